This is an optimization exercise on Yosys and OpenROAD, whose aim is small area, not a production implementation.
RTL that was checked went through simulation tests only; none was proved equivalent to the original.
The runs stand in the order in which they began. Some may have run side by side, so a run need not build on the results above it, and the first need not be the original design.
Some runs may be left out. An edit can pass the tests and still lose a function that they never use.
No functional check of the RTL was part of runs 1 and 8.
Power is estimated from default activity; no workload was simulated.

==> flow/design.v <==
module full_adder 
#(
    parameter DATA_WIDTH = 2
) 
(
    input  logic [DATA_WIDTH - 1:0] i_input1,
    input  logic [DATA_WIDTH - 1:0] i_input2,
    input  logic                    i_cin,
    output logic [DATA_WIDTH - 1:0] o_sum,
    output logic                    o_cout
);
    assign {o_cout, o_sum} = i_input1 + i_input2 + {1'b0, i_cin};
endmodule
module counter 
(
    input logic i_clk,
    input logic i_arstn,
    input logic i_valid,
    output logic [3:0] o_count
);
    always_ff @(posedge i_clk, negedge i_arstn) begin
        if (~ i_arstn) 
            o_count <= '0;
        else if (o_count == 4'd12)
            o_count <= '0;
        else if (i_valid)
            o_count <= o_count + 4'b1;
    end
endmodule
module i2b
(
    input  logic       i_clk,
    input  logic       i_arstn,
    input  logic       i_valid,
    input  logic       i_a,
    input  logic       i_b,
    output logic [1:0] o_sum,
    output logic       o_a,
    output logic       o_b
);
    logic s_a_ff1;
    logic s_a_ff2;
    logic s_b_ff1;
    logic s_b_ff2;
    logic s_A0;
    logic s_A1;
    logic s_B0;
    logic s_B1;
    logic s_carry_out;
    logic s_carry_in;
    assign s_A0 = s_a_ff1 & s_b_ff2;
    assign s_A1 = i_a     & s_b_ff2;
    assign s_B0 = s_a_ff2 & s_b_ff1;
    assign s_B1 = s_a_ff1 & s_b_ff1;
    always_ff @(posedge i_clk, negedge i_arstn) begin
        if (~ i_arstn) begin
            s_a_ff1    <= 1'b0;
            s_a_ff2    <= 1'b0;
            s_b_ff1    <= 1'b0;
            s_b_ff2    <= 1'b0;
            s_carry_in <= 1'b0;
        end
        else if (i_valid) begin
            s_a_ff1    <= i_a;
            s_a_ff2    <= s_a_ff1;
            s_b_ff1    <= i_b;
            s_b_ff2    <= s_b_ff1;
            s_carry_in <= s_carry_out;
        end
    end
    full_adder FA1 (
        .i_input1 ( {s_A1, s_A0} ),
        .i_input2 ( {s_B1, s_B0} ),
        .i_cin    ( s_carry_in   ),
        .o_sum    ( o_sum        ),
        .o_cout   ( s_carry_out  )
    );
    assign o_a = s_a_ff2;
    assign o_b = s_b_ff2;
endmodule
module t2b
(
    input  logic        i_clk,
    input  logic        i_arstn,
    input  logic        i_valid,
    input  logic        i_a,
    input  logic        i_b,
    output logic [1:0] o_sum,
    output logic       o_b
);
    logic s_a_ff1;
    logic s_b_ff1;
    logic s_A0;
    logic s_A1;
    logic s_B0;
    logic s_B1;
    logic s_carry_out;
    logic s_carry_in;
    assign s_A0 = s_a_ff1 & s_b_ff1;
    assign s_A1 = i_a     & s_b_ff1;
    assign s_B0 = 1'b0;
    assign s_B1 = s_a_ff1 & i_b;
    always_ff @(posedge i_clk, negedge i_arstn) begin
        if (~ i_arstn) begin
            s_a_ff1    <= 1'b0;
            s_b_ff1    <= 1'b0;
            s_carry_in <= 1'b0;
        end
        else if (i_valid) begin
            s_a_ff1    <= i_a;
            s_b_ff1    <= i_b;
            s_carry_in <= s_carry_out;
        end
    end
    full_adder FA0 (
        .i_input1 ( {s_A1, s_A0} ),
        .i_input2 ( {s_B1, s_B0} ),
        .i_cin    ( s_carry_in   ),
        .o_sum    ( o_sum        ),
        .o_cout   ( s_carry_out  )
    );
    assign o_b = s_b_ff1;
endmodule
module serial_mul
#(
    parameter DATA_WIDTH = 8    
)
(
    input  logic       i_clk,
    input  logic       i_arstn,
    input  logic       i_valid,
    input  logic       i_a,
    input  logic       i_b,
    output logic [1:0] o_product
);
    localparam N_OF_I2B = 1 + (DATA_WIDTH - 4)/2;  
    localparam N_OF_2FA = N_OF_I2B;                
    logic [1:0] s_i2b_sum [N_OF_I2B - 1:0];
    logic [1:0] s_t2b_sum;
    logic s_a [N_OF_I2B - 1:0];
    logic s_b [N_OF_I2B - 1:0];
    logic unused_s_b_i2b_out;
    logic [N_OF_2FA - 1:0] s_carry_in;
    logic [N_OF_2FA - 1:0] s_carry_out;
    logic [1:0] s_adder_sum_0;
    logic [1:0] s_adder_sum_1;
    logic [1:0] s_adder_sum_2;
    i2b I2B0 (
        .i_clk   ( i_clk              ),
        .i_arstn ( i_arstn            ),
        .i_valid ( i_valid            ),
        .i_a     ( i_a                ),
        .i_b     ( s_b[0]             ),
        .o_sum   ( s_i2b_sum[0]       ),
        .o_a     ( s_a[0]             ),
        .o_b     ( unused_s_b_i2b_out )
    );
    genvar i;
    generate
        for (i = 0; i < N_OF_I2B - 1; i++) begin : i2b_multipier
            i2b I2B_MODULE (
                .i_clk   ( i_clk            ),
                .i_arstn ( i_arstn          ),
                .i_valid ( i_valid          ),
                .i_a     ( s_a[i]           ),
                .i_b     ( s_b[i + 1]       ),
                .o_sum   ( s_i2b_sum[i + 1] ),
                .o_a     ( s_a[i + 1]       ),
                .o_b     ( s_b[i]           )
            );
        end
    endgenerate
    t2b T2B0 (
        .i_clk   ( i_clk             ),
        .i_arstn ( i_arstn           ),
        .i_valid ( i_valid           ),
        .i_a     ( s_a[N_OF_I2B - 1] ),
        .i_b     ( i_b               ),
        .o_sum   ( s_t2b_sum         ),
        .o_b     ( s_b[N_OF_I2B - 1] )
    );
    full_adder FA0_0 (
        .i_input1 ( s_i2b_sum[0]   ),
        .i_input2 ( s_i2b_sum[1]   ),
        .i_cin    ( s_carry_in[0]  ),
        .o_sum    ( s_adder_sum_0  ),
        .o_cout   ( s_carry_out[0] )
    );
    full_adder FA0_3 (
        .i_input1 ( s_i2b_sum[2]   ),
        .i_input2 ( s_t2b_sum      ),
        .i_cin    ( s_carry_in[1]  ),
        .o_sum    ( s_adder_sum_1  ),
        .o_cout   ( s_carry_out[1] )
    );
    full_adder FA1_0 (
        .i_input1 ( s_adder_sum_0  ),
        .i_input2 ( s_adder_sum_1  ),
        .i_cin    ( s_carry_in[2]  ),
        .o_sum    ( s_adder_sum_2  ),
        .o_cout   ( s_carry_out[2] )
    );
    always_ff @( posedge i_clk, negedge i_arstn ) begin
        if ( ~ i_arstn ) 
            s_carry_in <= '0;
        else if (i_valid) 
            s_carry_in <= s_carry_out;
    end
    assign o_product = s_adder_sum_2;
endmodule
module conv_top
#(
    parameter DATA_WIDTH  = 8,
    parameter KERNEL_SIZE = 25
)
(
    input  logic                     i_clk,
    input  logic                     i_arstn,
	input  logic                     i_arstn_perf,
	input  logic                     i_enable_count2,
    input  logic                     i_ready,
    input  logic                     i_valid,
    input  logic [KERNEL_SIZE - 1:0] i_bit_X,
    input  logic [KERNEL_SIZE - 1:0] i_bit_K,
    output logic [              1:0] o_conv,
    output logic                     o_ready,
    output logic                     o_valid,
	output logic [             31:0] o_perf_cycle_count,
	output logic [             31:0] o_perf_cycle_count2
);
    logic [3:0] s_count;
    logic s_valid_data_in;
    logic s_valid_data_out;
	logic [KERNEL_SIZE - 1:0] s_bit_X_delayed;
	logic [KERNEL_SIZE - 1:0] s_bit_K_delayed;
    logic [1:0] s_product [KERNEL_SIZE - 1:0];
    localparam N_OF_2FA = KERNEL_SIZE - 1;
    logic [N_OF_2FA - 1:0] s_carry_in;
    logic [N_OF_2FA - 1:0] s_carry_out;
    always_ff @(posedge i_clk, negedge i_arstn) begin
        if (~ i_arstn) begin
            s_bit_X_delayed <= '0;
            s_bit_K_delayed <= '0;
        end
        else if (s_valid_data_in) begin
            s_bit_X_delayed <= i_bit_X;
            s_bit_K_delayed <= i_bit_K;
        end
    end
    genvar i;
    generate
        for (i = 0; i < KERNEL_SIZE; i++) begin : serial_multipier
            serial_mul #(
                .DATA_WIDTH ( DATA_WIDTH )
            ) S_MUL0 (
                .i_clk     ( i_clk              ),
                .i_arstn   ( i_arstn            ),
                .i_valid   ( s_valid_data_in    ),
                .i_a       ( s_bit_X_delayed[i] ),
                .i_b       ( s_bit_K_delayed[i] ),
                .o_product ( s_product[i]       )
            );
        end
    endgenerate
    counter COUNT0 (
        .i_clk   ( i_clk           ),
        .i_arstn ( i_arstn         ),
        .i_valid ( s_valid_data_in ),
        .o_count ( s_count         )
    );
	assign s_valid_data_out = (s_count >= 4'd5) & (s_count <= 4'd12);
	always_ff @(posedge i_clk, negedge i_arstn_perf) begin
	    if (~ i_arstn_perf)
		    o_perf_cycle_count <= 32'b0;
		else if (s_valid_data_in)
		    o_perf_cycle_count <= o_perf_cycle_count + 32'b1;
	end
	always_ff @(posedge i_clk, negedge i_arstn_perf) begin
	     if (~ i_arstn_perf)
		    o_perf_cycle_count2 <= 32'b0;
		else if (i_enable_count2)
		    o_perf_cycle_count2 <= o_perf_cycle_count2 + 32'b1;
	end
    logic [1:0] s_sum_0;
    logic [1:0] s_sum_1;
    logic [1:0] s_sum_2;
    logic [1:0] s_sum_3;
    logic [1:0] s_sum_4;
    logic [1:0] s_sum_5;
    logic [1:0] s_sum_6;
    logic [1:0] s_sum_7;
    logic [1:0] s_sum_8;
    logic [1:0] s_sum_9;
    logic [1:0] s_sum_10;
    logic [1:0] s_sum_11;
    logic [1:0] s_sum_12;
    logic [1:0] s_sum_13;
    logic [1:0] s_sum_14;
    logic [1:0] s_sum_15;
    logic [1:0] s_sum_16;
    logic [1:0] s_sum_17;
    logic [1:0] s_sum_18;
    logic [1:0] s_sum_19;
    logic [1:0] s_sum_20;
    logic [1:0] s_sum_21;
    logic [1:0] s_sum_22;
    logic [1:0] s_sum_23;
    full_adder FA0_0 (
        .i_input1 ( s_product[0]    ),
        .i_input2 ( s_product[1]    ),
        .i_cin    ( s_carry_in[0]   ),
        .o_sum    ( s_sum_0         ),
        .o_cout   ( s_carry_out[0]  )
    );
    full_adder FA0_1 (
        .i_input1 ( s_product[2]    ),
        .i_input2 ( s_product[3]    ),
        .i_cin    ( s_carry_in[1]   ),
        .o_sum    ( s_sum_1         ),
        .o_cout   ( s_carry_out[1]  )
    );
    full_adder FA0_2 (
        .i_input1 ( s_product[4]    ),
        .i_input2 ( s_product[5]    ),
        .i_cin    ( s_carry_in[2]   ),
        .o_sum    ( s_sum_2         ),
        .o_cout   ( s_carry_out[2]  )
    );
    full_adder FA0_3 (
        .i_input1 ( s_product[6]    ),
        .i_input2 ( s_product[7]    ),
        .i_cin    ( s_carry_in[3]   ),
        .o_sum    ( s_sum_3         ),
        .o_cout   ( s_carry_out[3]  )
    );
    full_adder FA0_4 (
        .i_input1 ( s_product[8]    ),
        .i_input2 ( s_product[9]    ),
        .i_cin    ( s_carry_in[4]   ),
        .o_sum    ( s_sum_4         ),
        .o_cout   ( s_carry_out[4]  )
    );
    full_adder FA0_5 (
        .i_input1 ( s_product[10]   ),
        .i_input2 ( s_product[11]   ),
        .i_cin    ( s_carry_in[5]   ),
        .o_sum    ( s_sum_5         ),
        .o_cout   ( s_carry_out[5]  )
    );
    full_adder FA0_6 (
        .i_input1 ( s_product[12]   ),
        .i_input2 ( s_product[13]   ),
        .i_cin    ( s_carry_in[6]   ),
        .o_sum    ( s_sum_6         ),
        .o_cout   ( s_carry_out[6]  )
    );
    full_adder FA0_7 (
        .i_input1 ( s_product[14]   ),
        .i_input2 ( s_product[15]   ),
        .i_cin    ( s_carry_in[7]   ),
        .o_sum    ( s_sum_7         ),
        .o_cout   ( s_carry_out[7]  )
    );
    full_adder FA0_8 (
        .i_input1 ( s_product[16]   ),
        .i_input2 ( s_product[17]   ),
        .i_cin    ( s_carry_in[8]   ),
        .o_sum    ( s_sum_8         ),
        .o_cout   ( s_carry_out[8]  )
    );
    full_adder FA0_9 (
        .i_input1 ( s_product[18]   ),
        .i_input2 ( s_product[19]   ),
        .i_cin    ( s_carry_in[9]   ),
        .o_sum    ( s_sum_9         ),
        .o_cout   ( s_carry_out[9]  )
    );
    full_adder FA0_10 (
        .i_input1 ( s_product[20]   ),
        .i_input2 ( s_product[21]   ),
        .i_cin    ( s_carry_in[10]  ),
        .o_sum    ( s_sum_10        ),
        .o_cout   ( s_carry_out[10] )
    );
    full_adder FA0_11 (
        .i_input1 ( s_product[22]   ),
        .i_input2 ( s_product[23]   ),
        .i_cin    ( s_carry_in[11]  ),
        .o_sum    ( s_sum_11        ),
        .o_cout   ( s_carry_out[11] )
    );
    logic [1:0] s_last;
    assign s_last = s_product[24];  
    full_adder FA1_0 (
        .i_input1 ( s_sum_0         ),
        .i_input2 ( s_sum_1         ),
        .i_cin    ( s_carry_in[12]  ),
        .o_sum    ( s_sum_12        ),
        .o_cout   ( s_carry_out[12] )
    );
    full_adder FA1_1 (
        .i_input1 ( s_sum_2         ),
        .i_input2 ( s_sum_3         ),
        .i_cin    ( s_carry_in[13]  ),
        .o_sum    ( s_sum_13        ),
        .o_cout   ( s_carry_out[13] )
    );
    full_adder FA1_2 (
        .i_input1 ( s_sum_4         ),
        .i_input2 ( s_sum_5         ),
        .i_cin    ( s_carry_in[14]  ),
        .o_sum    ( s_sum_14        ),
        .o_cout   ( s_carry_out[14] )
    );
    full_adder FA1_3 (
        .i_input1 ( s_sum_6         ),
        .i_input2 ( s_sum_7         ),
        .i_cin    ( s_carry_in[15]  ),
        .o_sum    ( s_sum_15        ),
        .o_cout   ( s_carry_out[15] )
    );
    full_adder FA1_4 (
        .i_input1 ( s_sum_8         ),
        .i_input2 ( s_sum_9         ),
        .i_cin    ( s_carry_in[16]  ),
        .o_sum    ( s_sum_16        ),
        .o_cout   ( s_carry_out[16] )
    );
    full_adder FA1_5 (
        .i_input1 ( s_sum_10        ),
        .i_input2 ( s_sum_11        ),
        .i_cin    ( s_carry_in[17]  ),
        .o_sum    ( s_sum_17        ),
        .o_cout   ( s_carry_out[17] )
    );
    full_adder FA2_0 (
        .i_input1 ( s_sum_12        ),
        .i_input2 ( s_sum_13        ),
        .i_cin    ( s_carry_in[18]  ),
        .o_sum    ( s_sum_18        ),
        .o_cout   ( s_carry_out[18] )
    );
    full_adder FA2_1 (
        .i_input1 ( s_sum_14        ),
        .i_input2 ( s_sum_15        ),
        .i_cin    ( s_carry_in[19]  ),
        .o_sum    ( s_sum_19        ),
        .o_cout   ( s_carry_out[19] )
    );
    full_adder FA2_2 (
        .i_input1 ( s_sum_16        ),
        .i_input2 ( s_sum_17        ),
        .i_cin    ( s_carry_in[20]  ),
        .o_sum    ( s_sum_20        ),
        .o_cout   ( s_carry_out[20] )
    );
    full_adder FA3_0 (
        .i_input1 ( s_sum_18        ),
        .i_input2 ( s_sum_19        ),
        .i_cin    ( s_carry_in[21]  ),
        .o_sum    ( s_sum_21        ),
        .o_cout   ( s_carry_out[21] )
    );
    full_adder FA3_1 (
        .i_input1 ( s_sum_20        ),
        .i_input2 ( s_last          ),  
        .i_cin    ( s_carry_in[22]  ),
        .o_sum    ( s_sum_22        ),
        .o_cout   ( s_carry_out[22] )
    );
    full_adder FA4_0 (
        .i_input1 ( s_sum_21        ),
        .i_input2 ( s_sum_22        ),
        .i_cin    ( s_carry_in[23]  ),
        .o_sum    ( s_sum_23        ),  
        .o_cout   ( s_carry_out[23] )
    );
    assign o_conv = s_sum_23;
    always_ff @( posedge i_clk, negedge i_arstn ) begin
        if ( ~ i_arstn ) 
            s_carry_in <= '0;
        else if (s_valid_data_in) 
            s_carry_in <= s_carry_out;
    end
    typedef enum logic [2:0] {
        IDLE      = 3'd0,
        READ      = 3'd1,
        WAIT_RES  = 3'd2,
        READ_DONE = 3'd3,
        WRITE     = 3'd4,
        WRITE_DONE = 3'd5
    } state_t;
    state_t PS;
    state_t NS;
    always_ff @(posedge i_clk, negedge i_arstn) begin
        if (~ i_arstn)
            PS <= IDLE;
        else
            PS <= NS;
    end
    always_comb begin
        NS = PS;
        case (PS)
            IDLE: 
				if (i_valid) 
				    NS = READ;
            READ:   NS = WAIT_RES;
            WAIT_RES: 
				if (s_valid_data_out)
				    NS = WRITE;
                else
					NS = READ_DONE;
            READ_DONE: 
				if (~ i_valid)
				     NS = IDLE;
            WRITE:
				if (~ i_ready)
				    NS = WRITE_DONE;
            WRITE_DONE: 
				if (i_ready)
				    NS = IDLE;
            default: 
				    NS = PS;
        endcase
    end
    always_comb begin
        s_valid_data_in = 1'b0;
        o_ready         = 1'b0;
        o_valid         = 1'b0;
        case (PS)
            IDLE : o_ready         = 1'b1;
            READ : s_valid_data_in = 1'b1; 
            WRITE: o_valid         = 1'b1;
            default: begin
                s_valid_data_in = 1'b0;
                o_ready         = 1'b0;
                o_valid         = 1'b0;
            end
        endcase
    end
endmodule
==> flow/run.sh <==
#!/bin/bash
# synth_recipe.tcl (not shown) runs the flow's synth.tcl, then flattens the netlist and writes it again
# the make line also repeats each setting of config.mk as NAME=value (left out here)
make -C /OpenROAD-flow-scripts/flow DESIGN_CONFIG=/design/flow/config.mk WORK_HOME=/design/flow/orfs CLKGATE_MAP_FILE= SYNTH_SCRIPT=/design/flow/synth_recipe.tcl finish
==> flow/config.mk <==
export PLATFORM = sky130hd
export DESIGN_NAME = conv_top
export DESIGN_NICKNAME = conv_top
export VERILOG_FILES = /design/flow/design.v
export SDC_FILE = /design/flow/constraint.sdc
export NUM_CORES = 4
export LEC_CHECK = 0
export CAP_MARGIN = 20
export CORE_MARGIN = 2
export CORE_UTILIZATION = 40
export SLEW_MARGIN = 20
==> flow/constraint.sdc <==
create_clock -name core_clock -period 12.0 [get_ports {i_clk}]
set_input_delay 2.4000 -clock core_clock [delete_from_list [all_inputs] [get_ports {i_clk}]]
set_output_delay 2.4000 -clock core_clock [all_outputs]
set_load 0.01 [all_outputs]
==> flow_metrics.py, run 1 <==
metrics = {
    "setup_path": {
        "crit_chain": "and2_1 -> fa_1 -> fa_1 -> inv_1 -> fa_1 -> inv_1 -> fa_1 -> inv_1 -> fa_1 -> inv_1 -> fa_1 -> fa_1 -> fa_1 -> fa_1 -> clkdlybuf4s50_1",
        "criticalPathCategory": "reg2out",
        "path_buf_inv": 5,
        "r2r.worst_path.cells": 16,
        "cp.arrival_ns": 6.63,
        "required_ns": 9.60,
        "cp_slowest_cell": "fa_1",
        "reg2reg_slack_ns": 6.46,
        "slowest_delay_ns": 0.61,
        "worstSetupStartpointType": "flip-flop",
        "crit_family": "adder cells",
        "endpoint_kind": "primary output",
        "cp.depth": 15,
        "critPathMaxFanout": 4,
        "r2r-end": "s_carry_in[23]",
        "cpMostUsedCell": "fa_1",
    },
    "clock_network": {
        "cts.hold.buffers_added": 0,
        "cts-root-buf": "clkbuf_16",
        "cts_tree": "yes",
        "clk_pin_slew_ns": 0.06,
        "cts_htree_levels": 3,
        "clock_latency_ns": 0.62,
        "numCtsBuffers": 79,
        "clockBufferDepth": 3,
        "ctsResizeCount": 0,
        "clock_sinks": 670,
        "postCtsSetupRepairBufs": 0,
    },
    "logic_synthesis": {
        "synth_nets": 4215,
        "ys_warn_count": 9,
        "synth_cell_types": 36,
        "syn-cell-area_sq_um": 36300,
        "avgSynthCellArea_sq_um": 9.65,
        "ys_seq_area_frac": 0.462,
        "async_flop_share": 1.00,
        "synth_edf_count": 0,
        "synth_top_area_frac": 0.462,
        "syn_inst": 3755,
        "ys_ff_latch": 670,
        "yosysTopAreaCell": "dfrtp_1",
        "synth-main-ff-cell": "dfrtp_1",
        "synth.area.top_cells": "dfrtp_1 46%, fa_1 21%, nand2_1 18%",
    },
    "routing": {
        "initialDrtViolationCount": 1311,
        "vias": 23100,
        "first_pass_iters": 5,
        "wl_per_cell_um": 13.0,
        "drc_errors": 0,
        "ant_nets": 0,
        "wl_um": 66200,
        "post_drt_via_cell_ratio": 4.55,
    },
    "sta": {
        "finalCritPeriodShare": 0.752,
        "rsz0062_at_grt": "false",
        "setup_tns_ns": 0,
        "slew_headroom": 0.302,
        "timing.fmax_ghz": 0.111,
        "fin_crit_ns": 9.03,
        "worst-slew-pin-transition_ns": 1.05,
        "worst_clock_skew_ns": 0.0346,
        "hold_viol_final": 0,
        "slew_viol_final": 0,
        "finalSetupViolations": 0,
        "holdWs_ns": 0.478,
    },
    "floorplanning": {
        "die_w_um": 305,
        "die_y_um": 305,
        "core_area_sq_um": 89900,
        "ioPinCount": 124,
        "start_util": 0.403,
        "num_rows": 110,
        "die_area_sq_um": 93100,
    },
    "finish": {
        "finish.utilization": 0.459,
        "antennaDiodeCount": 0,
        "mostFrequentLayoutCell": "nand2_1",
        "post-route-cell-area_sq_um": 41300,
        "area_growth_pct": 13.8,
        "n_fill_cell": 8551,
        "drive_gt1_frac": 0.0403,
        "final_cell_mix": "1,726 x nand2_1, 670 x dfrtp_1, 373 x fa_1, 318 x and2_1, 240 x inv_1",
        "final_nets": 4297,
    },
    "global_routing": {
        "track_usage": 0.150,
        "grt_pass1_vias": 24000,
        "antenna_found_initial": 0,
        "grt_first_pass_wirelength_um": 118000,
        "grt_overflow": 0,
        "grt_max_degree": 173,
    },
    "placement": {
        "hpwlAfterDp_um": 43000,
        "place_area_sq_um": 38600,
        "globalplace.congestion": 0.748,
        "port_buffers": 123,
    },
    "min_path": {
        "hold_end": "o_perf_cycle_count[31]",
        "min-delay-start": "o_perf_cycle_count[31]",
        "whs_path_depth": 1,
        "min_path_type": "reg2reg",
    },
    "run_status": {
        "status": "timing/DRC/antenna clean",
    },
    "job": {
        "drv_cap": 0,
    },
}
==> cell usage after synthesis, types with 3 or more instances <==
cell type	count
nand4_1	31
clkbuf_1	112
nand2_1	1726
fa_1	373
nor3_1	6
xor2_1	8
nand3_1	19
xnor2_1	55
nand2b_1	4
and2_1	318
inv_1	240
o21ai_0	81
buf_1	5
a21oi_1	3
and4_1	9
buf_2	24
dfrtp_1	670
and3_1	8
nor2_1	9
ha_1	31
==> per-stage QoR <==
step	std cells	setup WS (ns)
floorplan	3755	4.36
detailed placement	4932	3.55
global placement	4932	3.57
finish	5074	2.97
CTS	5074	2.85
global route	5074	2.69
==> area by class of cell <==
class	instances	area [sq um]	share of cell area
Clock buffer	118	2360	0.0573
Clock inverter	24	323	0.00782
Inverter	240	901	0.0218
Multi-Input combinational cell	2702	18000	0.437
Sequential cell	670	16800	0.406
Tap cell	1176	1470	0.0357
Timing Repair Buffer	144	1410	0.0343
==> cell families after synthesis <==
| logic type | after synthesis | share of synthesized area |
|---|---|---|
| compound gates | 91 | 0.0132 |
| simple gates | 2142 | 0.251 |
| buf+inv | 383 | 0.0408 |
| xor+xnor | 63 | 0.0152 |
| flops | 670 | 0.462 |
| mux | 2 | 0.000621 |
| fa+ha+maj | 404 | 0.217 |
==> routing by layer <==
metal	wire length (um)	track usage	up-vias
met1	32100	0.214	11300
li1	-	-	11500
met5	0	0	-
met2	31200	0.241	191
met4	1130	0.0403	0
met3	1790	0.0214	72
==> flip-flops by register name (all words and copies together) (netlist names), 32 cells and up <==
| register | flops |
|---|---|
| serial_multipier.S_MUL0.s_carry_in | 75 |
| serial_multipier.S_MUL0.i2b_multipier.I2B_MODULE.s_a_ff2 | 50 |
| serial_multipier.S_MUL0.i2b_multipier.I2B_MODULE.s_a_ff1 | 50 |
| serial_multipier.S_MUL0.i2b_multipier.I2B_MODULE.s_b_ff1 | 50 |
| o_perf_cycle_count | 32 |
| o_perf_cycle_count2 | 32 |
| serial_multipier.S_MUL0.i2b_multipier.I2B_MODULE.s_carry_in | 50 |
| serial_multipier.S_MUL0.i2b_multipier.I2B_MODULE.s_b_ff2 | 50 |
==> worst reg2reg max path, delay by kind of cell (launching register included) <==
family / cells / cell delay (ns)
adders and majority gates: 9 / 4.44
buffers and inverters: 4 / 0.24
DFF: 1 / 0.42
and+or+nand+nor: 3 / 0.32
==> worst max path at each step <==
stage / to / slack [ns]
after detailed placement: o_conv[1] / 3.55
after global routing: o_conv[1] / 2.69
after floorplan: o_conv[1] / 4.36
after CTS: o_conv[1] / 2.85
final: o_conv[1] / 2.97
after global placement: o_conv[1] / 3.57
Power of run 1 is not shown: the default activity estimate is doubtful for this run.
==> run 2: changes to the inputs <==
==> flow/design.v (replaced) <==
module fa (
    input  logic a,
    input  logic b,
    input  logic ci,
    output logic s,
    output logic co
);
    assign {co, s} = a + b + ci;
endmodule
module ha (
    input  logic a,
    input  logic b,
    output logic s,
    output logic co
);
    assign {co, s} = a + b;
endmodule
module counter (
    input  logic        i_clk,
    input  logic        i_arstn,
    input  logic        i_inc,
    output logic [31:0] o_count
);
    always_ff @(posedge i_clk, negedge i_arstn) begin
        if (~i_arstn)
            o_count <= 32'b0;
        else
            o_count <= o_count + {31'b0, i_inc};
    end
endmodule
module popcnt #(parameter N = 50) (
    input  logic [N-1:0] e,
    input  logic [N-1:0] o,
    output logic [7:0]   p
);
    logic s1;
    logic c2;
    logic s3;
    logic c4;
    logic s5;
    logic c6;
    logic s7;
    logic c8;
    logic s9;
    logic c10;
    logic s11;
    logic c12;
    logic s13;
    logic c14;
    logic s15;
    logic c16;
    logic s17;
    logic c18;
    logic s19;
    logic c20;
    logic s21;
    logic c22;
    logic s23;
    logic c24;
    logic s25;
    logic c26;
    logic s27;
    logic c28;
    logic s29;
    logic c30;
    logic s31;
    logic c32;
    logic s33;
    logic c34;
    logic s35;
    logic c36;
    logic s37;
    logic c38;
    logic s39;
    logic c40;
    logic s41;
    logic c42;
    logic s43;
    logic c44;
    logic s45;
    logic c46;
    logic s47;
    logic c48;
    logic s49;
    logic c50;
    logic s51;
    logic c52;
    logic s53;
    logic c54;
    logic s55;
    logic c56;
    logic s57;
    logic c58;
    logic s59;
    logic c60;
    logic s61;
    logic c62;
    logic s63;
    logic c64;
    logic s65;
    logic c66;
    logic s67;
    logic c68;
    logic s69;
    logic c70;
    logic s71;
    logic c72;
    logic s73;
    logic c74;
    logic s75;
    logic c76;
    logic s77;
    logic c78;
    logic s79;
    logic c80;
    logic s81;
    logic c82;
    logic s83;
    logic c84;
    logic s85;
    logic c86;
    logic s87;
    logic c88;
    logic s89;
    logic c90;
    logic s91;
    logic c92;
    logic s93;
    logic c94;
    logic s95;
    logic c96;
    logic s97;
    logic c98;
    logic s99;
    logic c100;
    logic s101;
    logic c102;
    logic s103;
    logic c104;
    logic s105;
    logic c106;
    logic s107;
    logic c108;
    logic s109;
    logic c110;
    logic s111;
    logic c112;
    logic s113;
    logic c114;
    logic s115;
    logic c116;
    logic s117;
    logic c118;
    logic s119;
    logic c120;
    logic s121;
    logic c122;
    logic s123;
    logic c124;
    logic s125;
    logic c126;
    logic s127;
    logic c128;
    logic s129;
    logic c130;
    logic s131;
    logic c132;
    logic s133;
    logic c134;
    logic s135;
    logic c136;
    logic s137;
    logic c138;
    logic s139;
    logic c140;
    logic s141;
    logic c142;
    logic s143;
    logic c144;
    logic s145;
    logic c146;
    logic s147;
    logic c148;
    logic s149;
    logic c150;
    logic s151;
    logic c152;
    logic s153;
    logic c154;
    logic s155;
    logic c156;
    logic s157;
    logic c158;
    logic s159;
    logic c160;
    logic s161;
    logic c162;
    logic s163;
    logic c164;
    logic s165;
    logic c166;
    logic s167;
    logic c168;
    logic s169;
    logic c170;
    logic s171;
    logic c172;
    logic s173;
    logic c174;
    logic s175;
    logic c176;
    logic s177;
    logic c178;
    logic s179;
    logic c180;
    logic s181;
    logic c182;
    logic s183;
    logic c184;
    logic s185;
    logic c186;
    logic s187;
    logic c188;
    logic s189;
    logic c190;
    logic s191;
    logic c192;
    logic s193;
    logic c194;
    logic s195;
    logic c196;
    logic s197;
    logic c198;
    logic s199;
    logic c200;
    logic s201;
    logic c202;
    logic s203;
    logic c204;
    logic s205;
    logic c206;
    logic s207;
    logic c208;
    logic s209;
    logic c210;
    logic s211;
    logic c212;
    fa u2 (.a(e[0]), .b(e[1]), .ci(e[2]), .s(s1), .co(c2));
    fa u4 (.a(e[3]), .b(e[4]), .ci(e[5]), .s(s3), .co(c4));
    fa u6 (.a(e[6]), .b(e[7]), .ci(e[8]), .s(s5), .co(c6));
    fa u8 (.a(e[9]), .b(e[10]), .ci(e[11]), .s(s7), .co(c8));
    fa u10 (.a(o[0]), .b(o[1]), .ci(o[2]), .s(s9), .co(c10));
    fa u12 (.a(o[3]), .b(o[4]), .ci(o[5]), .s(s11), .co(c12));
    fa u14 (.a(o[6]), .b(o[7]), .ci(o[8]), .s(s13), .co(c14));
    fa u16 (.a(o[9]), .b(o[10]), .ci(o[11]), .s(s15), .co(c16));
    fa u18 (.a(o[12]), .b(o[13]), .ci(o[14]), .s(s17), .co(c18));
    fa u20 (.a(o[15]), .b(o[16]), .ci(o[17]), .s(s19), .co(c20));
    fa u22 (.a(s1), .b(s3), .ci(s5), .s(s21), .co(c22));
    fa u24 (.a(s7), .b(e[12]), .ci(e[13]), .s(s23), .co(c24));
    fa u26 (.a(e[14]), .b(e[15]), .ci(e[16]), .s(s25), .co(c26));
    fa u28 (.a(e[17]), .b(e[18]), .ci(e[19]), .s(s27), .co(c28));
    fa u30 (.a(e[20]), .b(e[21]), .ci(e[22]), .s(s29), .co(c30));
    fa u32 (.a(e[23]), .b(e[24]), .ci(e[25]), .s(s31), .co(c32));
    fa u34 (.a(e[26]), .b(e[27]), .ci(e[28]), .s(s33), .co(c34));
    fa u36 (.a(s9), .b(s11), .ci(s13), .s(s35), .co(c36));
    fa u38 (.a(s15), .b(s17), .ci(s19), .s(s37), .co(c38));
    fa u40 (.a(o[18]), .b(o[19]), .ci(o[20]), .s(s39), .co(c40));
    fa u42 (.a(o[21]), .b(o[22]), .ci(o[23]), .s(s41), .co(c42));
    fa u44 (.a(o[24]), .b(o[25]), .ci(o[26]), .s(s43), .co(c44));
    fa u46 (.a(o[27]), .b(o[28]), .ci(o[29]), .s(s45), .co(c46));
    fa u48 (.a(o[30]), .b(o[31]), .ci(o[32]), .s(s47), .co(c48));
    fa u50 (.a(o[33]), .b(o[34]), .ci(o[35]), .s(s49), .co(c50));
    fa u52 (.a(o[36]), .b(o[37]), .ci(o[38]), .s(s51), .co(c52));
    fa u54 (.a(o[39]), .b(o[40]), .ci(o[41]), .s(s53), .co(c54));
    ha u56 (.a(o[42]), .b(o[43]), .s(s55), .co(c56));
    fa u58 (.a(s21), .b(s23), .ci(s25), .s(s57), .co(c58));
    fa u60 (.a(s27), .b(s29), .ci(s31), .s(s59), .co(c60));
    fa u62 (.a(s33), .b(e[29]), .ci(e[30]), .s(s61), .co(c62));
    fa u64 (.a(e[31]), .b(e[32]), .ci(e[33]), .s(s63), .co(c64));
    ha u66 (.a(e[34]), .b(e[35]), .s(s65), .co(c66));
    fa u68 (.a(s35), .b(s37), .ci(s39), .s(s67), .co(c68));
    fa u70 (.a(s41), .b(s43), .ci(s45), .s(s69), .co(c70));
    fa u72 (.a(s47), .b(s49), .ci(s51), .s(s71), .co(c72));
    fa u74 (.a(s53), .b(s55), .ci(o[44]), .s(s73), .co(c74));
    fa u76 (.a(o[45]), .b(o[46]), .ci(o[47]), .s(s75), .co(c76));
    fa u78 (.a(o[48]), .b(o[49]), .ci(c2), .s(s77), .co(c78));
    fa u80 (.a(c4), .b(c6), .ci(c8), .s(s79), .co(c80));
    fa u82 (.a(c10), .b(c12), .ci(c14), .s(s81), .co(c82));
    fa u84 (.a(c16), .b(c18), .ci(c20), .s(s83), .co(c84));
    ha u86 (.a(c36), .b(c38), .s(s85), .co(c86));
    fa u88 (.a(s57), .b(s59), .ci(s61), .s(s87), .co(c88));
    fa u90 (.a(s63), .b(s65), .ci(e[36]), .s(s89), .co(c90));
    fa u92 (.a(e[37]), .b(e[38]), .ci(e[39]), .s(s91), .co(c92));
    fa u94 (.a(s67), .b(s69), .ci(s71), .s(s93), .co(c94));
    fa u96 (.a(s73), .b(s75), .ci(s77), .s(s95), .co(c96));
    fa u98 (.a(s79), .b(c22), .ci(c24), .s(s97), .co(c98));
    fa u100 (.a(c26), .b(c28), .ci(c30), .s(s99), .co(c100));
    ha u102 (.a(c32), .b(c34), .s(s101), .co(c102));
    fa u104 (.a(s81), .b(s83), .ci(s85), .s(s103), .co(c104));
    fa u106 (.a(c40), .b(c42), .ci(c44), .s(s105), .co(c106));
    fa u108 (.a(c46), .b(c48), .ci(c50), .s(s107), .co(c108));
    fa u110 (.a(c52), .b(c54), .ci(c56), .s(s109), .co(c110));
    fa u112 (.a(c68), .b(c70), .ci(c72), .s(s111), .co(c112));
    ha u114 (.a(c74), .b(c76), .s(s113), .co(c114));
    fa u116 (.a(s87), .b(s89), .ci(s91), .s(s115), .co(c116));
    fa u118 (.a(e[40]), .b(e[41]), .ci(e[42]), .s(s117), .co(c118));
    fa u120 (.a(s93), .b(s95), .ci(s97), .s(s119), .co(c120));
    fa u122 (.a(s99), .b(s101), .ci(c58), .s(s121), .co(c122));
    fa u124 (.a(c60), .b(c62), .ci(c64), .s(s123), .co(c124));
    fa u126 (.a(s103), .b(s105), .ci(s107), .s(s125), .co(c126));
    fa u128 (.a(s109), .b(s111), .ci(s113), .s(s127), .co(c128));
    fa u130 (.a(c78), .b(c80), .ci(c94), .s(s129), .co(c130));
    ha u132 (.a(c96), .b(c98), .s(s131), .co(c132));
    fa u134 (.a(c82), .b(c84), .ci(c86), .s(s133), .co(c134));
    fa u136 (.a(c104), .b(c106), .ci(c108), .s(s135), .co(c136));
    fa u138 (.a(s115), .b(s117), .ci(e[43]), .s(s137), .co(c138));
    ha u140 (.a(e[44]), .b(e[45]), .s(s139), .co(c140));
    fa u142 (.a(s119), .b(s121), .ci(s123), .s(s141), .co(c142));
    fa u144 (.a(c66), .b(c88), .ci(c90), .s(s143), .co(c144));
    ha u146 (.a(c92), .b(c116), .s(s145), .co(c146));
    fa u148 (.a(s125), .b(s127), .ci(s129), .s(s147), .co(c148));
    fa u150 (.a(s131), .b(c100), .ci(c102), .s(s149), .co(c150));
    fa u152 (.a(c120), .b(c122), .ci(c124), .s(s151), .co(c152));
    fa u154 (.a(s133), .b(s135), .ci(c110), .s(s153), .co(c154));
    fa u156 (.a(c112), .b(c114), .ci(c126), .s(s155), .co(c156));
    fa u158 (.a(c128), .b(c130), .ci(c132), .s(s157), .co(c158));
    fa u160 (.a(s137), .b(s139), .ci(e[46]), .s(s159), .co(c160));
    fa u162 (.a(s141), .b(s143), .ci(s145), .s(s161), .co(c162));
    ha u164 (.a(c118), .b(c138), .s(s163), .co(c164));
    fa u166 (.a(s147), .b(s149), .ci(s151), .s(s165), .co(c166));
    fa u168 (.a(c142), .b(c144), .ci(c146), .s(s167), .co(c168));
    fa u170 (.a(s153), .b(s155), .ci(s157), .s(s169), .co(c170));
    fa u172 (.a(c148), .b(c150), .ci(c152), .s(s171), .co(c172));
    fa u174 (.a(c134), .b(c136), .ci(c154), .s(s173), .co(c174));
    ha u176 (.a(c156), .b(c158), .s(s175), .co(c176));
    ha u178 (.a(s159), .b(e[47]), .s(s177), .co(c178));
    fa u180 (.a(s161), .b(s163), .ci(c140), .s(s179), .co(c180));
    fa u182 (.a(s165), .b(s167), .ci(c162), .s(s181), .co(c182));
    fa u184 (.a(s169), .b(s171), .ci(c166), .s(s183), .co(c184));
    fa u186 (.a(s173), .b(s175), .ci(c170), .s(s185), .co(c186));
    ha u188 (.a(s177), .b(e[48]), .s(s187), .co(c188));
    fa u190 (.a(s179), .b(c160), .ci(c178), .s(s189), .co(c190));
    fa u192 (.a(s181), .b(c164), .ci(c180), .s(s191), .co(c192));
    fa u194 (.a(s183), .b(c168), .ci(c182), .s(s193), .co(c194));
    fa u196 (.a(s185), .b(c172), .ci(c184), .s(s195), .co(c196));
    fa u198 (.a(c174), .b(c176), .ci(c186), .s(s197), .co(c198));
    ha u200 (.a(s187), .b(e[49]), .s(s199), .co(c200));
    fa u202 (.a(s189), .b(c188), .ci(c200), .s(s201), .co(c202));
    fa u204 (.a(s191), .b(c190), .ci(c202), .s(s203), .co(c204));
    fa u206 (.a(s193), .b(c192), .ci(c204), .s(s205), .co(c206));
    fa u208 (.a(s195), .b(c194), .ci(c206), .s(s207), .co(c208));
    fa u210 (.a(s197), .b(c196), .ci(c208), .s(s209), .co(c210));
    ha u212 (.a(c198), .b(c210), .s(s211), .co(c212));
    assign p = {c212, s211, s209, s207, s205, s203, s201, s199};
endmodule
module t2b (
    input  logic [15:0] i_acc,
    input  logic [2:0]  i_cnt,
    output logic [1:0]  o_digit
);
    logic [2:0] s_d;
    assign s_d     = i_cnt + 3'd3;
    assign o_digit = i_acc[{s_d, 1'b0} +: 2];
endmodule
module serial_mul (
    input  logic i_clk,
    input  logic i_ins_e,
    input  logic i_ins_o,
    input  logic i_x,         
    input  logic i_k,         
    output logic o_x_e,       
    output logic o_x_o,       
    output logic o_k_e,       
    output logic o_k_o        
);
    logic [3:0] r_x_e, r_x_o, r_k_e, r_k_o;
    assign o_x_e = i_ins_e ? i_x : r_x_e[3];
    assign o_x_o = i_ins_o ? i_x : r_x_o[3];
    assign o_k_e = i_ins_e ? i_k : r_k_e[3];
    assign o_k_o = i_ins_o ? i_k : r_k_o[3];
    always_ff @(posedge i_clk) begin
        r_x_e <= {r_x_e[2:0], o_x_e};
        r_x_o <= {r_x_o[2:0], o_x_o};
        r_k_e <= {r_k_e[2:0], o_k_e};
        r_k_o <= {r_k_o[2:0], o_k_o};
    end
endmodule
module conv_top
#(
    parameter DATA_WIDTH  = 8,
    parameter KERNEL_SIZE = 25
)
(
    input  logic                     i_clk,
    input  logic                     i_arstn,
    input  logic                     i_arstn_perf,
    input  logic                     i_enable_count2,
    input  logic                     i_ready,
    input  logic                     i_valid,
    input  logic [KERNEL_SIZE - 1:0] i_bit_X,
    input  logic [KERNEL_SIZE - 1:0] i_bit_K,
    output logic [              1:0] o_conv,
    output logic                     o_ready,
    output logic                     o_valid,
    output logic [             31:0] o_perf_cycle_count,
    output logic [             31:0] o_perf_cycle_count2
);
    typedef enum logic [2:0] {
        IDLE       = 3'd0,
        READ       = 3'd1,
        WAIT_RES   = 3'd2,
        READ_DONE  = 3'd3,
        WRITE      = 3'd4,
        WRITE_DONE = 3'd5
    } state_t;
    state_t PS;
    state_t NS;
    logic [3:0] s_count;     
    logic       s_c2;        
    logic [1:0] s_ph;        
    logic       s_idle;
    assign s_idle = (PS == IDLE);
    always_comb begin
        NS = PS;
        case (PS)
            IDLE:       if (i_valid) NS = READ;
            READ:       NS = WAIT_RES;
            WAIT_RES:   NS = ((s_count >= 4'd5) & (s_count <= 4'd12)) ? WRITE : READ_DONE;
            READ_DONE:  if (~i_valid) NS = IDLE;
            WRITE:      if (~i_ready) NS = WRITE_DONE;
            WRITE_DONE: if (i_ready)  NS = IDLE;
            default:    NS = PS;
        endcase
    end
    always_ff @(posedge i_clk, negedge i_arstn) begin
        if (~i_arstn) begin
            PS      <= IDLE;
            s_count <= 4'd0;
            s_c2    <= 1'b0;
            s_ph    <= 2'd0;
        end
        else begin
            PS      <= NS;
            s_c2    <= (PS == WAIT_RES);
            s_ph    <= s_ph + 2'd1;
            if (s_idle & i_valid)
                s_count <= s_count + 4'd1;
        end
    end
    assign o_ready = s_idle;
    assign o_valid = (PS == WRITE);
    counter PERF1 (
        .i_clk   ( i_clk              ),
        .i_arstn ( i_arstn_perf       ),
        .i_inc   ( PS == READ         ),
        .o_count ( o_perf_cycle_count )
    );
    counter PERF2 (
        .i_clk   ( i_clk               ),
        .i_arstn ( i_arstn_perf        ),
        .i_inc   ( i_enable_count2     ),
        .o_count ( o_perf_cycle_count2 )
    );
    logic [3:0] s_bit;       
    logic       s_act;
    logic [2:0] s_col_e, s_col_o;
    logic       s_mk_e, s_mk_o, s_mx_e, s_mx_o, s_ins_e, s_ins_o;
    assign s_bit   = s_idle ? s_count : s_count - 4'd1;
    assign s_act   = (s_idle ? i_valid : ((PS == READ) | (PS == WAIT_RES) | s_c2)) & ~s_bit[3];
    assign s_col_e = {s_ph, 1'b0};
    assign s_col_o = {s_ph, 1'b1};
    assign s_mk_e  = s_act & (s_col_e <= s_bit[2:0]);
    assign s_mk_o  = s_act & (s_col_o <= s_bit[2:0]);
    assign s_mx_e  = s_act & (s_col_e <  s_bit[2:0]);
    assign s_mx_o  = s_act & (s_col_o <  s_bit[2:0]);
    assign s_ins_e = s_act & (s_col_e == s_bit[2:0]);
    assign s_ins_o = s_act & (s_col_o == s_bit[2:0]);
    logic [KERNEL_SIZE - 1:0] s_x, s_k;          
    logic [KERNEL_SIZE - 1:0] s_hold_x, s_hold_k;
    logic [KERNEL_SIZE - 1:0] s_pp_e1, s_pp_e2, s_pp_o1, s_pp_o2;
    assign s_x = s_idle ? i_bit_X : s_hold_x;
    assign s_k = s_idle ? i_bit_K : s_hold_k;
    always_ff @(posedge i_clk) begin
        s_hold_x <= s_x;
        s_hold_k <= s_k;
    end
    genvar i;
    generate
        for (i = 0; i < KERNEL_SIZE; i++) begin : serial_multipier
            logic s_tx_e, s_tx_o, s_tk_e, s_tk_o;
            serial_mul S_MUL0 (
                .i_clk   ( i_clk   ),
                .i_ins_e ( s_ins_e ),
                .i_ins_o ( s_ins_o ),
                .i_x     ( s_x[i]  ),
                .i_k     ( s_k[i]  ),
                .o_x_e   ( s_tx_e  ),
                .o_x_o   ( s_tx_o  ),
                .o_k_e   ( s_tk_e  ),
                .o_k_o   ( s_tk_o  )
            );
            assign s_pp_e1[i] = s_x[i] & s_tk_e & s_mk_e;
            assign s_pp_e2[i] = s_k[i] & s_tx_e & s_mx_e;
            assign s_pp_o1[i] = s_x[i] & s_tk_o & s_mk_o;
            assign s_pp_o2[i] = s_k[i] & s_tx_o & s_mx_o;
        end
    endgenerate
    logic [7:0] s_pop;
    popcnt #(.N(2 * KERNEL_SIZE)) POP0 (
        .e ( {s_pp_e2, s_pp_e1} ),
        .o ( {s_pp_o2, s_pp_o1} ),
        .p ( s_pop              )
    );
    logic [7:0]  s_pop_q;
    logic [3:0]  s_sh, s_sh_q;
    logic [15:0] s_acc;
    assign s_sh = s_bit + {1'b0, s_col_e};
    always_ff @(posedge i_clk, negedge i_arstn) begin
        if (~i_arstn) begin
            s_pop_q <= 8'd0;
            s_sh_q  <= 4'd0;
            s_acc   <= 16'd0;
        end
        else begin
            s_pop_q <= s_pop;
            s_sh_q  <= s_sh;
            s_acc   <= s_acc + ({8'd0, s_pop_q} << s_sh_q);
        end
    end
    logic [15:0] s_acc_out;
    assign s_acc_out = {s_acc[15:8],
                        s_acc[7] ^ (s_pop_q[0] & (s_sh_q == 4'd7)) ^ (s_pop[0] & (s_sh == 4'd7)),
                        s_acc[6:0]};
    t2b DIGIT0 (
        .i_acc   ( s_acc_out    ),
        .i_cnt   ( s_count[2:0] ),
        .o_digit ( o_conv       )
    );
endmodule
==> run 2 against run 1 <==
  * Still clean on timing, DRC and antenna
  * Critical path depth is 11 higher
  * Cell count is 49% lower
  * Routed wire length is 33% lower
  * Non-clock buffer count is 42 higher
  * Final area is 42% lower
  * Synthesized cell count is 55% lower
  * Maximum frequency is 22% lower
  * Worst setup slack worse by 2.6 ns
  * Die area is 45% lower
  * Largest cell class is now flip-flops and latches
==> flow_metrics.py, run 2 <==
metrics = {
    "routing": {
        "initialDrtViolationCount": 733,
        "post_drt_via_cell_ratio": 4.73,
        "wl_um": 44100,
        "wl_per_cell_um": 17.1,
        "drc_errors": 0,
        "ant_nets": 0,
        "vias": 12200,
        "first_pass_iters": 6,
    },
    "logic_synthesis": {
        "synth_top_area_frac": 0.458,
        "ys_warn_count": 3,
        "synth_nets": 1878,
        "synth-main-ff-cell": "dfxtp_1",
        "yosysTopAreaCell": "dfxtp_1",
        "synth_cell_types": 60,
        "avgSynthCellArea_sq_um": 11.7,
        "ys_ff_latch": 552,
        "synth.area.top_cells": "dfxtp_1 46%, dfrtp_1 13%, fa_1 9.6%",
        "yosysMostFrequentCell": "dfxtp_1",
        "syn-cell-area_sq_um": 19700,
        "synth_edf_count": 0,
        "async_flop_share": 0.185,
        "syn_inst": 1686,
        "synth_commonest_cells": "450 x dfxtp_1, 184 x nand2_1, 134 x inv_1",
        "ys_seq_area_frac": 0.587,
    },
    "sta": {
        "finalCritPeriodShare": 0.969,
        "finalSetupViolations": 0,
        "slew_viol_final": 0,
        "slew_headroom": 0.399,
        "rsz0062_at_grt": "false",
        "final.setup.worst_slack_ns": 0.375,
        "worst-slew-pin-transition_ns": 0.902,
        "fin_crit_ns": 11.63,
        "hold_viol_final": 0,
        "timing.fmax_ghz": 0.0860,
        "worst_clock_skew_ns": 0.0197,
    },
    "global_routing": {
        "grt_overflow": 0,
        "track_usage": 0.175,
        "antenna_found_initial": 0,
        "grt_first_pass_wirelength_um": 69000,
        "grt_max_degree": 65,
        "grt_pass1_vias": 12400,
    },
    "placement": {
        "hpwlAfterDp_um": 31100,
        "place_area_sq_um": 21900,
        "port_buffers": 123,
        "globalplace.congestion": 0.846,
        "preCtsSetupSlack_ns": -0.285,
    },
    "setup_path": {
        "slowest_delay_ns": 0.55,
        "cp.arrival_ns": 9.23,
        "crit_family": "adder cells",
        "cpMostUsedCell": "fa_1",
        "cp_slowest_cell": "fa_1",
        "critPathMaxFanout": 6,
        "worstSetupStartpointType": "input port",
        "endpoint_kind": "primary output",
        "criticalPathCategory": "in2out",
        "path_buf_inv": 7,
        "required_ns": 9.60,
    },
    "floorplanning": {
        "die_w_um": 226,
        "ioPinCount": 124,
        "die_area_sq_um": 51000,
        "core_area_sq_um": 48700,
        "num_rows": 81,
        "die_y_um": 226,
        "start_util": 0.404,
    },
    "clock_network": {
        "cts-root-buf": "clkbuf_16",
        "clock_latency_ns": 0.59,
        "clock_sinks": 552,
        "cts_htree_levels": 2,
        "clk_pin_slew_ns": 0.06,
        "cts_tree": "yes",
        "clockBufferDepth": 3,
        "numCtsBuffers": 54,
    },
    "finish": {
        "final_cell_mix": "450 x dfxtp_1, 184 x nand2_1, 133 x inv_1, 119 x clkdlybuf4s50_1, 102 x dfrtp_1",
        "drive_gt1_frac": 0.103,
        "post-route-cell-area_sq_um": 24000,
        "area_growth_pct": 21.9,
        "seqCellArea_sq_um": 11600,
        "finish.utilization": 0.492,
        "mostFrequentLayoutCell": "dfxtp_1",
        "final_nets": 2062,
        "antennaDiodeCount": 0,
        "multi_input_area_sq_um": 7420,
        "n_fill_cell": 4380,
    },
    "min_path": {
        "min_path_type": "reg2reg",
    },
    "run_status": {
        "status": "timing/DRC/antenna clean",
    },
    "pwr": {
        "peakVddDrop_uv": 209,
        "p_leak_nw": 10.4,
        "p_per_area_nw_per_um2": 301,
        "total_power_mw": 7.22,
    },
    "job": {
        "drv_cap": 0,
    },
}
-- run 2: changes by cell type in the layout (fill, tap and decap cells not counted), moves of 48 or more --
cell and change:
fa_1 -280, nand2_1 -1542, nor2_1 +85, o21ai_0 -62, dfxtp_1 +450, and2_1 -300
dfrtp_1 -568, a21oi_1 +48, inv_1 -107
-- run 2: metal layers --
metal,track usage,up-vias,wire length (um)
li1,-,5924,-
met1,0.237,5964,20700
met2,0.281,220,20200
met3,0.0340,88,1810
met4,0.0598,0,1380
met5,0,-,0
-- run 2: per-stage QoR --
step / setup TNS (ns) / std cells / hold WS [ns]
floorplan: 0 / 1686 / 0.310
global placement: -0.225 / 2470 / 0.310
detailed placement: -0.285 / 2470 / 0.312
CTS: 0 / 2575 / 0.311
global route: 0 / 2579 / 0.313
finish: 0 / 2579 / 0.312
-- run 2: layout make-up --
type                       instances  area share
inverter                         135      0.0211
clock inverter                    28      0.0122
multi-input combinational        941       0.309
clock buffer                      73      0.0648
timing repair buffer             186      0.0768
tap                              664      0.0346
sequential                       552       0.482
-- run 2: cells by family after synthesis --
logic type | after synthesis | share of synthesized area
AND/OR/NAND/NOR | 438 | 0.103
buffers and inverters | 193 | 0.0416
multiplexers | 60 | 0.0330
XOR/XNOR | 80 | 0.0367
adder cells (fa/ha/maj) | 136 | 0.122
AO/OA/AOI/OAI | 227 | 0.0763
flip-flops | 552 | 0.587
-- run 2: power by group --
| part | total (mW) | internal (mW) | switching [mW] |
|---|---|---|---|
| registers | 2.79 | 2.53 | 0.263 |
| logic | 2.70 | 1.16 | 1.54 |
| clock network | 1.73 | 1.00 | 0.722 |
| total | 7.22 | 4.69 | 2.53 |
-- run 2: final timing paths --
kind / slack (ns) / start / cells past startpoint / endpoint
worst max register to register: 1.11 / PS[1] / 29 / s_pop_q[6]
worst min register to register: 0.31 / serial_multipier[24].S_MUL0.r_k_e[1] / 0 / serial_multipier[24].S_MUL0.r_k_e[2]
min in group asynchronous: 1.94 / i_arstn / 1 / s_c2
worst max-delay path: 0.37 / i_valid / 26 / o_conv[1]
max in group asynchronous: 9.49 / i_arstn / 1 / s_acc[15]
worst min-delay path: 0.31 / serial_multipier[24].S_MUL0.r_k_e[1] / 0 / serial_multipier[24].S_MUL0.r_k_e[2]
-- run 2: what timing repair did --
action	in CTS	in global routing
endpoints found under the setup margin	1	1
cloned	2	2
resized for setup	21	9
hold buffers	0	0
pin swaps	9	12
buffers inserted	2	2
==> run 3: changes to the inputs <==
--- a/flow/design.v
+++ b/flow/design.v
@@ -467,5 +467,5 @@
     logic       s_mk_e, s_mk_o, s_mx_e, s_mx_o, s_ins_e, s_ins_o;
     assign s_bit   = s_idle ? s_count : s_count - 4'd1;
-    assign s_act   = (s_idle ? i_valid : ((PS == READ) | (PS == WAIT_RES) | s_c2)) & ~s_bit[3];
+    assign s_act   = (s_idle | (PS == READ) | (PS == WAIT_RES) | s_c2) & ~s_bit[3];
     assign s_col_e = {s_ph, 1'b0};
     assign s_col_o = {s_ph, 1'b1};
@@ -523,5 +523,5 @@
         end
         else begin
-            s_pop_q <= s_pop;
+            s_pop_q <= (s_idle & ~i_valid) ? 8'd0 : s_pop;
             s_sh_q  <= s_sh;
             s_acc   <= s_acc + ({8'd0, s_pop_q} << s_sh_q);
==> run 3 against run 2 <==
  * Via count fell by 5.0%
  * Still clean on timing, DRC and antenna
  * Register-to-register slack improved by 0.16 ns
  * Critical endpoint unchanged
  * Largest cell class unchanged
  * Area after synthesis fell by 1.2%
  * Final area fell by 2.0%
==> flow_metrics.py, run 3 <==
metrics = {
    "run_status": {
        "status": "timing/DRC/antenna clean",
    },
    "sta": {
        "fin_crit_ns": 11.61,
        "finalSetupViolations": 0,
        "rsz0062_at_grt": "false",
        "finalCritPeriodShare": 0.967,
        "holdWs_ns": 0.305,
        "worst_clock_skew_ns": 0.0246,
        "slew_viol_final": 0,
        "slew_headroom": 0.404,
        "timing.fmax_ghz": 0.0861,
        "final.setup.worst_slack_ns": 0.392,
        "worst-slew-pin-transition_ns": 0.894,
        "setup_tns_ns": 0,
        "hold_viol_final": 0,
    },
    "routing": {
        "wl_per_cell_um": 17.1,
        "drc_errors": 0,
        "initialDrtViolationCount": 633,
        "post_drt_via_cell_ratio": 4.69,
        "vias": 11600,
        "wl_um": 42400,
        "first_pass_iters": 5,
        "ant_nets": 0,
    },
    "min_path": {
        "min_path_type": "reg2reg",
        "min-delay-start": "serial_multipier[24].S_MUL0.r_x_o[0]",
    },
    "logic_synthesis": {
        "syn_inst": 1637,
        "ys_seq_area_frac": 0.594,
        "ys_warn_count": 3,
        "synth.area.top_cells": "dfxtp_1 46%, dfrtp_1 13%, fa_1 9.7%",
        "yosysTopAreaCell": "dfxtp_1",
        "synth-main-ff-cell": "dfxtp_1",
        "synth_cell_types": 62,
        "avgSynthCellArea_sq_um": 11.9,
        "synth_edf_count": 0,
        "syn-cell-area_sq_um": 19500,
        "synth_commonest_cells": "450 x dfxtp_1, 172 x nor2_1, 145 x inv_1",
        "async_flop_share": 0.185,
        "yosysMostFrequentCell": "dfxtp_1",
        "synth_nets": 1828,
        "synth_top_area_frac": 0.463,
        "ys_ff_latch": 552,
    },
    "floorplanning": {
        "die_w_um": 225,
        "ioPinCount": 124,
        "start_util": 0.407,
        "die_area_sq_um": 50400,
        "num_rows": 80,
        "die_y_um": 225,
        "core_area_sq_um": 47800,
    },
    "job": {
        "drv_cap": 0,
    },
    "setup_path": {
        "cp-startpoint": "i_bit_K[0]",
        "endpoint_kind": "primary output",
        "criticalPathCategory": "in2out",
        "r2r_start": "PS[1]",
        "worstSetupStartpointType": "input port",
        "critPathMaxFanout": 2,
        "required_ns": 9.60,
        "cp.arrival_ns": 9.21,
    },
    "finish": {
        "final_cell_mix": "450 x dfxtp_1, 171 x nor2_1, 145 x inv_1, 121 x clkdlybuf4s50_1, 105 x a21oi_1",
        "antennaDiodeCount": 0,
        "final_nets": 2008,
        "area_growth_pct": 20.9,
        "finish.utilization": 0.492,
        "drive_gt1_frac": 0.101,
        "mostFrequentLayoutCell": "dfxtp_1",
    },
    "global_routing": {
        "grt_max_degree": 69,
        "met2_usage": 0.286,
        "grt_util_met1": 0.227,
        "grt_first_pass_wirelength_um": 66500,
        "grt_overflow": 0,
        "met3_usage": 0.0312,
        "antenna_found_initial": 0,
        "busiest_layer": "met2",
        "track_usage": 0.170,
        "grt_pass1_vias": 11900,
    },
    "clock_network": {
        "cts_htree_levels": 2,
        "clock_sinks": 552,
        "numCtsBuffers": 53,
        "clockBufferDepth": 3,
        "clock_latency_ns": 0.62,
        "clk_pin_slew_ns": 0.06,
        "cts-root-buf": "clkbuf_16",
        "cts_tree": "yes",
        "cts.hold.buffers_added": 0,
    },
    "placement": {
        "globalplace.congestion": 0.848,
        "preCtsSetupSlack_ns": 0.245,
        "port_buffers": 123,
        "hpwlAfterDp_um": 30200,
    },
}
## run 3: cell count changes in the layout (fill, tap and decap cells not counted), moves of 20 or more
cell | previous run | this run
nand2_1 | 184 | 79
nor2_1 | 94 | 171
a21oi_1 | 51 | 105
and3_1 | 41 | 13
a21o_1 | 31 | 4
nor3b_1 | 5 | 29
o21ai_1 | 25 | 1
or3b_1 | 0 | 22
o2111ai_1 | 22 | 1
o21a_1 | 22 | 2
## run 3: repair_timing
action	4_1_cts	5_1_grt
pin swaps	1	2
setup endpoints to repair	1	1
gates cloned	1	1
setup buffers	1	2
resized for setup	3	7
## run 3: kinds of logic (layout without fill, tap and decap cells)
kind of cell,after synthesis,count (layout),synth area share
flip-flops,552,552,0.594
AND/OR/NAND/NOR,429,429,0.112
buffers and inverters,200,420,0.0417
AO/OA/AOI/OAI,170,170,0.0507
adder cells (fa/ha/maj),135,135,0.123
XOR/XNOR,81,81,0.0372
multiplexers,70,70,0.0410
## run 3: per-stage QoR
step	instances	cell area (sq um)
global route	2472	23500
global placement	2372	21600
CTS	2469	23500
detailed placement	2372	21600
finish	2472	23500
floorplan	1637	19500
## run 3: critical path: stages
cell and delay (ns):
clkdlybuf4s50_1 0.45, mux2i_1 0.25, a21oi_1 0.13, nor3b_2 0.18
fa_1 0.53, inv_1 0.05, fa_1 0.58, fa_1 0.48
fa_1 0.50, fa_1 0.55, inv_1 0.06, fa_1 0.50
inv_1 0.05, fa_1 0.49, inv_1 0.04, ha_1 0.27
ha_1 0.28, ha_1 0.30, nand4_1 0.11, nor2_2 0.16
xnor2_1 0.11, a31oi_1 0.18, clkdlybuf4s50_1 0.56
## run 3: worst paths after layout
path | end | slack [ns] | depth (start not counted)
worst min-delay path | serial_multipier[24].S_MUL0.r_x_o[1] | 0.31 | 0
min in group asynchronous | s_acc[10] | 1.93 | 1
worst max-delay path | o_conv[1] | 0.39 | 23
max in group asynchronous | PS[1] | 9.45 | 1
worst max register to register | s_pop_q[6] | 1.27 | 30
worst min register to register | serial_multipier[24].S_MUL0.r_x_o[1] | 0.31 | 0
## run 3: final cells by class
type / count / area [sq um]
fillers: 4283 / 24300
flip-flops and latches: 552 / 11600
multi-input cells: 885 / 7130
repair buffers: 178 / 1700
clock buffers: 76 / 1600
well taps: 615 / 769
inverters: 147 / 553
clock inverters: 19 / 215
## run 3: per-layer routing
layer,part of all wire,vias up,wire [um]
met5,0,-,0
met4,0.015,0,615
met3,0.036,42,1520
met2,0.48,192,20300
met1,0.47,5671,20000
li1,-,5679,-
Power of run 3 is not shown: the default activity estimate is doubtful for this run.
==> run 4: changes to the inputs <==
--- a/flow/config.mk
+++ b/flow/config.mk
@@ -8,4 +8,4 @@
 export CAP_MARGIN = 20
 export CORE_MARGIN = 2
-export CORE_UTILIZATION = 40
+export CORE_UTILIZATION = 65
 export SLEW_MARGIN = 20
==> run 4 against run 3 <==
  * Worst setup slack gained 0.0018 ns
  * Count of clock-buffer cells in the layout shrank 2
  * Area after synthesis is the same
  * Global-route usage grew 10 points
  * Register-to-register slack lost 0.03 ns
  * Final area shrank 1.9%
  * Maximum frequency is essentially flat
  * Largest cell class unchanged
==> flow_metrics.py, run 4 <==
metrics = {
    "floorplanning": {
        "die_w_um": 177,
        "ioPinCount": 124,
        "num_rows": 63,
        "start_util": 0.658,
        "core_area_sq_um": 29600,
        "die_y_um": 177,
        "die_area_sq_um": 31300,
    },
    "finish": {
        "n_fill_cell": 1879,
        "final_nets": 2001,
        "antennaDiodeCount": 0,
        "final_cell_mix": "450 x dfxtp_1, 172 x nor2_1, 145 x inv_1, 121 x clkdlybuf4s50_1, 105 x a21oi_1",
        "seqCellArea_sq_um": 11600,
        "area_growth_pct": 18.6,
        "drive_gt1_frac": 0.0972,
        "multi_input_area_sq_um": 7130,
        "mostFrequentLayoutCell": "dfxtp_1",
    },
    "routing": {
        "ant_nets": 0,
        "vias": 11900,
        "first_pass_iters": 5,
        "wl_per_cell_um": 18.3,
        "wl_um": 40900,
        "post_drt_via_cell_ratio": 5.31,
        "initialDrtViolationCount": 694,
        "drc_errors": 0,
    },
    "clock_network": {
        "cts.hold.buffers_added": 0,
        "clock_sinks": 552,
        "cts_htree_levels": 2,
        "cts-root-buf": "clkbuf_16",
        "clock_latency_ns": 0.57,
        "cts_tree": "yes",
        "clockBufferDepth": 3,
        "clk_pin_slew_ns": 0.06,
        "numCtsBuffers": 51,
    },
    "sta": {
        "fin_crit_ns": 11.61,
        "timing.fmax_ghz": 0.0862,
        "slew_headroom": 0.428,
        "worst_clock_skew_ns": 0.0239,
        "hold_viol_final": 0,
        "final.setup.worst_slack_ns": 0.394,
        "finalSetupViolations": 0,
        "worst-slew-pin-transition_ns": 0.857,
        "slew_viol_final": 0,
        "finalCritPeriodShare": 0.967,
    },
    "setup_path": {
        "required_ns": 9.60,
        "endpoint_kind": "primary output",
        "cp_slowest_cell": "fa_1",
        "crit_family": "adder cells",
        "cp.arrival_ns": 9.21,
        "worstSetupStartpointType": "flip-flop",
        "path_buf_inv": 7,
        "critPathMaxFanout": 39,
        "slowest_delay_ns": 0.57,
        "cpMostUsedCell": "fa_1",
        "reg2reg_slack_ns": 1.24,
        "criticalPathCategory": "reg2out",
    },
    "logic_synthesis": {
        "synthAdderAreaFrac": 0.123,
        "synth_edf_count": 0,
        "synth-compound-area-share": 0.0507,
        "synth-simple-area-share": 0.112,
        "avgSynthCellArea_sq_um": 11.9,
        "synth-main-ff-cell": "dfxtp_1",
        "yosysMostFrequentCell": "dfxtp_1",
        "ys_seq_area_frac": 0.594,
        "synth.area.top_cells": "dfxtp_1 46%, dfrtp_1 13%, fa_1 9.7%",
        "ys_warn_count": 3,
        "synth_top_area_frac": 0.463,
        "yosysTopAreaCell": "dfxtp_1",
        "syn_inst": 1637,
        "synth_top_family_by_area": "adder cells",
        "synthXorXnorAreaFrac": 0.0372,
        "async_flop_share": 0.185,
        "synth_mux_area_frac": 0.0410,
        "synth_commonest_cells": "450 x dfxtp_1, 172 x nor2_1, 145 x inv_1",
        "synth_cell_types": 62,
        "syn-cell-area_sq_um": 19500,
        "synth_nets": 1828,
        "ys_ff_latch": 552,
    },
    "placement": {
        "globalplace.congestion": 0.843,
        "port_buffers": 123,
        "preCtsSetupSlack_ns": 0.213,
        "hpwlAfterDp_um": 28500,
    },
    "global_routing": {
        "grt_overflow": 0,
        "grt_first_pass_wirelength_um": 65500,
        "antenna_found_initial": 0,
        "grt_max_degree": 87,
        "track_usage": 0.271,
        "grt_pass1_vias": 12200,
    },
    "run_status": {
        "status": "timing/DRC/antenna clean",
    },
    "min_path": {
        "min_path_type": "reg2reg",
    },
    "job": {
        "drv_cap": 0,
    },
}
run 4: changes by cell type in the layout (fill, tap and decap cells not counted), sizes merged:
cell    before  now
buf         55   52
bufbuf       1    0
clkinv      14    8
inv        148  155
clkbuf      77   74
run 4: cell families after synthesis:
family	Yosys count
flip-flops	552
AND/OR/NAND/NOR	429
adder cells (fa/ha/maj)	135
multiplexers	70
XOR/XNOR	81
buffers and inverters	200
AO/OA/AOI/OAI	170
run 4: final cells by class:
type | count | area share
timing repair buffer | 173 | 0.0703
tap | 390 | 0.0211
clock inverter | 20 | 0.00802
clock buffer | 74 | 0.0670
multi-input combinational | 885 | 0.309
inverter | 147 | 0.0239
sequential | 552 | 0.501
run 4: stage by stage:
step / hold slack (ns) / TNS [ns] / std cells / util / area, sq um
2_1_floorplan: 0.310 / 0 / 1637 / - / 19500
3_3_place_gp: 0.310 / 0 / 2145 / 0.720 / 21300
3_5_place_dp: 0.312 / 0 / 2145 / 0.720 / 21300
4_1_cts: 0.322 / 0 / 2239 / 0.779 / 23000
5_1_grt: 0.319 / -0.0656 / 2241 / 0.781 / 23100
6_report: 0.311 / 0 / 2241 / 0.781 / 23100
run 4: final timing paths:
| kind | from | endpoint | cells past startpoint |
|---|---|---|---|
| hold / removal | serial_multipier[20].S_MUL0.r_k_o[0] | serial_multipier[20].S_MUL0.r_k_o[1] | 0 |
| min in group asynchronous | i_arstn | s_c2 | 1 |
| setup reg to reg | PS[1] | s_pop_q[6] | 30 |
| hold reg to reg | serial_multipier[20].S_MUL0.r_k_o[0] | serial_multipier[20].S_MUL0.r_k_o[1] | 0 |
| max in group asynchronous | i_arstn_perf | PERF1.o_count[3] | 2 |
| setup / recovery | PS[1] | o_conv[1] | 30 |
run 4: per-layer routing:
layer  global-route usage  vias to the layer above  part of all wire
li1                     -                     5659                 -
met1                0.360                     5833              0.43
met2                0.450                      318              0.48
met3               0.0412                       92             0.048
met4                0.105                        0             0.038
met5                    0                        -                 0
run 4: what timing repair did:
item	CTS	global route
setup buffers	0	2
gates resized for setup	4	11
endpoints found under the hold margin	0	0
pin swaps	0	2
setup endpoints to repair	1	1
run 4: worst register-to-register path, delay by kind of cell (launching register included):
family	cells	cell delay [ns]
compound gates	1	0.17
buf+inv	5	0.81
xor+xnor	1	0.14
flops	1	0.48
fa+ha+maj	16	7.44
simple gates	7	1.60
Power of run 4 is not shown: the default activity estimate is doubtful for this run.
==> run 5: changes to the inputs <==
--- a/flow/config.mk
+++ b/flow/config.mk
@@ -6,6 +6,7 @@
 export NUM_CORES = 4
 export LEC_CHECK = 0
+export ABC_AREA = 1
 export CAP_MARGIN = 20
 export CORE_MARGIN = 2
-export CORE_UTILIZATION = 65
+export CORE_UTILIZATION = 40
 export SLEW_MARGIN = 20
==> run 5 against run 4 <==
  * Still clean on timing, DRC and antenna
  * Utilization is 29 points lower
  * Area after synthesis is 1.5% higher
  * Cell count is 22% higher
  * Critical path type is now in2out
==> flow_metrics.py, run 5 <==
metrics = {
    "setup_path": {
        "worstSetupStartpointType": "input port",
        "r2r_start": "s_count[1]",
        "endpoint_kind": "primary output",
        "critPathMaxFanout": 2,
        "cp.arrival_ns": 8.97,
        "criticalPathCategory": "in2out",
        "required_ns": 9.60,
        "cp-startpoint": "i_bit_K[8]",
    },
    "clock_network": {
        "numCtsBuffers": 55,
        "cts_htree_levels": 2,
        "clk_pin_slew_ns": 0.06,
        "clock_sinks": 552,
        "clockBufferDepth": 3,
        "cts-root-buf": "clkbuf_16",
        "cts_tree": "yes",
        "clock_latency_ns": 0.61,
    },
    "sta": {
        "fin_crit_ns": 11.37,
        "worst_clock_skew_ns": 0.0299,
        "hold_viol_final": 0,
        "worst-slew-pin-transition_ns": 0.918,
        "finalSetupViolations": 0,
        "finalCritPeriodShare": 0.947,
        "slew_headroom": 0.388,
        "rsz0062_at_grt": "false",
        "slew_viol_final": 0,
        "timing.fmax_ghz": 0.0880,
        "setup_tns_ns": 0,
    },
    "routing": {
        "vias": 12500,
        "drc_errors": 0,
        "wl_per_cell_um": 15.7,
        "dr.max_layer_used": "met4",
        "initialDrtViolationCount": 792,
        "post_drt_via_cell_ratio": 4.56,
        "ant_nets": 0,
        "wl_met1_um": 20500,
        "first_pass_iters": 5,
        "met3_length_um": 1860,
        "dr_wl_met2_um": 19700,
        "wl_um": 43100,
    },
    "floorplanning": {
        "ioPinCount": 124,
        "die_y_um": 226,
        "core_area_sq_um": 48800,
        "num_rows": 81,
        "die_area_sq_um": 51200,
        "die_w_um": 226,
        "start_util": 0.404,
    },
    "placement": {
        "hpwlAfterDp_um": 30900,
        "port_buffers": 123,
        "globalplace.congestion": 0.862,
    },
    "logic_synthesis": {
        "synth_commonest_cells": "450 x dfxtp_1, 263 x nand2_1, 247 x inv_1",
        "synth_cell_types": 45,
        "synth_edf_count": 0,
        "avgSynthCellArea_sq_um": 10.7,
        "synth.area.top_cells": "dfxtp_1 46%, dfrtp_1 13%, fa_1 9.5%",
        "synth-main-ff-cell": "dfxtp_1",
        "synth_top_area_frac": 0.456,
        "ys_warn_count": 3,
        "async_flop_share": 0.185,
        "synth_nets": 2044,
        "yosysTopAreaCell": "dfxtp_1",
        "syn_inst": 1853,
        "ys_ff_latch": 552,
        "yosysMostFrequentCell": "dfxtp_1",
        "syn-cell-area_sq_um": 19800,
        "ys_seq_area_frac": 0.585,
    },
    "finish": {
        "final_nets": 2225,
        "mostFrequentLayoutCell": "dfxtp_1",
        "area_growth_pct": 21.0,
        "final_cell_mix": "450 x dfxtp_1, 263 x nand2_1, 246 x inv_1, 120 x clkdlybuf4s50_1, 101 x dfrtp_1",
        "drive_gt1_frac": 0.125,
        "n_fill_cell": 4416,
    },
    "global_routing": {
        "grt_first_pass_wirelength_um": 69200,
        "antenna_found_initial": 1,
        "grt_overflow": 0,
        "track_usage": 0.174,
        "grt_max_degree": 65,
        "grt_pass1_vias": 12900,
    },
    "job": {
        "drv_cap": 0,
    },
    "min_path": {
        "min-delay-start": "serial_multipier[12].S_MUL0.r_k_o[2]",
        "min_path_type": "reg2reg",
    },
    "run_status": {
        "status": "timing/DRC/antenna clean",
    },
}
run 5: cell types whose count changed after synthesis, sizes merged, moves of 30 or more:
cell	before	now
xor2	21	51
xnor2	59	24
inv	146	254
a21oi	116	16
o21ai	21	169
nor2	172	87
nand2	79	269
or2	3	49
nor3	8	54
nor3b	32	0
nand3	29	101
mux2i	56	1
run 5: cells by family after synthesis:
logic type,count (synthesis),share of synthesized area
flip-flops,552,0.585
AO/OA/AOI/OAI,210,0.0627
adder cells (fa/ha/maj),135,0.121
AND/OR/NAND/NOR,583,0.135
XOR/XNOR,75,0.0332
buffers and inverters,297,0.0623
multiplexers,1,0.000507
run 5: critical path, cell delays in order:
cell             delay (ns)
clkdlybuf4s50_1        0.45
inv_1                  0.04
o21ai_0                0.22
inv_1                  0.09
nand2_1                0.08
o21ai_2                0.07
nor3_2                 0.20
fa_1                   0.45
inv_1                  0.09
fa_1                   0.45
fa_1                   0.56
fa_1                   0.45
fa_1                   0.58
inv_1                  0.06
fa_1                   0.50
inv_1                  0.05
fa_1                   0.50
inv_1                  0.04
ha_1                   0.27
ha_1                   0.27
ha_1                   0.31
nand3_1                0.08
nor2_1                 0.14
nand4_1                0.10
nand3_1                0.11
nand2_1                0.06
a21oi_1                0.15
dlymetal6s2s_1         0.18
run 5: final timing paths:
path	to	slack (ns)	cells past startpoint
setup / recovery	o_conv[1]	0.63	28
hold / removal	serial_multipier[12].S_MUL0.r_k_o[3]	0.31	0
setup reg to reg	s_pop_q[6]	1.34	36
hold reg to reg	serial_multipier[12].S_MUL0.r_k_o[3]	0.31	0
max in group asynchronous	s_count[0]	9.44	1
min in group asynchronous	s_acc[12]	1.93	1
run 5: repair_timing:
| item | CTS | global route |
|---|---|---|
| hold buffers | 0 | 0 |
| buffers inserted | 0 | 1 |
| endpoints found under the setup margin | 1 | 1 |
| hold endpoints to repair | 0 | 0 |
| pin swaps | 0 | 0 |
| resized for setup | 1 | 17 |
run 5: cell type report:
cell class                      count  area [sq um]  area share
Antenna cell                        1          2.50    0.000105
Clock buffer                       76          1640      0.0686
Clock inverter                     27           340      0.0142
Inverter                          255           961      0.0402
Multi-Input combinational cell   1004          7000       0.293
Sequential cell                   552         11600       0.484
Tap cell                          664           831      0.0347
Timing Repair Buffer              166          1570      0.0657
run 5: per-stage QoR:
step	cells	hold WS (ns)	setup WS (ns)	area, sq um	util
detailed placement	2640	0.312	0.0339	21900	0.448
floorplan	1853	0.310	1.41	19800	-
global placement	2640	0.310	0.0730	21900	0.448
CTS	2743	0.303	0.00879	23900	0.489
finish	2745	0.309	0.631	23900	0.489
global route	2744	0.308	0.244	23900	0.489
run 5: layer usage:
metal	up-vias	global-route usage
met3	72	0.0284
li1	6198	-
met2	273	0.279
met5	-	0
met4	0	0.0571
met1	5981	0.239
Power of run 5 is not shown: default switching activity piles up to over one toggle a cycle in this logic, so the estimate is an artifact.
==> run 6: changes to the inputs <==
--- a/flow/config.mk
+++ b/flow/config.mk
@@ -6,7 +6,9 @@
 export NUM_CORES = 4
 export LEC_CHECK = 0
-export ABC_AREA = 1
 export CAP_MARGIN = 20
 export CORE_MARGIN = 2
-export CORE_UTILIZATION = 40
+export CORE_UTILIZATION = 65
+export CTS_BUF_LIST = sky130_fd_sc_hd__clkbuf_8
+export CTS_CLUSTER_DIAMETER = 50
+export CTS_CLUSTER_SIZE = 15
 export SLEW_MARGIN = 20
==> run 6 against run 5 <==
  * Count of clock-buffer cells in the layout down 25
  * Critical endpoint unchanged
  * Synthesized cell count is 12% lower
  * Worst hold slack better by 0.0042 ns
  * Via count decreased by 7.0%
==> flow_metrics.py, run 6 <==
metrics = {
    "run_status": {
        "status": "timing/DRC/antenna clean",
    },
    "logic_synthesis": {
        "synth_top_area_frac": 0.463,
        "syn_inst": 1637,
        "synth_commonest_cells": "450 x dfxtp_1, 172 x nor2_1, 145 x inv_1",
        "yosysTopAreaCell": "dfxtp_1",
        "ys_seq_area_frac": 0.594,
        "avgSynthCellArea_sq_um": 11.9,
        "syn-cell-area_sq_um": 19500,
        "ys_warn_count": 3,
        "yosysMostFrequentCell": "dfxtp_1",
        "synth_cell_types": 62,
        "synth-main-ff-cell": "dfxtp_1",
        "synth.area.top_cells": "dfxtp_1 46%, dfrtp_1 13%, fa_1 9.7%",
        "ys_ff_latch": 552,
        "synth_edf_count": 0,
        "synth_nets": 1828,
        "async_flop_share": 0.185,
    },
    "floorplanning": {
        "core_area_sq_um": 29600,
        "die_w_um": 177,
        "die_area_sq_um": 31300,
        "start_util": 0.658,
        "num_rows": 63,
        "ioPinCount": 124,
        "die_y_um": 177,
    },
    "setup_path": {
        "r2r-end": "s_pop_q[6]",
        "required_ns": 9.60,
        "cp_slowest_cell": "fa_1",
        "worstSetupStartpointType": "flip-flop",
        "reg2reg_slack_ns": 1.21,
        "criticalPathCategory": "reg2out",
        "r2r_start": "PS[1]",
        "endpoint_kind": "primary output",
        "critPathMaxFanout": 15,
        "slowest_delay_ns": 0.56,
        "cp.arrival_ns": 9.18,
        "r2r.worst_path.cells": 30,
        "cpMostUsedCell": "fa_1",
    },
    "routing": {
        "ant_nets": 0,
        "wl_per_cell_um": 17.9,
        "initialDrtViolationCount": 649,
        "vias": 11600,
        "post_drt_via_cell_ratio": 5.25,
        "first_pass_iters": 5,
        "wl_um": 39600,
        "drc_errors": 0,
    },
    "clock_network": {
        "clock_latency_ns": 0.59,
        "clockBufferDepth": 3,
        "cts-root-buf": "clkbuf_8",
        "cts_htree_levels": 2,
        "clock_sinks": 552,
        "clk_pin_slew_ns": 0.09,
        "numCtsBuffers": 48,
        "cts_tree": "yes",
    },
    "global_routing": {
        "grt_first_pass_wirelength_um": 63700,
        "grt_overflow": 0,
        "antenna_found_initial": 0,
        "track_usage": 0.263,
        "grt_max_degree": 87,
        "grt_pass1_vias": 11900,
    },
    "placement": {
        "globalplace.congestion": 0.843,
        "dp_cells": 2145,
        "port_buffers": 123,
        "hpwlAfterDp_um": 28500,
    },
    "finish": {
        "drive_gt1_frac": 0.0881,
        "final_cell_mix": "450 x dfxtp_1, 172 x nor2_1, 151 x inv_1, 121 x clkdlybuf4s50_1, 105 x a21oi_1",
        "mostFrequentLayoutCell": "dfxtp_1",
        "antennaDiodeCount": 0,
        "area_growth_pct": 14.1,
        "final_nets": 1997,
        "finish.utilization": 0.751,
        "fin_cells": 2218,
    },
    "sta": {
        "timing.fmax_ghz": 0.0863,
        "worst_clock_skew_ns": 0.0215,
        "finalCritPeriodShare": 0.965,
        "rsz0062_at_grt": "false",
        "hold_viol_final": 0,
        "fin_crit_ns": 11.58,
        "slew_headroom": 0.435,
        "worst-slew-pin-transition_ns": 0.848,
        "slew_viol_final": 0,
        "finalSetupViolations": 0,
        "setup_tns_ns": 0,
    },
    "min_path": {
        "min-delay-start": "serial_multipier[18].S_MUL0.r_x_o[0]",
        "hold_end": "serial_multipier[18].S_MUL0.r_x_o[1]",
        "min_path_type": "reg2reg",
        "whs_path_depth": 0,
    },
    "job": {
        "drv_cap": 0,
    },
}
## run 6: cell types whose count changed in the layout (fill, tap and decap cells not counted), sizes merged, moves of 32 or more
cell	change
nand2	-190
o21ai	-148
a21oi	+100
inv	-96
nor2	+85
nand3	-72
mux2i	+55
nor3	-46
or2	-46
xnor2	+35
nor3b	+32
## run 6: critical path: cells and delay by family (launching register included)
family	cells	cell delay (ns)
adders and majority gates	10	4.35
xor gates and xnor gates	2	0.37
DFF	1	0.48
and+or+nand+nor	6	1.52
AOI/OAI and AO/OA	1	0.17
buffers and inverters	10	1.68
## run 6: worst max-delay path by stage
stage	start	to	slack, ns	cells after the start
2_1_floorplan	PS[0]	o_conv[1]	1.37	31
3_3_place_gp	i_bit_K[8]	o_conv[1]	0.42	22
3_5_place_dp	i_bit_K[8]	o_conv[1]	0.21	22
4_1_cts	PS[1]	o_conv[1]	0.02	29
5_1_grt	PS[1]	o_conv[1]	0.02	30
6_report	PS[1]	o_conv[1]	0.42	29
## run 6: repair_timing
action,4_1_cts,5_1_grt
gates resized for setup,4,15
pin swaps,0,2
cloned,0,0
endpoints found under the setup margin,1,1
buffers inserted,0,1
hold buffers,0,0
## run 6: layout make-up
cell class | instances | area [sq um]
flip-flops and latches | 552 | 11600
fillers | 2047 | 7350
multi-input cells | 885 | 7130
repair buffers | 172 | 1620
clock buffers | 51 | 702
inverters | 147 | 552
well taps | 390 | 488
clock inverters | 21 | 148
## run 6: cell families after synthesis
logic type	count (synthesis)	share of synthesized area
flip-flops	552	0.594
AND/OR/NAND/NOR	429	0.112
buffers and inverters	200	0.0417
AO/OA/AOI/OAI	170	0.0507
adder cells (fa/ha/maj)	135	0.123
XOR/XNOR	81	0.0372
multiplexers	70	0.0410
## run 6: routing by layer
metal  up-vias  wire, um  global-route usage
li1       5624         -                   -
met1      5671     17600               0.354
met2       280     19000               0.442
met3        71      1830              0.0387
met4         0      1190              0.0833
met5         -         0                   0
## run 6: stage by stage
| stage | instance area [sq um] | setup WS, ns | hold slack, ns |
|---|---|---|---|
| floorplan | 19500 | 1.37 | 0.310 |
| global placement | 21300 | 0.421 | 0.310 |
| detailed placement | 21300 | 0.213 | 0.312 |
| CTS | 22200 | 0.0200 | 0.311 |
| global route | 22200 | 0.0231 | 0.319 |
| finish | 22200 | 0.415 | 0.314 |
Power of run 6 is not shown: the default activity estimate is doubtful for this run.
==> run 7: changes to the inputs <==
--- a/flow/config.mk
+++ b/flow/config.mk
@@ -9,6 +9,6 @@
 export CORE_MARGIN = 2
 export CORE_UTILIZATION = 65
-export CTS_BUF_LIST = sky130_fd_sc_hd__clkbuf_8
-export CTS_CLUSTER_DIAMETER = 50
-export CTS_CLUSTER_SIZE = 15
+export CTS_BUF_LIST = sky130_fd_sc_hd__clkbuf_4
+export CTS_CLUSTER_DIAMETER = 40
+export CTS_CLUSTER_SIZE = 8
 export SLEW_MARGIN = 20
==> run 7 against run 6 <==
  * Still clean on timing, DRC and antenna
  * Sequential share of layout area down 0.35 points
  * Clock skew grew 0.057 ns
  * Via count rose by 2.4%
  * Area after synthesis did not move
  * Global-route usage increased by 0.38 points
  * Routed wire length is 1.0% higher
  * Utilization up 0.51 points
==> flow_metrics.py, run 7 <==
metrics = {
    "sta": {
        "holdWs_ns": 0.281,
        "timing.fmax_ghz": 0.0887,
        "fin_crit_ns": 11.28,
        "hold_viol_final": 0,
        "slew_headroom": 0.430,
        "slew_viol_final": 0,
        "setup_tns_ns": 0,
        "final.setup.worst_slack_ns": 0.724,
        "worst-slew-pin-transition_ns": 0.855,
        "rsz0062_at_grt": "false",
        "finalSetupViolations": 0,
        "worst_clock_skew_ns": 0.0787,
        "finalCritPeriodShare": 0.940,
    },
    "global_routing": {
        "grt_first_pass_wirelength_um": 64300,
        "track_usage": 0.266,
        "grt_max_degree": 87,
        "grt_overflow": 0,
        "antenna_found_initial": 1,
        "grt_pass1_vias": 12100,
    },
    "finish": {
        "n_fill_cell": 2049,
        "finish.utilization": 0.756,
        "area_growth_pct": 14.9,
        "final_cell_mix": "450 x dfxtp_1, 172 x nor2_1, 145 x inv_1, 120 x clkdlybuf4s50_1, 104 x a21oi_1",
        "final_nets": 2035,
        "mostFrequentLayoutCell": "dfxtp_1",
        "drive_gt1_frac": 0.114,
    },
    "run_status": {
        "status": "timing/DRC/antenna clean",
    },
    "min_path": {
        "min_path_type": "reg2reg",
    },
    "logic_synthesis": {
        "ys_ff_latch": 552,
        "syn-cell-area_sq_um": 19500,
        "synth-main-ff-cell": "dfxtp_1",
        "synth_top_area_frac": 0.463,
        "async_flop_share": 0.185,
        "ys_warn_count": 3,
        "synth_nets": 1828,
        "yosysMostFrequentCell": "dfxtp_1",
        "synth_edf_count": 0,
        "avgSynthCellArea_sq_um": 11.9,
        "synth_commonest_cells": "450 x dfxtp_1, 172 x nor2_1, 145 x inv_1",
        "syn_inst": 1637,
        "synth_cell_types": 62,
        "synth.area.top_cells": "dfxtp_1 46%, dfrtp_1 13%, fa_1 9.7%",
        "ys_seq_area_frac": 0.594,
        "yosysTopAreaCell": "dfxtp_1",
    },
    "setup_path": {
        "endpoint_kind": "primary output",
        "criticalPathCategory": "reg2out",
        "cpMostUsedCell": "fa_1",
        "required_ns": 9.60,
        "worstSetupStartpointType": "flip-flop",
        "cp.arrival_ns": 8.88,
        "cp_slowest_cell": "fa_1",
        "critPathMaxFanout": 13,
        "path_buf_inv": 6,
        "slowest_delay_ns": 0.62,
        "crit_family": "adder cells",
    },
    "floorplanning": {
        "die_w_um": 177,
        "die_area_sq_um": 31300,
        "ioPinCount": 124,
        "start_util": 0.658,
        "core_area_sq_um": 29600,
        "die_y_um": 177,
        "num_rows": 63,
    },
    "clock_network": {
        "cts_htree_levels": 3,
        "numCtsBuffers": 82,
        "clock_sinks": 552,
        "cts_tree": "yes",
        "clock_latency_ns": 0.76,
        "clk_pin_slew_ns": 0.10,
        "clockBufferDepth": 3,
        "cts-root-buf": "clkbuf_4",
    },
    "routing": {
        "vias": 11900,
        "post_drt_via_cell_ratio": 5.27,
        "first_pass_iters": 16,
        "wl_per_cell_um": 17.7,
        "initialDrtViolationCount": 549,
        "ant_nets": 0,
        "wl_um": 40000,
        "drc_errors": 0,
    },
    "placement": {
        "port_buffers": 123,
        "preCtsSetupSlack_ns": 0.213,
        "hpwlAfterDp_um": 28500,
        "globalplace.congestion": 0.843,
    },
    "job": {
        "drv_cap": 0,
    },
}
run 7: cell counts after synthesis:
No cell type changed its count.
run 7: cells by family (layout without fill, tap and decap cells):
| logic type | Yosys count | count (layout) | synth area share |
|---|---|---|---|
| buffers and inverters | 200 | 437 | 0.0417 |
| AND/OR/NAND/NOR | 429 | 429 | 0.112 |
| XOR/XNOR | 81 | 81 | 0.0372 |
| flip-flops | 552 | 552 | 0.594 |
| adder cells (fa/ha/maj) | 135 | 135 | 0.123 |
| multiplexers | 70 | 70 | 0.0410 |
| AO/OA/AOI/OAI | 170 | 170 | 0.0507 |
| other | 0 | 1 | 0 |
run 7: final cells by class:
| class | instances | area, sq um | area share |
|---|---|---|---|
| Inverter | 147 | 552 | 0.0247 |
| Clock buffer | 99 | 743 | 0.0332 |
| Antenna cell | 1 | 2.50 | 0.000112 |
| Sequential cell | 552 | 11600 | 0.517 |
| Timing Repair Buffer | 176 | 1660 | 0.0742 |
| Tap cell | 390 | 488 | 0.0218 |
| Clock inverter | 15 | 193 | 0.00862 |
| Multi-Input combinational cell | 885 | 7160 | 0.320 |
run 7: per-layer routing:
layer	part of all wire	vias up	track usage
met1	0.44	5808	0.355
met5	0	-	0
met4	0.029	0	0.0968
met3	0.047	77	0.0490
met2	0.49	299	0.439
li1	-	5742	-
run 7: final timing paths:
check | slack (ns) | endpoint | depth (start not counted) | from
setup / recovery | 0.72 | o_conv[1] | 29 | PS[1]
hold / removal | 0.28 | serial_multipier[23].S_MUL0.r_x_o[3] | 0 | serial_multipier[23].S_MUL0.r_x_o[2]
setup reg to reg | 1.29 | s_pop_q[6] | 30 | PS[1]
hold reg to reg | 0.28 | serial_multipier[23].S_MUL0.r_x_o[3] | 0 | serial_multipier[23].S_MUL0.r_x_o[2]
max in group asynchronous | 9.64 | PERF1.o_count[27] | 2 | i_arstn_perf
min in group asynchronous | 1.76 | PS[1] | 1 | i_arstn
run 7: through the flow:
stage          instance area [sq um]  instances
2_1_floorplan                  19500       1637
3_3_place_gp                   21300       2145
3_5_place_dp                   21300       2145
4_1_cts                        22300       2260
5_1_grt                        22400       2265
6_report                       22400       2265
run 7: repair_timing:
action	in CTS	in global routing
hold buffers	0	0
buffers inserted	1	4
pin swaps	2	1
setup endpoints to repair	1	1
resized for setup	9	15
Power of run 7 is not shown: the default activity estimate is doubtful for this run.
==> run 8: changes to the inputs <==
--- a/flow/design.v
+++ b/flow/design.v
@@ -22,9 +22,18 @@
     output logic [31:0] o_count
 );
+    logic [32:0] s_c;
+    logic [31:0] s_next;
+    assign s_c[0] = i_inc;
+    genvar j;
+    generate
+        for (j = 0; j < 32; j++) begin : inc
+            ha HA0 (.a(o_count[j]), .b(s_c[j]), .s(s_next[j]), .co(s_c[j + 1]));
+        end
+    endgenerate
     always_ff @(posedge i_clk, negedge i_arstn) begin
         if (~i_arstn)
             o_count <= 32'b0;
         else
-            o_count <= o_count + {31'b0, i_inc};
+            o_count <= s_next;
     end
 endmodule
@@ -515,5 +524,15 @@
     logic [3:0]  s_sh, s_sh_q;
     logic [15:0] s_acc;
+    logic [15:0] s_addend, s_acc_next;
+    logic [16:0] s_acc_c;
     assign s_sh = s_bit + {1'b0, s_col_e};
+    assign s_addend = {8'd0, s_pop_q} << s_sh_q;
+    assign s_acc_c[0] = 1'b0;
+    genvar j;
+    generate
+        for (j = 0; j < 16; j++) begin : acc_add
+            fa FA0 (.a(s_acc[j]), .b(s_addend[j]), .ci(s_acc_c[j]), .s(s_acc_next[j]), .co(s_acc_c[j + 1]));
+        end
+    endgenerate
     always_ff @(posedge i_clk, negedge i_arstn) begin
         if (~i_arstn) begin
@@ -525,5 +544,5 @@
             s_pop_q <= (s_idle & ~i_valid) ? 8'd0 : s_pop;
             s_sh_q  <= s_sh;
-            s_acc   <= s_acc + ({8'd0, s_pop_q} << s_sh_q);
+            s_acc   <= s_acc_next;
         end
     end
==> flow/flow/run.sh (new file) <==
#!/bin/bash
# Own layout flow: the standard layout (standard.sh, standard synthesis) with two changes
# made through ORFS variables appended to config.mk:
#  - port buffers are sky130_fd_sc_hd__buf_1 (buffer_ports -buffer_cell);
#  - clock tree synthesis without dummy loads, clkbuf_8 buffers, clusters of at most 15 sinks.
# The output of the ORFS make run goes to flow_make.log; ORFS keeps each tool's log in orfs/logs.
set -euo pipefail
cat >> config.mk <<'CFG'
export BUFFER_PORTS_ARGS = -buffer_cell sky130_fd_sc_hd__buf_1
export CTS_ARGS = -sink_clustering_enable -repair_clock_nets -dont_use_dummy_load -buf_list sky130_fd_sc_hd__clkbuf_8 -sink_clustering_size 15 -sink_clustering_max_diameter 50
CFG
bash standard.sh > flow_make.log 2>&1
==> flow/standard.sh (new file) <==
#!/bin/bash
# synth_recipe.tcl (not shown) runs the flow's synth.tcl, then flattens the netlist and writes it again
# the make line also repeats each setting of config.mk as NAME=value (left out here)
make -C /OpenROAD-flow-scripts/flow DESIGN_CONFIG=/design/flow/config.mk WORK_HOME=/design/flow/orfs CLKGATE_MAP_FILE= SYNTH_SCRIPT=/design/flow/synth_recipe.tcl "${@:-finish}"
==> flow/config.mk (replaced) <==
export PLATFORM = sky130hd
export DESIGN_NAME = conv_top
export DESIGN_NICKNAME = conv_top
export VERILOG_FILES = /design/flow/design.v
export SDC_FILE = /design/flow/constraint.sdc
export NUM_CORES = 4
export LEC_CHECK = 0
export CAP_MARGIN = 30
export CORE_MARGIN = 2
export CORE_UTILIZATION = 65
export CTS_BUF_LIST = sky130_fd_sc_hd__clkbuf_8
export CTS_CLUSTER_DIAMETER = 50
export CTS_CLUSTER_SIZE = 15
export SLEW_MARGIN = 20
export BUFFER_PORTS_ARGS = -buffer_cell sky130_fd_sc_hd__buf_1
export CTS_ARGS = -sink_clustering_enable -repair_clock_nets -dont_use_dummy_load -buf_list sky130_fd_sc_hd__clkbuf_8 -sink_clustering_size 15 -sink_clustering_max_diameter 50
removed: flow/run.sh
==> run 8 against run 7 <==
  * First-iteration DRC count is 48% higher
  * Highest routed layer unchanged
  * Area after synthesis is 2.2% higher
  * Register-to-register slack worse by 0.32 ns
  * Worst setup slack better by 0.039 ns
  * Sequential cell count stayed put
  * Largest cell class unchanged
  * Final area is 6.2% lower
  * Routed wire length is 0.83% higher
  * Cell count is 8.4% lower
  * Via count is 7.5% lower
  * Sequential share of layout area is 3.4 points higher
==> flow_metrics.py, run 8 <==
metrics = {
    "run_status": {
        "status": "timing/DRC/antenna clean",
    },
    "finish": {
        "area_growth_pct": 5.51,
        "final_cell_mix": "450 x dfxtp_1, 124 x inv_1, 121 x buf_1, 107 x fa_1, 102 x dfrtp_1",
        "mostFrequentLayoutCell": "dfxtp_1",
        "drive_gt1_frac": 0.0822,
        "final_nets": 1931,
        "antennaDiodeCount": 0,
    },
    "sta": {
        "fin_crit_ns": 11.24,
        "hold_viol_final": 0,
        "finalCritPeriodShare": 0.936,
        "rsz0062_at_grt": "false",
        "worst_clock_skew_ns": 0.0669,
        "slew_headroom": 0.417,
        "setup_tns_ns": 0,
        "slew_viol_final": 0,
        "worst-slew-pin-transition_ns": 0.866,
        "timing.fmax_ghz": 0.0890,
        "finalSetupViolations": 0,
    },
    "floorplanning": {
        "die_y_um": 179,
        "core_area_sq_um": 30300,
        "num_rows": 64,
        "start_util": 0.655,
        "die_area_sq_um": 32000,
        "ioPinCount": 124,
        "die_w_um": 179,
    },
    "setup_path": {
        "cp.arrival_ns": 8.84,
        "cp_slowest_cell": "fa_1",
        "critPathMaxFanout": 30,
        "r2r-end": "s_pop_q[6]",
        "required_ns": 9.60,
        "cpMostUsedCell": "fa_1",
        "reg2reg_slack_ns": 0.97,
        "criticalPathCategory": "reg2out",
        "endpoint_kind": "primary output",
        "worstSetupStartpointType": "flip-flop",
        "r2r_start": "PS[1]",
        "r2r.worst_path.cells": 33,
        "slowest_delay_ns": 0.64,
    },
    "min_path": {
        "min_path_type": "reg2reg",
        "whs_path_depth": 0,
        "hold_end": "serial_multipier[22].S_MUL0.r_k_o[2]",
        "min-delay-start": "serial_multipier[22].S_MUL0.r_k_o[1]",
    },
    "logic_synthesis": {
        "synth_nets": 1861,
        "synth_cell_types": 53,
        "syn_inst": 1611,
        "ys_warn_count": 3,
        "yosysMostFrequentCell": "dfxtp_1",
        "yosysTopAreaCell": "dfxtp_1",
        "ys_ff_latch": 552,
        "ys_seq_area_frac": 0.581,
        "async_flop_share": 0.185,
        "synth.area.top_cells": "dfxtp_1 45%, dfrtp_1 13%, fa_1 11%",
        "synth_commonest_cells": "450 x dfxtp_1, 125 x inv_1, 107 x fa_1",
        "syn-cell-area_sq_um": 19900,
        "synth-main-ff-cell": "dfxtp_1",
        "synth_edf_count": 0,
        "synth_top_area_frac": 0.453,
        "avgSynthCellArea_sq_um": 12.3,
    },
    "clock_network": {
        "clock_latency_ns": 0.59,
        "cts.hold.buffers_added": 0,
        "numCtsBuffers": 47,
        "postCtsSetupRepairBufs": 0,
        "clock_sinks": 552,
        "cts-root-buf": "clkbuf_8",
        "ctsResizeCount": 0,
        "clockBufferDepth": 3,
        "clk_pin_slew_ns": 0.08,
        "cts_tree": "yes",
        "cts_htree_levels": 2,
    },
    "routing": {
        "wl_um": 40400,
        "wl_per_cell_um": 19.5,
        "first_pass_iters": 5,
        "ant_nets": 0,
        "drc_errors": 0,
        "initialDrtViolationCount": 810,
        "vias": 11000,
        "post_drt_via_cell_ratio": 5.32,
    },
    "global_routing": {
        "grt_max_degree": 53,
        "grt_pass1_vias": 11200,
        "track_usage": 0.262,
        "met2_usage": 0.434,
        "grt_util_met1": 0.351,
        "grt_overflow": 0,
        "met3_usage": 0.0422,
        "grt_first_pass_wirelength_um": 62600,
        "antenna_found_initial": 0,
        "busiest_layer": "met2",
    },
    "placement": {
        "hpwlAfterDp_um": 29800,
        "port_buffers": 123,
        "globalplace.congestion": 0.918,
    },
    "job": {
        "drv_cap": 0,
    },
}
run 8: changes by cell type in the layout (fill, tap and decap cells not counted), sizes merged, moves of 50 or more:
cell and delta:
buf +92, clkbuf -50, nor2 -65, xnor2 -52, clkdlybuf4s50 -120, a21oi -77
run 8: worst max path at each step:
stage | start | end | slack, ns | cells after the start
finish | PS[1] | o_conv[1] | 0.76 | 29
floorplan | PS[1] | s_pop_q[6] | 1.43 | 35
detailed placement | PS[1] | s_pop_q[6] | 0.93 | 33
global route | PS[1] | o_conv[1] | 0.26 | 31
global placement | i_bit_K[7] | o_conv[1] | 0.97 | 22
CTS | PS[1] | o_conv[1] | 0.64 | 26
run 8: kinds of logic after synthesis:
kind of cell / Yosys count / synth area share
flip-flops: 552 / 0.581
AND/OR/NAND/NOR: 342 / 0.0858
buffers and inverters: 253 / 0.0634
adder cells (fa/ha/maj): 194 / 0.162
AO/OA/AOI/OAI: 187 / 0.0615
multiplexers: 70 / 0.0395
XOR/XNOR: 13 / 0.00573
run 8: worst max-delay path, delay by kind of cell (launching register included):
| kind | cells | cell delay [ns] |
|---|---|---|
| xor gates and xnor gates | 1 | 0.16 |
| DFF | 1 | 0.54 |
| AOI/OAI and AO/OA | 4 | 0.94 |
| and+or+nand+nor | 5 | 0.87 |
| adders and majority gates | 11 | 4.82 |
| buffers and inverters | 8 | 0.94 |
run 8: routing by layer:
metal,part of all wire,vias to the layer above
met5,0,-
met1,0.44,5369
li1,-,5302
met3,0.051,74
met4,0.033,0
met2,0.48,289
run 8: cell type report:
type | count | area [sq um]
tap | 396 | 495
sequential | 552 | 11600
multi-input combinational | 806 | 7100
timing repair buffer | 149 | 704
fill | 2272 | 9370
inverter | 125 | 469
clock buffer | 47 | 647
run 8: per-stage QoR:
stage                     cells  setup WS [ns]  utilization  cell area (sq um)  hold slack, ns
after floorplan            1611           1.43            -              19900           0.310
after global placement     2026          0.974        0.668              20300           0.310
after detailed placement   2026          0.929        0.668              20300           0.312
after CTS                  2073          0.638        0.690              20900           0.305
after global routing       2075          0.262        0.691              21000           0.314
final                      2075          0.763        0.691              21000           0.295
Power of run 8 is left out: the tool's default activity adds up to more than one toggle a clock period on the data nets, which glitch-free logic cannot reach.
==> run 9: changes to the inputs <==
--- a/flow/design.v
+++ b/flow/design.v
@@ -22,18 +22,9 @@
     output logic [31:0] o_count
 );
-    logic [32:0] s_c;
-    logic [31:0] s_next;
-    assign s_c[0] = i_inc;
-    genvar j;
-    generate
-        for (j = 0; j < 32; j++) begin : inc
-            ha HA0 (.a(o_count[j]), .b(s_c[j]), .s(s_next[j]), .co(s_c[j + 1]));
-        end
-    endgenerate
     always_ff @(posedge i_clk, negedge i_arstn) begin
         if (~i_arstn)
             o_count <= 32'b0;
         else
-            o_count <= s_next;
+            o_count <= o_count + {31'b0, i_inc};
     end
 endmodule
@@ -524,15 +515,5 @@
     logic [3:0]  s_sh, s_sh_q;
     logic [15:0] s_acc;
-    logic [15:0] s_addend, s_acc_next;
-    logic [16:0] s_acc_c;
     assign s_sh = s_bit + {1'b0, s_col_e};
-    assign s_addend = {8'd0, s_pop_q} << s_sh_q;
-    assign s_acc_c[0] = 1'b0;
-    genvar j;
-    generate
-        for (j = 0; j < 16; j++) begin : acc_add
-            fa FA0 (.a(s_acc[j]), .b(s_addend[j]), .ci(s_acc_c[j]), .s(s_acc_next[j]), .co(s_acc_c[j + 1]));
-        end
-    endgenerate
     always_ff @(posedge i_clk, negedge i_arstn) begin
         if (~i_arstn) begin
@@ -544,5 +525,5 @@
             s_pop_q <= (s_idle & ~i_valid) ? 8'd0 : s_pop;
             s_sh_q  <= s_sh;
-            s_acc   <= s_acc_next;
+            s_acc   <= s_acc + ({8'd0, s_pop_q} << s_sh_q);
         end
     end
==> flow/flow/run.sh (replaced) <==
#!/bin/bash
# Own layout flow: the standard layout (standard.sh, standard synthesis) with two changes
# made through ORFS variables appended to config.mk:
#  - port buffers are sky130_fd_sc_hd__buf_1 (buffer_ports -buffer_cell);
#  - clock tree synthesis without dummy loads, clkbuf_4 buffers, clusters of at most 10 sinks.
# The output of the ORFS make run goes to flow_make.log; ORFS keeps each tool's log in orfs/logs.
set -euo pipefail
cat >> config.mk <<'CFG'
export BUFFER_PORTS_ARGS = -buffer_cell sky130_fd_sc_hd__buf_1
export CTS_ARGS = -sink_clustering_enable -repair_clock_nets -dont_use_dummy_load -buf_list sky130_fd_sc_hd__clkbuf_4 -sink_clustering_size 10 -sink_clustering_max_diameter 40
CFG
bash standard.sh > flow_make.log 2>&1
--- a/flow/config.mk
+++ b/flow/config.mk
@@ -14,3 +14,3 @@
 export SLEW_MARGIN = 20
 export BUFFER_PORTS_ARGS = -buffer_cell sky130_fd_sc_hd__buf_1
-export CTS_ARGS = -sink_clustering_enable -repair_clock_nets -dont_use_dummy_load -buf_list sky130_fd_sc_hd__clkbuf_8 -sink_clustering_size 15 -sink_clustering_max_diameter 50
+export CTS_ARGS = -sink_clustering_enable -repair_clock_nets -dont_use_dummy_load -buf_list sky130_fd_sc_hd__clkbuf_4 -sink_clustering_size 10 -sink_clustering_max_diameter 40
==> run 9 against run 8 <==
  * Area after synthesis fell by 2.1%
  * Synthesized cell count rose by 1.6%
  * Non-clock buffer count rose by 3
  * First-iteration DRC count fell by 36%
  * Count of clock-buffer cells in the layout rose by 22
  * Sequential cell count did not move
  * Clock skew fell by 0.00090 ns
  * Global-route usage fell by 0.30 points
  * Sequential share of layout area barely moved
==> flow_metrics.py, run 9 <==
metrics = {
    "run_status": {
        "status": "timing/DRC/antenna clean",
    },
    "global_routing": {
        "met3_usage": 0.0384,
        "grt_max_degree": 65,
        "grt_util_met1": 0.349,
        "grt_overflow": 0,
        "grt_first_pass_wirelength_um": 62400,
        "busiest_layer": "met2",
        "met2_usage": 0.421,
        "antenna_found_initial": 1,
        "track_usage": 0.259,
        "grt_pass1_vias": 11900,
    },
    "floorplanning": {
        "die_w_um": 177,
        "ioPinCount": 124,
        "die_y_um": 177,
        "start_util": 0.658,
        "die_area_sq_um": 31300,
        "num_rows": 63,
        "core_area_sq_um": 29600,
    },
    "routing": {
        "drc_errors": 0,
        "first_pass_iters": 7,
        "wl_per_cell_um": 17.9,
        "post_drt_via_cell_ratio": 5.30,
        "ant_nets": 0,
        "vias": 11700,
        "initialDrtViolationCount": 515,
        "wl_um": 39400,
    },
    "finish": {
        "drive_gt1_frac": 0.0787,
        "n_fill_cell": 2195,
        "mostFrequentLayoutCell": "dfxtp_1",
        "finish.utilization": 0.709,
        "final_nets": 1998,
        "area_growth_pct": 7.77,
        "final_cell_mix": "450 x dfxtp_1, 172 x nor2_1, 145 x inv_1, 121 x buf_1, 105 x a21oi_1",
    },
    "placement": {
        "globalplace.congestion": 0.884,
        "port_buffers": 123,
        "hpwlAfterDp_um": 28200,
    },
    "sta": {
        "worst-slew-pin-transition_ns": 0.991,
        "worst_clock_skew_ns": 0.0660,
        "hold_viol_final": 0,
        "setup_tns_ns": 0,
        "timing.fmax_ghz": 0.0867,
        "fin_crit_ns": 11.54,
        "finalSetupViolations": 0,
        "slew_headroom": 0.339,
        "finalCritPeriodShare": 0.962,
        "slew_viol_final": 0,
        "rsz0062_at_grt": "false",
    },
    "setup_path": {
        "criticalPathCategory": "reg2out",
        "r2r_start": "PS[0]",
        "required_ns": 9.60,
        "cpMostUsedCell": "fa_1",
        "worstSetupStartpointType": "flip-flop",
        "slowest_delay_ns": 0.63,
        "critPathMaxFanout": 16,
        "cp-startpoint": "PS[0]",
        "cp_slowest_cell": "fa_1",
        "endpoint_kind": "primary output",
        "cp.arrival_ns": 9.14,
    },
    "logic_synthesis": {
        "synth_edf_count": 0,
        "yosysMostFrequentCell": "dfxtp_1",
        "synth.area.top_cells": "dfxtp_1 46%, dfrtp_1 13%, fa_1 9.7%",
        "ys_seq_area_frac": 0.594,
        "synth_cell_types": 62,
        "synth_nets": 1828,
        "synth_top_area_frac": 0.463,
        "syn_inst": 1637,
        "ys_warn_count": 3,
        "async_flop_share": 0.185,
        "synth_commonest_cells": "450 x dfxtp_1, 172 x nor2_1, 145 x inv_1",
        "avgSynthCellArea_sq_um": 11.9,
        "yosysTopAreaCell": "dfxtp_1",
        "synth-main-ff-cell": "dfxtp_1",
        "ys_ff_latch": 552,
        "syn-cell-area_sq_um": 19500,
    },
    "min_path": {
        "min-delay-start": "serial_multipier[1].S_MUL0.r_k_e[0]",
        "min_path_type": "reg2reg",
    },
    "job": {
        "drv_cap": 0,
    },
    "clock_network": {
        "clock_latency_ns": 0.73,
        "numCtsBuffers": 69,
        "clock_sinks": 552,
        "cts.hold.buffers_added": 0,
        "cts_tree": "yes",
        "clk_pin_slew_ns": 0.11,
        "clockBufferDepth": 3,
        "cts-root-buf": "clkbuf_4",
        "cts_htree_levels": 3,
    },
}
run 9: path summary, 6_finish.rpt:
check / to / slack [ns] / cells past startpoint
max in group asynchronous: PERF2.o_count[22] / 9.54 / 2
worst min-delay path: serial_multipier[1].S_MUL0.r_k_e[1] / 0.27 / 0
worst max-delay path: o_conv[1] / 0.46 / 28
worst min register to register: serial_multipier[1].S_MUL0.r_k_e[1] / 0.27 / 0
min in group asynchronous: s_ph[1] / 1.53 / 1
worst max register to register: s_pop_q[6] / 1.16 / 30
run 9: critical path: cells and delay by family, from the launching register on:
family	cells	cell delay, ns
fa+ha+maj	11	4.73
simple gates	8	1.94
compound gates	3	0.62
buf+inv	5	0.57
flops	1	0.48
xor+xnor	1	0.10
run 9: cell families (layout without fill, tap and decap cells):
family / count (synthesis) / after routing / synth area share
buf+inv: 200 / 368 / 0.0417
simple gates: 429 / 429 / 0.112
flops: 552 / 552 / 0.594
other cells: 0 / 2 / 0
xor+xnor: 81 / 81 / 0.0372
mux: 70 / 70 / 0.0410
compound gates: 170 / 170 / 0.0507
fa+ha+maj: 135 / 135 / 0.123
run 9: through the flow:
step	instances	hold slack, ns	setup slack, ns	instance area, sq um
after global placement	2120	0.310	0.733	20300
final	2197	0.270	0.460	21000
after floorplan	1637	0.310	1.37	19500
after detailed placement	2120	0.312	0.544	20300
after global routing	2197	0.275	0.0514	21000
after CTS	2189	0.271	0.0963	20900
run 9: repair_timing:
item / 4_1_cts / 5_1_grt
buffers inserted: 0 / 4
setup endpoints to repair: 1 / 1
resized for setup: 3 / 11
pin swaps: 0 / 1
hold endpoints to repair: 0 / 0
cloned: 0 / 1
run 9: final cells by class:
| class | instances | area, sq um | area share |
|---|---|---|---|
| Tap cell | 390 | 488 | 0.0233 |
| Sequential cell | 552 | 11600 | 0.551 |
| Antenna cell | 2 | 5.00 | 0.000239 |
| Inverter | 147 | 552 | 0.0263 |
| Clock buffer | 69 | 518 | 0.0247 |
| Timing Repair Buffer | 152 | 732 | 0.0349 |
| Multi-Input combinational cell | 885 | 7110 | 0.339 |
run 9: metal layers:
metal,wire (um),vias up
met2,18500,273
li1,-,5626
met3,1720,90
met4,1600,0
met5,0,-
met1,17600,5664
Power of run 9 is not shown: the default activity estimate is doubtful for this run.
==> run 10: changes to the inputs <==
==> flow/flow/run.sh (replaced) <==
#!/bin/bash
# Own layout flow: the standard layout (standard.sh, standard synthesis) with two changes
# made through ORFS variables appended to config.mk:
#  - port buffers are sky130_fd_sc_hd__buf_1 (buffer_ports -buffer_cell);
#  - clock tree synthesis without dummy loads, clkbuf_8 buffers, clusters of at most 15 sinks.
# The output of the ORFS make run goes to flow_make.log; ORFS keeps each tool's log in orfs/logs.
set -euo pipefail
cat >> config.mk <<'CFG'
export BUFFER_PORTS_ARGS = -buffer_cell sky130_fd_sc_hd__buf_1
export CTS_ARGS = -sink_clustering_enable -repair_clock_nets -dont_use_dummy_load -buf_list sky130_fd_sc_hd__clkbuf_8 -sink_clustering_size 15 -sink_clustering_max_diameter 50
CFG
bash standard.sh > flow_make.log 2>&1
--- a/flow/config.mk
+++ b/flow/config.mk
@@ -14,3 +14,3 @@
 export SLEW_MARGIN = 20
 export BUFFER_PORTS_ARGS = -buffer_cell sky130_fd_sc_hd__buf_1
-export CTS_ARGS = -sink_clustering_enable -repair_clock_nets -dont_use_dummy_load -buf_list sky130_fd_sc_hd__clkbuf_4 -sink_clustering_size 10 -sink_clustering_max_diameter 40
+export CTS_ARGS = -sink_clustering_enable -repair_clock_nets -dont_use_dummy_load -buf_list sky130_fd_sc_hd__clkbuf_8 -sink_clustering_size 15 -sink_clustering_max_diameter 50
==> run 10 against run 9 <==
  * Still clean on timing, DRC and antenna
  * Register-to-register slack lost 0.09 ns
  * Sequential cell count stayed put
  * Worst setup slack improved by 0.13 ns
==> flow_metrics.py, run 10 <==
metrics = {
    "run_status": {
        "status": "timing/DRC/antenna clean",
    },
    "setup_path": {
        "worstSetupStartpointType": "flip-flop",
        "required_ns": 9.60,
        "cp_slowest_cell": "fa_1",
        "cp.arrival_ns": 9.01,
        "critPathMaxFanout": 57,
        "criticalPathCategory": "reg2out",
        "slowest_delay_ns": 0.56,
        "endpoint_kind": "primary output",
        "cpMostUsedCell": "fa_1",
    },
    "logic_synthesis": {
        "synth_cell_types": 62,
        "avgSynthCellArea_sq_um": 11.9,
        "syn_inst": 1637,
        "syn-cell-area_sq_um": 19500,
        "synth-main-ff-cell": "dfxtp_1",
        "synth_commonest_cells": "450 x dfxtp_1, 172 x nor2_1, 145 x inv_1",
        "synth_top_area_frac": 0.463,
        "yosysMostFrequentCell": "dfxtp_1",
        "async_flop_share": 0.185,
        "synth_edf_count": 0,
        "yosysTopAreaCell": "dfxtp_1",
        "ys_warn_count": 3,
        "ys_seq_area_frac": 0.594,
        "synth_nets": 1828,
        "synth.area.top_cells": "dfxtp_1 46%, dfrtp_1 13%, fa_1 9.7%",
        "ys_ff_latch": 552,
    },
    "routing": {
        "wl_um": 38900,
        "wl_per_cell_um": 18.0,
        "first_pass_iters": 5,
        "initialDrtViolationCount": 597,
        "drc_errors": 0,
        "vias": 11500,
        "ant_nets": 0,
        "post_drt_via_cell_ratio": 5.29,
    },
    "placement": {
        "globalplace.congestion": 0.884,
        "hpwlAfterDp_um": 28200,
        "port_buffers": 123,
        "preCtsSetupSlack_ns": 0.544,
    },
    "clock_network": {
        "numCtsBuffers": 47,
        "cts.hold.buffers_added": 0,
        "clock_sinks": 552,
        "cts_htree_levels": 2,
        "clock_latency_ns": 0.62,
        "postCtsSetupRepairBufs": 0,
        "ctsResizeCount": 1,
        "clk_pin_slew_ns": 0.09,
        "clockBufferDepth": 3,
        "cts_tree": "yes",
        "cts-root-buf": "clkbuf_8",
    },
    "sta": {
        "holdWs_ns": 0.300,
        "finalCritPeriodShare": 0.951,
        "slew_viol_final": 0,
        "hold_viol_final": 0,
        "fin_crit_ns": 11.41,
        "final.setup.worst_slack_ns": 0.586,
        "worst-slew-pin-transition_ns": 0.984,
        "rsz0062_at_grt": "false",
        "setup_tns_ns": 0,
        "timing.fmax_ghz": 0.0876,
        "finalSetupViolations": 0,
        "slew_headroom": 0.344,
        "worst_clock_skew_ns": 0.0805,
    },
    "global_routing": {
        "grt_pass1_vias": 11800,
        "track_usage": 0.257,
        "grt_first_pass_wirelength_um": 62000,
        "grt_max_degree": 65,
        "antenna_found_initial": 0,
        "grt_overflow": 0,
    },
    "floorplanning": {
        "num_rows": 63,
        "core_area_sq_um": 29600,
        "ioPinCount": 124,
        "start_util": 0.658,
        "die_y_um": 177,
        "die_w_um": 177,
        "die_area_sq_um": 31300,
    },
    "finish": {
        "area_growth_pct": 8.11,
        "antennaDiodeCount": 0,
        "drive_gt1_frac": 0.0636,
        "mostFrequentLayoutCell": "dfxtp_1",
        "final_nets": 1971,
        "final_cell_mix": "450 x dfxtp_1, 172 x nor2_1, 145 x inv_1, 121 x buf_1, 105 x a21oi_1",
    },
    "job": {
        "drv_cap": 0,
    },
    "min_path": {
        "min_path_type": "reg2reg",
    },
}
## run 10: cell types whose count changed in the layout (fill, tap and decap cells not counted), sizes merged
cell,change
clkbuf,-23
buf,-4
diode,-2
## run 10: path summary, 6_finish.rpt
check	from	depth (start not counted)	slack [ns]	endpoint
worst max-delay path	PS[1]	29	0.59	o_conv[1]
worst min-delay path	serial_multipier[6].S_MUL0.r_k_e[1]	0	0.30	serial_multipier[6].S_MUL0.r_k_e[2]
worst max register to register	PS[1]	30	1.07	s_pop_q[6]
worst min register to register	serial_multipier[6].S_MUL0.r_k_e[1]	0	0.30	serial_multipier[6].S_MUL0.r_k_e[2]
max in group asynchronous	i_arstn_perf	2	9.47	PERF2.o_count[22]
min in group asynchronous	i_arstn	1	1.66	s_ph[1]
## run 10: worst max-delay path: cells and delay by family, from the launching register on
family                     cells  cell delay [ns]
adders and majority gates     10             4.11
and+or+nand+nor                8             1.76
buffers and inverters          6             1.10
AOI/OAI and AO/OA              4             0.84
DFF                            1             0.50
xor gates and xnor gates       1             0.10
## run 10: kinds of logic (layout without fill, tap and decap cells)
group                    after synthesis  after routing  share of synthesized area
AO/OA/AOI/OAI                        170            170                     0.0507
XOR/XNOR                              81             81                     0.0372
adder cells (fa/ha/maj)              135            135                      0.123
buffers and inverters                200            341                     0.0417
flip-flops                           552            552                      0.594
multiplexers                          70             70                     0.0410
AND/OR/NAND/NOR                      429            429                      0.112
## run 10: final cells by class
| cell class | instances | area, sq um |
|---|---|---|
| fillers | 2162 | 8520 |
| clock buffers | 47 | 647 |
| inverters | 147 | 552 |
| well taps | 390 | 488 |
| repair buffers | 147 | 682 |
| multi-input cells | 885 | 7110 |
| flip-flops and latches | 552 | 11600 |
## run 10: through the flow
stage	util	std cells	instance area, sq um
final	0.712	2168	21000
after global routing	0.712	2168	21000
after CTS	0.710	2167	21000
after detailed placement	0.688	2120	20300
after global placement	0.688	2120	20300
after floorplan	-	1637	19500
## run 10: metal layers
layer	GRT usage	share of wire
met5	0	0
met4	0.100	0.036
met3	0.0402	0.042
met2	0.423	0.47
met1	0.346	0.45
Power of run 10 is not shown: the default activity estimate is doubtful for this run.
==> run 11: changes to the inputs <==
--- a/flow/flow/run.sh
+++ b/flow/flow/run.sh
@@ -3,4 +3,5 @@
 # made through ORFS variables appended to config.mk:
 #  - port buffers are sky130_fd_sc_hd__buf_1 (buffer_ports -buffer_cell);
+#  - power recovery (downsizing) after global routing;
 #  - clock tree synthesis without dummy loads, clkbuf_8 buffers, clusters of at most 15 sinks.
 # The output of the ORFS make run goes to flow_make.log; ORFS keeps each tool's log in orfs/logs.
@@ -9,4 +10,5 @@
 export BUFFER_PORTS_ARGS = -buffer_cell sky130_fd_sc_hd__buf_1
 export CTS_ARGS = -sink_clustering_enable -repair_clock_nets -dont_use_dummy_load -buf_list sky130_fd_sc_hd__clkbuf_8 -sink_clustering_size 15 -sink_clustering_max_diameter 50
+export RECOVER_POWER = 100
 CFG
 bash standard.sh > flow_make.log 2>&1
--- a/flow/config.mk
+++ b/flow/config.mk
@@ -15,2 +15,3 @@
 export BUFFER_PORTS_ARGS = -buffer_cell sky130_fd_sc_hd__buf_1
 export CTS_ARGS = -sink_clustering_enable -repair_clock_nets -dont_use_dummy_load -buf_list sky130_fd_sc_hd__clkbuf_8 -sink_clustering_size 15 -sink_clustering_max_diameter 50
+export RECOVER_POWER = 100
==> run 11 against run 10 <==
  * Utilization is 0.38 points lower
  * The layout now fails its checks (max-capacitance violations, max-slew violations)
  * Global-route usage stayed put
  * Register-to-register slack worse by 0.38 ns
  * Routed wire length is 0.15% lower
==> flow_metrics.py, run 11 <==
metrics = {
    "sta": {
        "timing.fmax_ghz": 0.0878,
        "slew_viol_final": 99,
        "fin_crit_ns": 11.38,
        "hold_viol_final": 0,
        "setup_tns_ns": 0,
        "holdWs_ns": 0.300,
        "finalCritPeriodShare": 0.949,
        "worst_clock_skew_ns": 0.0801,
        "finalSetupViolations": 0,
        "slew_headroom": -1.22,
        "worst-slew-pin-transition_ns": 3.33,
        "rsz0062_at_grt": "false",
    },
    "setup_path": {
        "reg2reg_slack_ns": 0.69,
        "cp.depth": 29,
        "criticalPathCategory": "reg2out",
        "critPathMaxFanout": 57,
        "worstSetupStartpointType": "flip-flop",
        "endpoint_kind": "primary output",
        "cp_slowest_cell": "fa_1",
        "required_ns": 9.60,
        "r2r_start": "PS[1]",
        "cpMostUsedCell": "fa_1",
        "cp-startpoint": "PS[1]",
        "cp.arrival_ns": 8.98,
        "r2r-end": "s_pop_q[6]",
        "slowest_delay_ns": 0.56,
        "cp-endpoint": "o_conv[1]",
        "crit_family": "adder cells",
        "path_buf_inv": 7,
        "r2r.worst_path.cells": 30,
    },
    "clock_network": {
        "postCtsSetupRepairBufs": 0,
        "cts_htree_levels": 2,
        "cts.hold.buffers_added": 0,
        "clock_latency_ns": 0.62,
        "cts_tree": "yes",
        "clk_pin_slew_ns": 0.09,
        "numCtsBuffers": 47,
        "clock_sinks": 552,
        "cts-root-buf": "clkbuf_8",
        "clockBufferDepth": 3,
    },
    "routing": {
        "wl_met1_um": 17400,
        "initialDrtViolationCount": 617,
        "met3_length_um": 1700,
        "vias": 11500,
        "drc_errors": 0,
        "first_pass_iters": 5,
        "dr_wl_met2_um": 18400,
        "ant_nets": 0,
        "post_drt_via_cell_ratio": 5.30,
        "wl_um": 38900,
        "dr.max_layer_used": "met4",
        "wl_per_cell_um": 17.9,
    },
    "finish": {
        "area_growth_pct": 7.54,
        "drive_gt1_frac": 0.0489,
        "antennaDiodeCount": 0,
        "multi_input_area_sq_um": 7060,
        "seqCellArea_sq_um": 11600,
        "n_fill_cell": 2190,
        "mostFrequentLayoutCell": "dfxtp_1",
        "finish.utilization": 0.708,
        "final_cell_mix": "450 x dfxtp_1, 172 x nor2_1, 146 x inv_1, 120 x buf_1, 113 x a21oi_1",
        "final_nets": 1971,
    },
    "logic_synthesis": {
        "async_flop_share": 0.185,
        "synth_nets": 1828,
        "ys_warn_count": 3,
        "ys_ff_latch": 552,
        "avgSynthCellArea_sq_um": 11.9,
        "synth_cell_types": 62,
        "synth_edf_count": 0,
        "yosysTopAreaCell": "dfxtp_1",
        "synth_top_area_frac": 0.463,
        "synth.area.top_cells": "dfxtp_1 46%, dfrtp_1 13%, fa_1 9.7%",
        "synth-main-ff-cell": "dfxtp_1",
        "syn_inst": 1637,
        "syn-cell-area_sq_um": 19500,
        "ys_seq_area_frac": 0.594,
        "synth_commonest_cells": "450 x dfxtp_1, 172 x nor2_1, 145 x inv_1",
        "yosysMostFrequentCell": "dfxtp_1",
    },
    "floorplanning": {
        "start_util": 0.658,
        "core_area_sq_um": 29600,
        "die_w_um": 177,
        "ioPinCount": 124,
        "die_area_sq_um": 31300,
        "num_rows": 63,
        "die_y_um": 177,
    },
    "min_path": {
        "min_path_type": "reg2reg",
        "min-delay-start": "serial_multipier[6].S_MUL0.r_k_e[1]",
    },
    "global_routing": {
        "grt_max_degree": 65,
        "grt_overflow": 0,
        "grt_pass1_vias": 11800,
        "antenna_found_initial": 0,
        "track_usage": 0.257,
        "grt_first_pass_wirelength_um": 62000,
    },
    "run_status": {
        "status": "complete, but fails checks",
        "check-failures": "max-capacitance violations, max-slew violations",
    },
    "placement": {
        "globalplace.congestion": 0.884,
        "hpwlAfterDp_um": 28200,
        "port_buffers": 123,
    },
    "job": {
        "drv_cap": 2,
    },
}
==> run 11: metal layers <==
| layer | vias to the layer above | global-route usage |
|---|---|---|
| li1 | 5556 | - |
| met1 | 5601 | 0.346 |
| met2 | 265 | 0.423 |
| met3 | 76 | 0.0402 |
| met4 | 0 | 0.100 |
| met5 | - | 0 |
==> run 11: worst reg2reg max path, delay by kind of cell (launching register included) <==
family / cells / cell delay, ns
flops: 1 / 0.50
fa+ha+maj: 16 / 7.30
simple gates: 6 / 1.95
buf+inv: 5 / 0.85
compound gates: 3 / 0.55
==> run 11: area by class of cell <==
type | count | share of cell area
flip-flops and latches | 552 | 0.552
multi-input cells | 885 | 0.337
clock buffers | 47 | 0.0309
repair buffers | 147 | 0.0294
inverters | 147 | 0.0264
well taps | 390 | 0.0233
==> run 11: kinds of logic after synthesis <==
group / count (synthesis) / share of synthesized area
flops: 552 / 0.594
simple gates: 429 / 0.112
buf+inv: 200 / 0.0417
compound gates: 170 / 0.0507
fa+ha+maj: 135 / 0.123
xor+xnor: 81 / 0.0372
mux: 70 / 0.0410
==> run 11: how the worst min path moves through the flow <==
stage / end / slack [ns] / cells after the start
after detailed placement: serial_multipier[0].S_MUL0.r_x_o[3] / 0.31 / 0
after floorplan: serial_multipier[0].S_MUL0.r_k_e[1] / 0.31 / 0
after global placement: serial_multipier[4].S_MUL0.r_k_o[2] / 0.31 / 0
final: serial_multipier[6].S_MUL0.r_k_e[2] / 0.30 / 0
after CTS: serial_multipier[6].S_MUL0.r_k_e[2] / 0.30 / 0
after global routing: serial_multipier[6].S_MUL0.r_k_e[2] / 0.30 / 0
==> run 11: what timing repair did <==
item | in CTS | in global routing
gates resized for setup | 1 | 9
endpoints found under the setup margin | 1 | 1
endpoints found under the hold margin | 0 | 0
==> run 11: metrics by stage <==
step                      instances  instance area (sq um)  setup slack (ns)
final                          2168                  20900             0.616
after floorplan                1637                  19500              1.37
after global routing           2168                  20900             0.116
after detailed placement       2120                  20300             0.544
after CTS                      2167                  21000            0.0539
after global placement         2120                  20300             0.733
Power of run 11 is not shown: the default activity estimate is doubtful for this run.

## what the ideal ports hide
How much do the figures lean on ideal ports? The routed layouts below were timed once more, with nothing changed but the port constraints.
Step 1 sets driving cells, clkbuf_16 on the clock port and buf_2 on the other inputs (assumed; they add their load-dependent delay and slew).
Step 2 times the ports against the registers' clock, not the clock port: input delays grow and output delays shrink by t, the midpoint of the rising clock arrivals with the driver on.
Three values: ideal, step 1, step 2; two values: the first two.
| run | shift t [ns] | slack for setup (ns) | hold WS [ns] | worst setup path at the end | slew at the worst register clock pin (ns) |
|---|---|---|---|---|---|
| run 1 | 0.673 | 2.972 / 2.907 / 3.580 | 0.478 / 0.478 / 0.478 | register to output | 0.06 / 0.06 |
| run 2 | 0.643 | 0.375 / 0.307 / 0.307 | 0.312 / 0.312 / 0.312 | input to output | 0.07 / 0.07 |
| run 3 | 0.656 | 0.392 / 0.371 / 0.371 | 0.305 / 0.305 / 0.305 | input to output | 0.06 / 0.06 |
| run 4 | 0.607 | 0.394 / 0.342 / 0.407 | 0.311 / 0.311 / 0.311 | input to output | 0.07 / 0.07 |
| run 5 | 0.655 | 0.631 / 0.604 / 0.570 | 0.309 / 0.309 / 0.309 | input to register | 0.07 / 0.07 |
| run 6 | 0.629 | 0.415 / 0.365 / 0.463 | 0.314 / 0.314 / 0.314 | input to output | 0.09 / 0.09 |
| run 7 | 0.770 | 0.724 / 0.675 / 0.525 | 0.281 / 0.281 / 0.281 | input to register | 0.10 / 0.10 |
| run 8 | 0.611 | 0.763 / 0.713 / 0.972 | 0.295 / 0.295 / 0.295 | register to register | 0.09 / 0.09 |
| run 9 | 0.720 | 0.460 / 0.409 / 0.862 | 0.270 / 0.270 / 0.270 | input to output | 0.11 / 0.11 |
| run 10 | 0.619 | 0.586 / 0.535 / 0.867 | 0.300 / 0.300 / 0.300 | input to output | 0.09 / 0.09 |
| run 11 | 0.619 | 0.616 / 0.567 / 0.694 | 0.300 / 0.300 / 0.300 | register to register | 0.09 / 0.09 |
For run 7, which loses most, drivers alone change the setup slack by -0.049 ns; drivers and shift together by -0.199 ns.
